This is an optimization exercise on Yosys and OpenROAD, whose aim is small area, not a production implementation.
At most, simulation tests tie the RTL to the original design; equivalence was not proved.
Runs are listed by start time; runs that overlapped did not see each other's results, and the first one shown may already differ from the original design.
Some runs may be left out. An edit can pass the tests and still lose a function that they never use.
Function not checked in runs 2 and 4: the RTL went through the layout flow alone.
In runs 7 to 12 the design's own scripts or RTL, not TritonCTS, make the clock network.
The flow treats the clock pin as an ideal source. Dropping or thinning the clock tree relies on that and would not hold on a real chip.
Power and IR drop assume default switching activity.

==> flow/config.mk <==
export PLATFORM = sky130hd
export DESIGN_NAME = top
export DESIGN_NICKNAME = top
export VERILOG_FILES = /design/flow/design.v
export SDC_FILE = /design/flow/constraint.sdc
export NUM_CORES = 4
export LEC_CHECK = 0
export CAP_MARGIN = 20
export CORE_MARGIN = 2
export CORE_UTILIZATION = 40
export SLEW_MARGIN = 20
==> flow/constraint.sdc <==
create_clock -name core_clock -period 10.0 [get_ports {CLK}]
set_input_delay 2.0000 -clock core_clock [delete_from_list [all_inputs] [get_ports {CLK}]]
set_output_delay 2.0000 -clock core_clock [all_outputs]
set_load 0.01 [all_outputs]
==> flow/design.v <==
`default_nettype none
module top(
           input  CLK,
           input  RST,
           input  BTN1,
           input  BTN2,
           input  BTN3,
           output LED1,
           output LED2,
           output LED3,
           output LED4,
           output LED5,
           output LEDR_N,
           output LEDG_N,
           output P1A1,
           output P1A2,
           output P1A3,
           output P1A4,
           output P1A7,
           output P1A8,
           output P1A9,
           output P1A10
           );
   reg [1:0]           radix;
   reg [2:0]        override;
   reg                  override_ena;
   reg                  hold_zero;
   reg                  btn1_press;
   reg                  btn2_press;
   reg                  btn3_press;
   reg                  btn1_release;
   reg                  btn2_release;
   reg                  btn3_release;
   reg   [3:0]          tens_digit, ones_digit;
   reg                  fi_active, bu_active;
   reg                  fi, bu;
   reg                  counter_inc;
   reg                  overflow;
   wire [7:0]           pmod_pins_n;
   wire [3:0]           led_ring_pins;
   assign {P1A10, P1A9, P1A8, P1A7, P1A4, P1A3, P1A2, P1A1} = pmod_pins_n;
   assign {LED5, LED4, LED3, LED2} = led_ring_pins;
   assign LEDR_N = ~bu_active;
   assign LEDG_N = ~fi_active;
   button_debouncer db1(
                        .clk(CLK),
                        .rst(RST),
                        .button_pin(BTN1),
                        .press_evt(btn1_press),
                        .release_evt(btn1_release)
                        );
   button_debouncer db2(
                        .clk(CLK),
                        .rst(RST),
                        .button_pin(BTN2),
                        .press_evt(btn2_press),
                        .release_evt(btn2_release)
                        );
   button_debouncer db3(
                        .clk(CLK),
                        .rst(RST),
                        .button_pin(BTN3),
                        .press_evt(btn3_press),
                        .release_evt(btn3_release)
                        );
   controller ctl(
                  .clk(CLK),
                  .rst(RST),
                  .btn1_press(btn1_press),
                  .btn1_release(btn1_release),
                  .btn2_press(btn2_press),
                  .btn2_release(btn2_release),
                  .btn3_press(btn3_press),
                  .btn3_release(btn3_release),
                  .radix(radix),
                  .override(override),
                  .override_ena(override_ena),
                  .hold_zero(hold_zero),
                  .fi_active(fi_active),
                  .bu_active(bu_active)
                  );
   hypercounter hc(
                   .clk(CLK),
                   .rst(RST),
                   .hold_zero(hold_zero),
                   .radix(radix),
                   .digit_msec(333),
                   .tens(tens_digit),
                   .ones(ones_digit),
                   .inc(counter_inc),
                   .overflow(overflow)
                   );
   zzer zz(
           .clk(CLK),
           .rst(RST),
           .inc(counter_inc),
           .hold_zero(hold_zero | overflow),
           .fi(fi),
           .bu(bu)
           );
   wire                 display_fi;
   wire                 display_bu;
   wire                 display_fb;
   wire                 all_ovrd_ena;
   wire [2:0]       all_ovrd;
   assign display_fi = fi_active & fi;
   assign display_bu = bu_active & bu;
   assign display_fb = display_fi & display_bu;
   assign all_ovrd_ena = override_ena | display_fi | display_bu;
   assign all_ovrd = (display_fb ? 3'd7 :
                      display_fi ? 3'd5 :
                      display_bu ? 3'd6 :
                      override);
   display_driver dd(
                     .clk(CLK),
                     .rst(RST),
                     .tens_digit(tens_digit),
                     .ones_digit(ones_digit),
                     .override(all_ovrd),
                     .override_ena(all_ovrd_ena),
                     .bright(display_fi | display_bu),
                     .blink(display_fi | display_bu),
                     .blank_leading(radix == 2'd0),
                     .pmod_pins_n(pmod_pins_n)
                     );
   led_anim la(
               .clk(CLK),
               .rst(RST),
               .btn_press(btn1_press | btn2_press | btn3_press),
               .btn_release(btn1_release | btn2_release | btn3_release),
               .fi(fi),
               .bu(bu),
               .center_led_pin(LED1),
               .led_ring_pins(led_ring_pins)
               );
endmodule  
module controller(
                  input                clk,
                  input                rst,
                  input                btn1_press,
                  input                btn1_release,
                  input                btn2_press,
                  input                btn2_release,
                  input                btn3_press,
                  input                btn3_release,
                  output reg [1:0]    radix,
                  output reg [2:0] override,
                  output reg           override_ena,
                  output reg           hold_zero,
                  output reg           fi_active,
                  output reg           bu_active
                  );
   always @(posedge clk) begin
      if (rst) begin
         radix <= 0; override <= 0; override_ena <= 0; hold_zero <= 0; fi_active <= 0; bu_active <= 0;
      end
      else begin
      if (btn1_press) begin
         radix <= radix + 1;
         hold_zero <= 1;
         override_ena <= 1;
         case ((radix + 1) & 3)
           2'd0: override <= 3'd1;
           2'd1:   override <= 3'd2;
           2'd2:     override <= 3'd3;
           2'd3:  override <= 3'd4;
         endcase
      end
      if (btn1_release) begin
         override_ena <= 0;
         hold_zero <= 0;
      end
      if (btn2_press) begin
         fi_active <= ~fi_active;
         override_ena <= 1;
         hold_zero <= 1;
         override <= 3'd0;
      end
      if (btn2_release) begin
         override_ena <= 0;
         hold_zero <= 0;
      end
      if (btn3_press) begin
         bu_active <= ~bu_active;
         override_ena <= 1;
         hold_zero <= 1;
         override <= 3'd0;
      end
      if (btn3_release) begin
         override_ena <= 0;
         hold_zero <= 0;
      end
   end
   end
endmodule  
module hypercounter(input            clk,
                    input            rst,
                    input            hold_zero,
                    input            [1:0] radix,
                    input [10:0]     digit_msec,
                    output reg [3:0] tens,
                    output reg [3:0] ones,
                    output reg       inc,
                    output reg       overflow
                    );
   reg [4:0] fast_counter;
   wire       khz_tick;
   assign khz_tick = fast_counter[4];
   reg [10:0] msec_counter;
   reg [3:0] max;
   always @(*)
     case (radix)
       2'd0: max <= 9;
       2'd1:   max <= 7;
       2'd2:     max <= 'hF;
       2'd3:  max <= 'b1;
     endcase
   always @(posedge clk) begin
      if (rst) begin
         fast_counter <= 0; msec_counter <= 0; tens <= 0; ones <= 0; inc <= 0; overflow <= 0;
      end
      else begin
      if (fast_counter[4])
        fast_counter <= 12 - 1;
      else
        fast_counter <= fast_counter - 1;
      if (khz_tick) begin
         if (hold_zero) begin
            tens <= 0;
            ones <= 0;
            msec_counter <= 0;
            inc <= 0;
         end
         else begin
            if (msec_counter) begin
               msec_counter <= msec_counter - 1;
               inc <= 0;
               overflow <= 0;
            end
            else begin
               msec_counter <= digit_msec;
               inc <= 1;
               if (ones == max) begin
                  ones <= 0;
                  if (tens == max) begin
                     tens <= 0;
                     overflow <= 1;
                  end
                  else
                    tens <= tens + 1;
               end
               else
                 ones <= ones + 1;
            end
         end
      end  
      else
        inc <= 0;
   end
   end
endmodule  
module zzer(input clk,
            input rst,
            input inc,
            input hold_zero,
            output reg fi,
            output reg bu
            );
   reg [1:0] fcount;
   reg [2:0] bcount;
   always @(posedge clk) begin
      if (rst) begin
         fcount <= 0; bcount <= 0; fi <= 0; bu <= 0;
      end
      else begin
      if (hold_zero) begin
         fcount <= 0;
         bcount <= 0;
         fi <= 0;
         bu <= 0;
      end
      else if (inc) begin
         if (fcount == 2) begin
            fcount <= 0;
            fi <= 1;
         end
         else begin
            fcount <= fcount + 1;
            fi <= 0;
         end
         if (bcount == 4) begin
            bcount <= 0;
            bu <= 1;
         end
         else begin
            bcount <= bcount + 1;
            bu <= 0;
         end
      end
   end
   end
endmodule  
module led_anim(input        clk,
                input        rst,
                input        btn_press,
                input        btn_release,
                input        fi,
                input        bu,
                output       center_led_pin,
                output [3:0] led_ring_pins
                );
   reg                       center_led;
   reg [3:0]                 led_ring;
   reg [14:0]                duration;
   reg                       counting;
   assign center_led_pin = center_led;
   assign led_ring_pins = led_ring;
   always @(posedge clk) begin
      if (rst) begin
         center_led <= 0; led_ring <= 0; duration <= 0; counting <= 0;
      end
      else begin
      if (btn_press) begin
         duration <= 0;
         counting <= 1;
      end
      if (btn_release) begin
         counting <= 0;
      end
      if (counting) begin
         if (!duration[14])
           duration <= duration + 1;
         center_led <= 1;
         led_ring <= 4'b0000;
      end
      else begin
         center_led <= 0;
         if (duration) begin
            duration <= duration - 1;
            led_ring <= 4'b1111;
         end
         else
           led_ring <= {4{fi}} & 4'b0011 | {4{bu}} & 4'b1100;
      end
   end
   end
endmodule  
module button_debouncer(input      clk,
                        input      rst,
                        input      button_pin,
                        output reg press_evt,
                        output reg release_evt
                        );
   localparam COUNT_BITS = 7;
   reg is_down;
   reg was_down;
   reg [COUNT_BITS-1:0]      counter;
   always @(posedge clk)
     if (rst)
       begin counter <= 0; is_down <= 0; was_down <= 0; press_evt <= 0; release_evt <= 0; end
     else
     if (counter) begin
        counter <= counter + 1;
        press_evt <= 0;
        release_evt <= 0;
        was_down <= is_down;
     end
     else begin
        was_down <= is_down;
        is_down <= button_pin;
        if (is_down != was_down) begin
           counter <= 1;
           press_evt <= is_down;
           release_evt <= was_down;
        end
     end
endmodule  
module display_driver(input           clk,
                      input           rst,
                      input  [3:0]    tens_digit,
                      input  [3:0]    ones_digit,
                      input [2:0] override,
                      input           override_ena,
                      input           bright,
                      input           blink,
                      input           blank_leading,
                      output [7:0]    pmod_pins_n
                      );
   reg [10:0] counter;
   wire [3:0] state;
   wire       blinker;
   assign state = counter[3:0];
   assign blinker = (counter[10] | counter[9]) & blink;
   reg [6:0] ones_segments, tens_segments;
   reg [6:0] left_segments, right_segments;
   digit_to_segments d2s1(clk, rst, ones_digit, ones_segments);
   digit_to_segments d2s10(clk, rst, tens_digit, tens_segments);
   special_to_segments s(clk, rst, override, left_segments, right_segments);
   reg [6:0] left_out;
   reg [6:0] right_out;
   reg [6:0] pmod_segments_n;
   reg       pmod_digit_sel;
   assign pmod_pins_n = {pmod_digit_sel, pmod_segments_n};
   always @(posedge clk) begin
      if (rst) begin
         counter <= 0; left_out <= 0; right_out <= 0; pmod_segments_n <= 0; pmod_digit_sel <= 0;
      end
      else begin
      counter <= counter + 1;
      if (override_ena) begin
         left_out <= left_segments;
         right_out <= right_segments;
      end
      else begin
         right_out <= ones_segments;
         if (tens_digit == 0 && blank_leading)
           left_out <= 0;
         else
           left_out <= tens_segments;
      end
      case (state)
        0: pmod_digit_sel <= 0;
        1: pmod_segments_n <= ~left_out | {7{blinker}};
        4: pmod_segments_n <= ~left_out | {7{~bright | blinker}};
        7: pmod_segments_n <= ~0;
        8: pmod_digit_sel <= 1;
        9: pmod_segments_n <= ~right_out | {7{blinker}};
        12: pmod_segments_n <= ~right_out | {7{~bright | blinker}};
        15: pmod_segments_n <= ~0;
      endcase
   end
   end
endmodule  
module special_to_segments(input            clk,
                           input            rst,
                           input [2:0]  override,
                           output reg [6:0] left_segments,
                           output reg [6:0] right_segments
                           );
   always @(posedge clk)
     if (rst)
       begin left_segments <= 0; right_segments <= 0; end
     else
     case (override)
       3'd0:
         begin
            left_segments  <= 0;
            right_segments <= 0;
         end
       3'd1:
         begin
            left_segments  <= 7'b1011110;
            right_segments <= 0;
         end
       3'd2:
         begin
            left_segments  <= 7'b1011100;
            right_segments <= 0;
         end
       3'd3:
         begin
            left_segments  <= 7'b1110100;
            right_segments <= 0;
         end
       3'd4:
         begin
            left_segments  <= 7'b1111100;
            right_segments <= 0;
         end
       3'd5:
         begin
            left_segments  <= 7'b1110001;
            right_segments <= 7'b0010000;
         end
       3'd6:
         begin
            left_segments  <= 7'b1111100;
            right_segments <= 7'b0011100;
         end
       3'd7:
         begin
            left_segments  <= 7'b1110001;
            right_segments <= 7'b1111100;
         end
     endcase
endmodule  
module digit_to_segments(input            clk,
                         input            rst,
                         input      [3:0] digit,
                         output reg [6:0] segments
                         );
   always @(posedge clk)
     if (rst)
       begin segments <= 0; end
     else
     case (digit)
       0: segments <= 7'b0111111;
       1: segments <= 7'b0000110;
       2: segments <= 7'b1011011;
       3: segments <= 7'b1001111;
       4: segments <= 7'b1100110;
       5: segments <= 7'b1101101;
       6: segments <= 7'b1111101;
       7: segments <= 7'b0000111;
       8: segments <= 7'b1111111;
       9: segments <= 7'b1101111;
       4'hA: segments <= 7'b1110111;
       4'hB: segments <= 7'b1111100;
       4'hC: segments <= 7'b0111001;
       4'hD: segments <= 7'b1011110;
       4'hE: segments <= 7'b1111001;
       4'hF: segments <= 7'b1110001;
     endcase
endmodule  
==> flow/run.sh <==
#!/bin/bash
# synth_recipe.tcl (not shown) runs the flow's synth.tcl, then flattens the netlist and writes it again
# the make line also repeats each setting of config.mk as NAME=value (left out here)
make -C /OpenROAD-flow-scripts/flow DESIGN_CONFIG=/design/flow/config.mk WORK_HOME=/design/flow/orfs CLKGATE_MAP_FILE= SYNTH_SCRIPT=/design/flow/synth_recipe.tcl finish
==> flow_metrics.env, run 1 <==
export IMPL_cts_buffers=17
export IMPL_outcome="timing/DRC/antenna clean"
export IMPL_antenna_found_initial=0
export IMPL_grt_max_degree=69
export IMPL_drive_above_1_share_pct=5.66
export IMPL_viasPerCell=5.24
export IMPL_synth_top_cells_by_area="dfxtp_1 41%, ha_1 7.1%, nor2_1 5.2%"
export IMPL_dieArea_um2=19200
export IMPL_grt_pass1_vias=5199
export IMPL_clock_sinks=149
export IMPL_report_final_slew_viol_count=0
export IMPL_fin_tns_setup_ns=0
export IMPL_core_area_um2=17800
export IMPL_max_freq_mhz=279
export IMPL_vdd_ir_drop_worst_uv=158
export IMPL_setup_violations=0
export IMPL_drtIter0Drc=355
export IMPL_routedWlPerCell_um=13.3
export IMPL_cts_resized=0
export IMPL_synth_warnings=9
export IMPL_max_stage_delay_ns=0.68
export IMPL_syn_nets=884
export IMPL_slew_headroom_pct=37.5
export IMPL_p_seq_share_pct=39.0
export IMPL_ant_nets=0
export IMPL_worst_pin_slew_ns=0.931
export IMPL_syn_avg_cell_area_um2=8.63
export IMPL_r2r_cells=6
export IMPL_ios=20
export IMPL_regToRegSetupSlack_ns=7.60
export IMPL_period_minus_slack_ns=3.58
export IMPL_clkPwrFrac_pct=30.6
export IMPL_hp_start="dd.left_out[6]$_SDFF_PP0_"
export IMPL_cellPowerDensity_nw_per_um2=268
export IMPL_hold_depth=1
export IMPL_async_flop_share_pct=0
export IMPL_p_sw_share_pct=36.1
export IMPL_crit_fanout=68
export IMPL_drc=0
export IMPL_crit_top_cell="buf_4"
export IMPL_grt_usage_pct=15.4
export IMPL_fillers=1719
export IMPL_cts_tree="done"
export IMPL_synth_edf_count=0
export IMPL_die_y_um=138
export IMPL_rsz0062_at_grt="no"
export IMPL_power_leakage_uw=0.00310
export IMPL_ys_seq_area_share_pct=41.2
export IMPL_htree_levels=4
export IMPL_ctsHoldBuffers=0
export IMPL_endpoint_kind="flop"
export IMPL_cts_buffer_depth=2
export IMPL_critical_path_arrival_ns=3.87
export IMPL_clk_pin_slew_ns=0.06
export IMPL_dr_pass1_iters=4
export IMPL_min_to="dd.pmod_segments_n[6]$_SDFFE_PP0P_"
export IMPL_timing_worst_setup_path_type="in2reg"
export IMPL_place_hpwl_um=9790
export IMPL_synthFlopType="dfxtp_1"
export IMPL_startpoint_type="input port"
export IMPL_final_cell_mix="149 x dfxtp_1, 101 x nor2_1, 58 x nand2_1"
export IMPL_place_congestion=0.821
export IMPL_row_count=49
export IMPL_cp_cell_sequence="buf_4, buf_4, nand2b_1, nor2_1, a311oi_1, a21oi_1"
export IMPL_postSynthCellCount=838
export IMPL_fin_nets=881
export IMPL_fin_crit_sh_pct=35.8
export IMPL_crit_path_top_delay_cell="buf_4"
export IMPL_p_comb_share_pct=30.4
export IMPL_insertion_delay_ns=0.42
export IMPL_synth_top_area_share_pct=41.2
export IMPL_diodes=0
export IMPL_syn_to_final_growth_pct=12.8
export IMPL_vias=5639
export IMPL_clock_tree_root_cell="clkbuf_16"
export IMPL_yosysTopAreaCell="dfxtp_1"
export IMPL_globalRoute_totalOverflow=0
export IMPL_clock_skew_ns=0.0101
export IMPL_p_int_uw=1400
export IMPL_cap_violations=0
export IMPL_timing_rr_end="la.duration[5]$_SDFF_PP0_"
export IMPL_hold_viol=0
export IMPL_grt_pass1_wl_um=24800
export IMPL_die_x_um=138
export IMPL_synth_cell_type_count=68
export IMPL_switchingPower_uw=791
export IMPL_synth_area_um2=7230
export IMPL_port_buffers=19
export IMPL_drt_total_wl_um=14300
export IMPL_mostFrequentLayoutCell="dfxtp_1"
export IMPL_cts_setup_buffers=0
export IMPL_synth_ff_latch_count=149
export IMPL_hold_class="reg2reg"
export IMPL_initial_core_util_pct=40.5
export IMPL_r2r_start="la.duration[0]$_SDFF_PP0_"
export IMPL_critPathRequiredTime_ns=10.29
export IMPL_fin_util_pct=45.7
power groups by stage:
| stage | Combinational, uW | Sequential, uW | Clock (uW) |
|---|---|---|---|
| floorplan | 588 | 785 | 0 |
| global placement | 659 | 866 | 0 |
| detailed placement | 664 | 867 | 0 |
| CTS | 668 | 853 | 683 |
| global route | 754 | 877 | 713 |
| finish | 665 | 855 | 669 |
synthesized netlist by cell type, types with 5 or more instances:
cell,n
nor2b_1,12
a31oi_1,15
nand3_1,33
inv_1,47
o21ai_0,28
nand3b_1,7
xor2_1,20
a211oi_1,17
o211ai_1,5
a22oi_1,7
or3_1,6
xnor2_1,22
a221oi_1,13
nor2_1,101
o21bai_1,9
o21ai_1,6
nand2b_1,15
and3_1,14
nor3_1,32
a21oi_1,44
clkbuf_1,32
dfxtp_1,149
nand2_1,58
nor3b_1,5
nor4_1,10
mux2i_1,12
nand4_1,6
ha_1,41
flip-flops by register name (all words and copies together) (netlist names), 4 cells and up:
name / count
dd.pmod_segments_n: 7
hc.fast_counter: 5
db2.counter: 7
hc.tens: 4
dd.d2s1.segments: 7
dd.d2s10.segments: 7
db1.counter: 7
dd.counter: 11
hc.ones: 4
dd.right_out: 7
dd.left_out: 7
hc.msec_counter: 11
la.duration: 15
db3.counter: 7
dd.s.left_segments: 6
worst max-delay path: cells and delay by family:
family	cells	cell delay, ns
buf+inv	2	1.13
simple gates	2	0.36
compound gates	2	0.32
cell type report:
| type | instances | area, um2 | area share (%) |
|---|---|---|---|
| Clock buffer | 20 | 457 | 5.60 |
| Clock inverter | 12 | 165 | 2.02 |
| Inverter | 47 | 176 | 2.16 |
| Multi-Input combinational cell | 600 | 3900 | 47.8 |
| Sequential cell | 149 | 2980 | 36.6 |
| Tap cell | 229 | 287 | 3.51 |
| Timing Repair Buffer | 20 | 195 | 2.39 |
cell families after synthesis:
family / after synthesis / share of synthesized area, %
AOI/OAI and AO/OA: 179 / 16.4
xor gates and xnor gates: 42 / 5.08
adders and majority gates: 44 / 7.51
buffers and inverters: 89 / 4.96
DFF: 149 / 41.2
muxes: 16 / 2.59
and+or+nand+nor: 319 / 22.2
metal layers:
layer  up-vias  routed length [um]  track usage (%)
met1      2617                7320             21.2
met2        59                6450             23.5
met3        18                 371             4.12
met4         0                 186             5.32
li1       2945                   -                -
met5         -                   0                0
how the worst max path moves through the flow:
stage               start                          to  slack, ns  cells after the start
floorplan             RST  la.duration[10]$_SDFF_PP0_       7.01                      4
global placement      RST   la.duration[5]$_SDFF_PP0_       5.99                      6
detailed placement    RST   la.duration[9]$_SDFF_PP0_       6.01                      6
CTS                   RST   la.duration[5]$_SDFF_PP0_       6.46                      6
global route          RST   la.duration[5]$_SDFF_PP0_       6.31                      6
finish                RST   la.duration[5]$_SDFF_PP0_       6.42                      6
stage by stage:
step | hold slack [ns] | instance area [um2] | total power (uW) | setup slack [ns] | cells
floorplan | 0.398 | 7230 | 1370 | 7.01 | 838
global placement | 0.405 | 7540 | 1530 | 5.99 | 1045
detailed placement | 0.410 | 7540 | 1530 | 6.01 | 1045
CTS | 0.418 | 8160 | 2200 | 6.46 | 1077
global route | 0.431 | 8160 | 2340 | 6.31 | 1077
finish | 0.416 | 8160 | 2190 | 6.42 | 1077
==> run 2, diff against run 1 <==
==> flow/design.v (replaced) <==
`default_nettype none
module top(
           input  CLK,
           input  RST,
           input  BTN1,
           input  BTN2,
           input  BTN3,
           output LED1,
           output LED2,
           output LED3,
           output LED4,
           output LED5,
           output LEDR_N,
           output LEDG_N,
           output P1A1,
           output P1A2,
           output P1A3,
           output P1A4,
           output P1A7,
           output P1A8,
           output P1A9,
           output P1A10
           );
   wire p1, r1, p2, r2, p3, r3;
   debounce db1(.clk(CLK), .rst(RST), .pin(BTN1), .press(p1), .release_(r1));
   debounce db2(.clk(CLK), .rst(RST), .pin(BTN2), .press(p2), .release_(r2));
   debounce db3(.clk(CLK), .rst(RST), .pin(BTN3), .press(p3), .release_(r3));
   reg [1:0] radix, radix_nx;
   reg       ovr_radix, ovr_radix_nx;    
   reg       hz, hz_nx;                  
   reg       fi_active, fi_active_nx;
   reg       bu_active, bu_active_nx;
   always @(*) begin
      radix_nx = radix;
      ovr_radix_nx = ovr_radix;
      hz_nx = hz;
      fi_active_nx = fi_active;
      bu_active_nx = bu_active;
      if (p1) radix_nx = radix + 1;
      if (p2 | p3) ovr_radix_nx = 0;
      else if (p1) ovr_radix_nx = 1;
      if (r3) hz_nx = 0;
      else if (p3) hz_nx = 1;
      else if (r2) hz_nx = 0;
      else if (p2) hz_nx = 1;
      else if (r1) hz_nx = 0;
      else if (p1) hz_nx = 1;
      if (p2) fi_active_nx = ~fi_active;
      if (p3) bu_active_nx = ~bu_active;
      if (RST) begin
         radix_nx = 0; ovr_radix_nx = 0; hz_nx = 0; fi_active_nx = 0; bu_active_nx = 0;
      end
   end
   always @(posedge CLK) begin
      radix <= radix_nx;
      ovr_radix <= ovr_radix_nx;
      hz <= hz_nx;
      fi_active <= fi_active_nx;
      bu_active <= bu_active_nx;
   end
   reg [3:0] fc;
   reg [8:0] msec;
   reg [3:0] tens, ones, tens_nx, ones_nx;
   reg       overflow, overflow_nx;
   reg [8:0] msec_nx;
   reg [3:0] fc_nx;
   wire      tick = (fc == 4'd15);
   wire      msec_zero = (msec == 0);
   wire      inc = (fc == 4'd11) && (msec == 9'd89);
   reg [3:0] max;
   always @(*)
     case (radix)
       2'd0: max = 4'd9;
       2'd1: max = 4'd7;
       2'd2: max = 4'd15;
       2'd3: max = 4'd1;
     endcase
   always @(*) begin
      if (tick)
        fc_nx = 4'd11;
      else if (fc == 4'd0)
        fc_nx = 4'd15;
      else
        fc_nx = fc - 1;
      tens_nx = tens;
      ones_nx = ones;
      msec_nx = msec;
      overflow_nx = overflow;
      if (tick) begin
         if (hz) begin
            tens_nx = 0;
            ones_nx = 0;
            msec_nx = 0;
         end
         else if (!msec_zero) begin
            msec_nx = {msec[7:0], ~(msec[8] ^ msec[4])};
            overflow_nx = 0;
         end
         else begin
            msec_nx = 9'd89;
            if (ones == max) begin
               ones_nx = 0;
               if (tens == max) begin
                  tens_nx = 0;
                  overflow_nx = 1;
               end
               else
                 tens_nx = tens + 1;
            end
            else
              ones_nx = ones + 1;
         end
      end
      if (RST) begin
         fc_nx = 0; tens_nx = 0; ones_nx = 0; msec_nx = 0; overflow_nx = 0;
      end
   end
   always @(posedge CLK) begin
      fc <= fc_nx;
      msec <= msec_nx;
      tens <= tens_nx;
      ones <= ones_nx;
      overflow <= overflow_nx;
   end
   reg [1:0] fs, fs_nx;
   reg [2:0] bs, bs_nx;
   wire      fi = (fs == 2'd3);
   wire      bu = (bs == 3'd5);
   always @(*) begin
      fs_nx = fs;
      bs_nx = bs;
      if (RST | hz | overflow) begin
         fs_nx = 0; bs_nx = 0;
      end
      else if (inc) begin
         fs_nx = (fs == 2'd3) ? 2'd1 : fs + 1;
         bs_nx = (bs == 3'd5) ? 3'd1 : bs + 1;
      end
   end
   always @(posedge CLK) begin
      fs <= fs_nx;
      bs <= bs_nx;
   end
   wire      any_press = p1 | p2 | p3;
   wire      any_release = r1 | r2 | r3;
   reg       counting;
   reg       center_led;
   reg       ring_f, ring_b;
   reg [14:0] d;    
   wire      dur_nz = |d;
   wire      sat = (d == 15'h7f01);
   wire [14:0] fwd = {d[13:0], ~(d[14] ^ d[13])};
   wire [14:0] bwd = {~(d[0] ^ d[14]), d[14:1]};
   always @(posedge CLK) begin
      if (RST) begin
         counting <= 0; center_led <= 0; ring_f <= 0; ring_b <= 0; d <= 0;
      end
      else begin
         if (any_release) counting <= 0;
         else if (any_press) counting <= 1;
         center_led <= counting;
         if (counting) begin
            ring_f <= 0; ring_b <= 0;
            if (!sat)
              d <= fwd;
            else if (any_press)
              d <= 0;
         end
         else begin
            ring_f <= dur_nz | fi;
            ring_b <= dur_nz | bu;
            if (dur_nz)
              d <= bwd;
         end
      end
   end
   assign LED1 = center_led;
   assign LED2 = ring_f;
   assign LED3 = ring_f;
   assign LED4 = ring_b;
   assign LED5 = ring_b;
   assign LEDR_N = ~bu_active;
   assign LEDG_N = ~fi_active;
   localparam [4:0] C_BLANK = 5'd16, C_O = 5'd17, C_H = 5'd18, C_I = 5'd19, C_U = 5'd20;
   localparam [4:0] C_D = 5'd13, C_B = 5'd11, C_F = 5'd15, C_8 = 5'd8;
   wire       dfi = fi_active & fi;
   wire       dbu = bu_active & bu;
   wire       bright = dfi | dbu;
   wire [2:0] override = ovr_radix ? {1'b0, radix} + 3'd1 : 3'd0;
   wire [2:0] all_ovrd = (dfi & dbu) ? 3'd7 : dfi ? 3'd5 : dbu ? 3'd6 : override;
   wire       ena_nx = hz_nx | (fi_active_nx & (fs_nx == 2'd3)) | (bu_active_nx & (bs_nx == 3'd5));
   wire       blank_nx = (tens_nx == 0) && (radix_nx == 2'd0);
   reg [10:0] dc;
   wire [3:0] st = dc[3:0];
   wire       blinker = (dc[10] | dc[9]) & bright;
   wire       right = st[3] ^ st[2];
   wire       load_sym = (st == 4'd15) || (st == 4'd2) || (st == 4'd7) || (st == 4'd10);
   reg [4:0]  ovr_sym;
   always @(*)
     if (!right)
       case (all_ovrd)
         3'd0: ovr_sym = C_BLANK;
         3'd1: ovr_sym = C_D;
         3'd2: ovr_sym = C_O;
         3'd3: ovr_sym = C_H;
         3'd4: ovr_sym = C_B;
         3'd5: ovr_sym = C_F;
         3'd6: ovr_sym = C_B;
         3'd7: ovr_sym = C_F;
       endcase
     else
       case (all_ovrd)
         3'd5: ovr_sym = C_I;
         3'd6: ovr_sym = C_U;
         3'd7: ovr_sym = C_B;
         default: ovr_sym = C_BLANK;
       endcase
   wire [4:0] sym_nx = ena_nx ? ovr_sym :
                       (!right && blank_nx) ? C_BLANK :
                       {1'b0, right ? ones : tens};
   reg [4:0]  sym;
   always @(posedge CLK)
     if (RST)
       sym <= C_BLANK;
     else if (load_sym)
       sym <= sym_nx;
   reg [4:0]  shown;
   reg        dsel;
   always @(posedge CLK) begin
      if (RST) begin
         dc <= 0; shown <= C_8; dsel <= 0;
      end
      else begin
         dc <= dc + 1;
         case (st)
           4'd0: dsel <= 0;
           4'd1, 4'd9: shown <= blinker ? C_BLANK : sym;
           4'd4, 4'd12: shown <= (~bright | blinker) ? C_BLANK : sym;
           4'd7, 4'd15: shown <= C_BLANK;
           4'd8: dsel <= 1;
           default: ;
         endcase
      end
   end
   wire [31:0] hot = 32'd1 << shown;
   wire [6:0]  seg;
   assign seg[0] = |(hot & 32'h0000d7ed);
   assign seg[1] = |(hot & 32'h0000279f);
   assign seg[2] = |(hot & 32'h00162ffb);
   assign seg[3] = |(hot & 32'h00127b6d);
   assign seg[4] = |(hot & 32'h001efd45);
   assign seg[5] = |(hot & 32'h0004df71);
   assign seg[6] = |(hot & 32'h0006ef7c);
   assign {P1A10, P1A9, P1A8, P1A7, P1A4, P1A3, P1A2, P1A1} = {dsel, ~seg};
endmodule  
module debounce(input clk, input rst, input pin, output press, output release_);
   reg       is_down, was_down;
   reg [6:0] cnt;
   wire      low0 = (cnt[5:1] == 0);
   wire      idle = low0 & ~cnt[6] & ~cnt[0];
   wire      first = low0 & ~cnt[6] & cnt[0];
   wire      last = low0 & cnt[6] & ~cnt[0];
   wire      fb = (cnt[6] ^ cnt[5]) & ~last | idle & (is_down ^ was_down);
   always @(posedge clk)
     if (rst) begin
        is_down <= 0; was_down <= 0; cnt <= 0;
     end
     else begin
        was_down <= is_down;
        if (idle) is_down <= pin;
        cnt <= {cnt[5:0], fb};
     end
   assign press = first & was_down;
   assign release_ = first & ~was_down;
endmodule  
==> flow/flow/run.sh (new file) <==
#!/bin/bash
# Layout flow: the standard synthesis, then an area-oriented re-mapping of
# its combinational logic (flip-flops untouched), then the standard ORFS
# steps with small port buffers and a clock tree of small buffers.
set -uo pipefail
R=orfs/results/${FLOW_PLATFORM}/top/base
LIB=$FLOW_HOME/platforms/sky130hd/lib/sky130_fd_sc_hd__tt_025C_1v80.lib

bash standard.sh synth > synth.log 2>&1 || exit 1
cp $R/1_2_yosys.v std_netlist.v

# Cells the platform does not allow.
DU=""
for c in $(sed -n '/^export DONT_USE_CELLS/,/^$/p' $FLOW_HOME/platforms/sky130hd/config.mk | tr -d '\\' | grep -o 'sky130_fd_sc_hd__[a-z0-9_]*'); do
  DU="$DU -dont_use $c"
done

yosys -p "read_liberty -ignore_miss_func $LIB; blackbox sky130_fd_sc_hd__dfxtp_1; read_verilog std_netlist.v; hierarchy -top top; flatten; opt_clean; abc -liberty $LIB $DU -script flow/area.abc; opt_clean -purge; stat -liberty $LIB; write_verilog -noattr resyn_netlist.v" > resyn.log 2>&1
ok=$?
if [ $ok -eq 0 ]; then
  # Prove the re-mapped netlist equal to the standard one (registers matched by name).
  yosys -p "read_liberty -ignore_miss_func $LIB; read_verilog std_netlist.v; rename top gold; read_verilog resyn_netlist.v; rename top gate; flatten; opt_clean; equiv_make gold gate equiv; hierarchy -top equiv; equiv_simple; equiv_induct; equiv_status -assert" > equiv.log 2>&1
  ok=$?
fi
if [ $ok -eq 0 ] && [ "$(grep -c 'sky130_fd_sc_hd__df' std_netlist.v)" = "$(grep -c 'sky130_fd_sc_hd__df' resyn_netlist.v)" ]; then
  echo "using re-mapped netlist" > netlist_choice.txt
  cp resyn_netlist.v $R/1_2_yosys.v
  rm -f $R/1_synth.odb $R/1_synth.sdc
else
  echo "using standard netlist" > netlist_choice.txt
fi

export BUFFER_PORTS_ARGS="-buffer_cell sky130_fd_sc_hd__buf_1"
export CTS_ARGS="-sink_clustering_enable -repair_clock_nets -dont_use_dummy_load -buf_list sky130_fd_sc_hd__clkbuf_8"
bash standard.sh > flow.log 2>&1
==> flow/flow/area.abc (new file) <==
&get -n
&st
&dch
&nf -R 1000
&put
strash
&get -n
&dch
&nf -R 1000
&put
strash
&get -n
&dch
&nf -R 1000
&put
==> flow/standard.sh (new file) <==
#!/bin/bash
# synth_recipe.tcl (not shown) runs the flow's synth.tcl, then flattens the netlist and writes it again
# the make line also repeats each setting of config.mk as NAME=value (left out here)
make -C /OpenROAD-flow-scripts/flow DESIGN_CONFIG=/design/flow/config.mk WORK_HOME=/design/flow/orfs CLKGATE_MAP_FILE= SYNTH_SCRIPT=/design/flow/synth_recipe.tcl "${@:-finish}"
removed: flow/run.sh
==> run 2 against run 1 <==
  * Power is 67% lower
  * Clock power shrank about 70%
  * Critical path depth grew 4
  * Still clean
  * Cell area fell by 44%
  * Largest cell class unchanged
==> flow_metrics.env, run 2 <==
export IMPL_outcome="timing/DRC/antenna clean"
export IMPL_max_freq_mhz=244
export IMPL_grt_use_met3_pct=3.83
export IMPL_cellPowerDensity_nw_per_um2=158
export IMPL_grt_pass1_vias=3087
export IMPL_mostFrequentLayoutCell="dfxtp_1"
export IMPL_postSynthCellCount=492
export IMPL_clock_tree_root_cell="clkbuf_8"
export IMPL_worst_pin_slew_ns=0.860
export IMPL_critPathRequiredTime_ns=10.20
export IMPL_place_area_um2=4470
export IMPL_antenna_found_initial=0
export IMPL_critPathTopFamily="simple AND/OR/NAND/NOR gates"
export IMPL_top_usage_layer="met2"
export IMPL_largest_register_ffs=15
export IMPL_hold_viol=0
export IMPL_hp_start="sym[4]$_SDFFE_PP1P_"
export IMPL_clock_sinks=101
export IMPL_slew_headroom_pct=42.5
export IMPL_power_leakage_uw=0.00169
export IMPL_hold_class="reg2reg"
export IMPL_top_regs="d: 15 flops, dc: 11 flops, msec: 9 flops"
export IMPL_drive_above_1_share_pct=2.30
export IMPL_crit_buf_inv=2
export IMPL_crit_path_top_delay_cell="buf_4"
export IMPL_final_cell_mix="101 x dfxtp_1, 74 x nor2_1, 42 x a21oi_1"
export IMPL_setup_violations=0
export IMPL_grt_pass1_wl_um=13800
export IMPL_period_minus_slack_ns=4.10
export IMPL_gr_usage_met2_pct=23.4
export IMPL_die_y_um=107
export IMPL_vdd_ir_drop_worst_uv=90.6
export IMPL_vias=3461
export IMPL_cp_startpoint="RST"
export IMPL_finalInstanceArea_um2=4590
export IMPL_final_cells=658
export IMPL_port_buffers=19
export IMPL_initial_core_util_pct=41.0
export IMPL_dieArea_um2=11400
export IMPL_dr_pass1_iters=4
export IMPL_htree_levels=3
export IMPL_grt_max_degree=70
export IMPL_crit_fanout=69
export IMPL_top_register="d"
export IMPL_timing_worst_setup_path_type="in2reg"
export IMPL_drt_total_wl_um=8000
export IMPL_drtIter0Drc=189
export IMPL_cp_cell_sequence="clkbuf_2, buf_4, nor2_1, nor2_1, nor3_1, nor3_1, a31o_1, nor2_1, a211oi_1, nor3_1"
export IMPL_globalRoute_totalOverflow=0
export IMPL_row_count=37
export IMPL_syn_avg_cell_area_um2=8.56
export IMPL_die_x_um=107
export IMPL_fin_tns_setup_ns=0
export IMPL_r2r_start="radix[0]$_DFF_P_"
export IMPL_clk_pin_slew_ns=0.07
export IMPL_cts_buffer_depth=2
export IMPL_cts_tree="done"
export IMPL_grt_usage_pct=14.5
export IMPL_insertion_delay_ns=0.35
export IMPL_syn_to_final_growth_pct=9.06
export IMPL_diodes=0
export IMPL_place_congestion=0.787
export IMPL_synth_area_um2=4210
export IMPL_clock_skew_ns=0.0204
export IMPL_report_final_slew_viol_count=0
export IMPL_ant_nets=0
export IMPL_viasPerCell=5.26
export IMPL_cts_resized=0
export IMPL_ios=20
export IMPL_rsz0062_at_grt="no"
export IMPL_cap_violations=0
export IMPL_critical_path_arrival_ns=4.30
export IMPL_ctsHoldBuffers=0
export IMPL_cts_setup_buffers=0
export IMPL_fin_crit_sh_pct=41.0
export IMPL_fillers=1038
export IMPL_synth_warnings=2
export IMPL_drc=0
export IMPL_place_hpwl_um=5610
export IMPL_max_stage_delay_ns=0.53
export IMPL_fin_nets=529
export IMPL_routedWlPerCell_um=12.2
export IMPL_dp_cells=649
export IMPL_cts_buffers=9
export IMPL_endpoint_kind="flop"
export IMPL_startpoint_type="input port"
export IMPL_use_met1_pct=19.3
export IMPL_core_area_um2=10300
export IMPL_syn_nets=497
## run 2: cell count changes in the layout (fill, tap and decap cells not counted), moves of 15 or more
cell,before,now
buf_1,0,18
nand2_1,58,39
inv_1,47,0
nand2b_1,15,0
dfxtp_1,149,101
ha_1,41,0
clkbuf_16,17,0
nor2b_1,12,37
nor2_1,101,74
nand3_1,33,8
clkdlybuf4s50_1,18,0
## run 2: metrics by stage
| stage | worst slack, ns | power (uW) | util [%] | hold WS (ns) |
|---|---|---|---|---|
| final | 5.90 | 727 | 44.7 | 0.459 |
| after global routing | 5.65 | 766 | 44.7 | 0.482 |
| after CTS | 5.90 | 738 | 44.7 | 0.467 |
| after detailed placement | 5.54 | 539 | 43.5 | 0.451 |
| after global placement | 5.65 | 537 | 43.5 | 0.451 |
| after floorplan | 6.48 | 513 | - | 0.434 |
## run 2: worst paths after layout
| kind | end | slack [ns] | depth (start not counted) |
|---|---|---|---|
| worst max-delay path | sym[2]$_SDFFE_PP0P_ | 5.90 | 10 |
| worst max register to register | sym[1]$_SDFFE_PP0P_ | 7.04 | 13 |
| worst min-delay path | sym[4]$_SDFFE_PP1P_ | 0.46 | 1 |
| worst min register to register | sym[4]$_SDFFE_PP1P_ | 0.46 | 1 |
## run 2: routing by layer
layer / share of wire (%) / vias up
li1: - / 1835
met1: 51 / 1572
met2: 44 / 45
met3: 3.2 / 9
met4: 1.3 / 0
met5: 0 / -
## run 2: layout make-up
cell class	count	area, um2	area share [%]
inverter	8	30.0	0.654
sequential	101	2020	44.0
multi-input combinational	383	2160	47.0
timing repair buffer	21	87.6	1.91
clock buffer	9	124	2.70
tap	136	170	3.70
## run 2: power breakdown
group | switching [uW] | internal [uW] | leakage (uW) | total, uW
clock network | 117 | 81.0 | 0.0000647 | 198
logic | 50.2 | 37.6 | 0.000811 | 87.9
registers | 21.4 | 420 | 0.000819 | 441
total | 188 | 539 | 0.00169 | 727
==> run 3, diff against run 2 <==
--- a/flow/design.v
+++ b/flow/design.v
@@ -145,2 +145,3 @@
    wire      any_release = r1 | r2 | r3;
+   localparam [14:0] Z = 15'h7f7e;
    reg       counting;
@@ -148,10 +149,11 @@
    reg       ring_f, ring_b;
-   reg [14:0] d;    
-   wire      dur_nz = |d;
-   wire      sat = (d == 15'h7f01);
-   wire [14:0] fwd = {d[13:0], ~(d[14] ^ d[13])};
-   wire [14:0] bwd = {~(d[0] ^ d[14]), d[14:1]};
-   always @(posedge CLK) begin
-      if (RST) begin
-         counting <= 0; center_led <= 0; ring_f <= 0; ring_b <= 0; d <= 0;
+   reg [14:0] d;
+   wire      low_ones = &d[13:0];
+   wire      sat = low_ones & d[14];
+   wire      dur_nz = (d != Z);
+   wire [14:0] fwd = {d[13:0], ~(d[14] ^ d[13]) | low_ones};
+   wire [14:0] bwd = {~(d[0] ^ d[14]) & ~sat, d[14:1]};
+   always @(posedge CLK) begin
+      if (RST) begin
+         counting <= 0; center_led <= 0; ring_f <= 0; ring_b <= 0; d <= Z;
       end
@@ -163,6 +165,3 @@
             ring_f <= 0; ring_b <= 0;
-            if (!sat)
-              d <= fwd;
-            else if (any_press)
-              d <= 0;
+            d <= (sat & any_press) ? Z : fwd;
          end
@@ -171,4 +170,3 @@
             ring_b <= dur_nz | bu;
-            if (dur_nz)
-              d <= bwd;
+            d <= dur_nz ? bwd : Z;
          end
@@ -227,6 +225,5 @@
    reg [4:0]  shown;
-   reg        dsel;
-   always @(posedge CLK) begin
-      if (RST) begin
-         dc <= 0; shown <= C_8; dsel <= 0;
+   always @(posedge CLK) begin
+      if (RST) begin
+         dc <= 0; shown <= C_8;
       end
@@ -235,3 +232,2 @@
          case (st)
-           4'd0: dsel <= 0;
            4'd1, 4'd9: shown <= blinker ? C_BLANK : sym;
@@ -239,3 +235,2 @@
            4'd7, 4'd15: shown <= C_BLANK;
-           4'd8: dsel <= 1;
            default: ;
@@ -253,2 +248,3 @@
    assign seg[6] = |(hot & 32'h0006ef7c);
+   wire       dsel = (st[3] & (st[2:0] != 0)) | ((st == 0) & shown[4]);
    assign {P1A10, P1A9, P1A8, P1A7, P1A4, P1A3, P1A2, P1A1} = {dsel, ~seg};
==> run 3 against run 2 <==
  * Still clean on timing, DRC and antenna
  * Sequential share of layout area fell by 4.8 points
  * Global-route usage is 0.95 points higher
  * Die area up 14%
  * Synthesized area increased by 15%
  * Clock skew increased by 0.00094 ns
  * Clock power about the same
  * Final cell count is 8.2% higher
  * Count of clock-buffer cells in the layout did not move
  * Register-to-register slack lost 0.49 ns
  * Worst hold slack worse by 0.0077 ns
==> flow_metrics.env, run 3 <==
export IMPL_fin_tns_setup_ns=0
export IMPL_drive_above_1_share_pct=4.25
export IMPL_viasPerCell=5.43
export IMPL_ctsHoldBuffers=0
export IMPL_place_hpwl_um=6830
export IMPL_finalInstanceArea_um2=5100
export IMPL_clock_skew_ns=0.0213
export IMPL_final_cell_mix="100 x dfxtp_1, 68 x nor2_1, 38 x nand2_1"
export IMPL_globalRoute_totalOverflow=0
export IMPL_synth_area_um2=4820
export IMPL_rsz0062_at_grt="no"
export IMPL_timing_rr_end="sym[3]$_SDFFE_PP0P_"
export IMPL_fillers=1209
export IMPL_hold_class="reg2reg"
export IMPL_place_area_um2=4980
export IMPL_postSynthCellCount=563
export IMPL_routedWlPerCell_um=13.4
export IMPL_diodes=0
export IMPL_setup_violations=0
export IMPL_drt_total_wl_um=9520
export IMPL_critical_path_arrival_ns=4.43
export IMPL_grt_max_degree=69
export IMPL_clk_pin_slew_ns=0.10
export IMPL_report_final_slew_viol_count=0
export IMPL_slew_headroom_pct=46.9
export IMPL_r2r_cells=9
export IMPL_hold_viol=0
export IMPL_syn_to_final_growth_pct=5.78
export IMPL_ant_nets=0
export IMPL_cts_resized=0
export IMPL_clock_tree_root_cell="clkbuf_8"
export IMPL_synth_ff_latch_count=100
export IMPL_mostFrequentLayoutCell="dfxtp_1"
export IMPL_largest_register_ffs=15
export IMPL_timing_worst_setup_path_type="in2reg"
export IMPL_drtIter0Drc=177
export IMPL_max_freq_mhz=239
export IMPL_grt_usage_pct=15.5
export IMPL_vias=3867
export IMPL_cap_violations=0
export IMPL_grt_pass1_wl_um=16500
export IMPL_synth_warnings=2
export IMPL_initial_core_util_pct=40.5
export IMPL_yosysTopAreaCell="dfxtp_1"
export IMPL_die_y_um=114
export IMPL_drc=0
export IMPL_fin_crit_sh_pct=41.9
export IMPL_regToRegSetupSlack_ns=6.55
export IMPL_syn_avg_cell_area_um2=8.57
export IMPL_row_count=40
export IMPL_async_flop_share_pct=0
export IMPL_cts_setup_buffers=0
export IMPL_cellPowerDensity_nw_per_um2=148
export IMPL_synthTopCellsByCount="100 x dfxtp_1, 68 x nor2_1, 38 x nand2_1"
export IMPL_ys_seq_area_share_pct=41.5
export IMPL_dieArea_um2=13000
export IMPL_worst_pin_slew_ns=0.790
export IMPL_syn_nets=589
export IMPL_htree_levels=3
export IMPL_place_congestion=0.815
export IMPL_dr_pass1_iters=6
export IMPL_power_leakage_uw=0.00198
export IMPL_synth_top_cells_by_area="dfxtp_1 41%, ha_1 5.4%, nor2_1 5.3%"
export IMPL_startpoint_type="input port"
export IMPL_top_register="d"
export IMPL_endpoint_kind="flop"
export IMPL_synth_top_area_share_pct=41.5
export IMPL_hp_start="db3.cnt[1]$_SDFF_PP0_"
export IMPL_top_regs="d: 15 flops, dc: 11 flops, msec: 9 flops"
export IMPL_die_x_um=114
export IMPL_core_area_um2=11900
export IMPL_antenna_found_initial=0
export IMPL_cts_buffer_depth=2
export IMPL_synthFlopType="dfxtp_1"
export IMPL_cts_tree="done"
export IMPL_cts_buffers=9
export IMPL_synth_edf_count=0
export IMPL_outcome="timing/DRC/antenna clean"
export IMPL_fin_nets=593
export IMPL_period_minus_slack_ns=4.19
export IMPL_crit_fanout=68
export IMPL_insertion_delay_ns=0.37
export IMPL_ios=20
export IMPL_hold_depth=1
export IMPL_seq_area_um2=2000
export IMPL_grt_pass1_vias=3572
export IMPL_clock_sinks=100
export IMPL_critPathRequiredTime_ns=10.25
export IMPL_r2r_start="radix[0]$_DFF_P_"
export IMPL_min_to="db3.cnt[2]$_SDFF_PP0_"
export IMPL_multi_input_comb_area_um2=2620
export IMPL_synth_most_common_cell="dfxtp_1"
export IMPL_vdd_ir_drop_worst_uv=73.5
export IMPL_synth_cell_type_count=63
export IMPL_port_buffers=19
## run 3: cell count changes in the layout (fill, tap and decap cells not counted), moves of 7 or more
| cell | change |
|---|---|
| o21ai_1 | +7 |
| nor3_1 | -25 |
| nand3_1 | +8 |
| inv_1 | +25 |
| ha_1 | +21 |
| a21oi_1 | -7 |
| clkinv_1 | -8 |
| nor2b_1 | -8 |
| o22a_1 | +10 |
## run 3: kinds of logic (layout without fill, tap and decap cells)
kind of cell             count (synthesis)  after routing  synth area share, %
AND/OR/NAND/NOR                        229            229                 24.6
AO/OA/AOI/OAI                          131            131                 18.3
flip-flops                             100            100                 41.5
buffers and inverters                   52             54                 4.20
adder cells (fa/ha/maj)                 21             21                 5.45
XOR/XNOR                                18             18                 3.27
multiplexers                            12             12                 2.62
## run 3: where the power goes
| group | internal [uW] | switching [uW] | leakage [uW] |
|---|---|---|---|
| Clock | 80.9 | 120 | 0.0000647 |
| Combinational | 47.1 | 60.8 | 0.00110 |
| Sequential | 420 | 27.6 | 0.000814 |
## run 3: worst max-delay path by stage
stage          start                   to  slack, ns
3_3_place_gp     RST  sym[1]$_SDFFE_PP0P_       5.50
2_1_floorplan    RST  sym[4]$_SDFFE_PP1P_       6.33
5_1_grt          RST  sym[0]$_SDFFE_PP0P_       5.61
3_5_place_dp     RST  sym[3]$_SDFFE_PP0P_       5.42
6_report         RST  sym[3]$_SDFFE_PP0P_       5.81
4_1_cts          RST  sym[3]$_SDFFE_PP0P_       5.81
## run 3: layout make-up
type	instances	share of cell area [%]
clock buffers	9	2.43
inverters	25	1.84
multi-input cells	411	51.3
flip-flops and latches	100	39.2
well taps	147	3.60
repair buffers	20	1.57
## run 3: per-layer routing
metal	vias to the layer above	wire [um]	global-route usage, %
met2	43	4360	25.1
met3	14	208	2.02
met4	0	171	7.24
met1	1796	4780	20.5
li1	2014	-	-
met5	-	0	0
## run 3: critical path: stages
cell,delay [ns]
clkbuf_2,0.08
buf_4,0.53
a41oi_1,0.24
and3b_1,0.26
nor4b_1,0.15
a311oi_1,0.26
or4b_4,0.52
and3_1,0.18
o221a_1,0.21
## run 3: stage by stage
step	std cells	util (%)	hold WS (ns)	power, uW	worst slack, ns
floorplan	563	-	0.430	540	6.33
global placement	703	41.8	0.447	561	5.50
detailed placement	703	41.8	0.457	565	5.42
CTS	712	42.8	0.458	765	5.81
global route	712	42.8	0.463	802	5.61
finish	712	42.8	0.452	756	5.81
==> run 4, diff against run 3 <==
--- a/flow/design.v
+++ b/flow/design.v
@@ -69,2 +69,5 @@
    wire      inc = (fc == 4'd11) && (msec == 9'd89);
+   function [3:0] dnext(input [3:0] v);
+      dnext = {v[2:0], v[3] ^ v[2] ^ (v[2:0] == 3'd0)};
+   endfunction
    reg [3:0] max;
@@ -72,5 +75,5 @@
      case (radix)
-       2'd0: max = 4'd9;
-       2'd1: max = 4'd7;
-       2'd2: max = 4'd15;
+       2'd0: max = 4'd5;
+       2'd1: max = 4'd13;
+       2'd2: max = 4'd8;
        2'd3: max = 4'd1;
@@ -107,6 +110,6 @@
                else
-                 tens_nx = tens + 1;
+                 tens_nx = dnext(tens);
             end
             else
-              ones_nx = ones + 1;
+              ones_nx = dnext(ones);
          end
@@ -182,3 +185,3 @@
    localparam [4:0] C_BLANK = 5'd16, C_O = 5'd17, C_H = 5'd18, C_I = 5'd19, C_U = 5'd20;
-   localparam [4:0] C_D = 5'd13, C_B = 5'd11, C_F = 5'd15, C_8 = 5'd8;
+   localparam [4:0] C_D = 5'd14, C_B = 5'd7, C_F = 5'd8, C_8 = 5'd10;
    wire       dfi = fi_active & fi;
@@ -241,9 +244,9 @@
    wire [6:0]  seg;
-   assign seg[0] = |(hot & 32'h0000d7ed);
-   assign seg[1] = |(hot & 32'h0000279f);
-   assign seg[2] = |(hot & 32'h00162ffb);
-   assign seg[3] = |(hot & 32'h00127b6d);
-   assign seg[4] = |(hot & 32'h001efd45);
-   assign seg[5] = |(hot & 32'h0004df71);
-   assign seg[6] = |(hot & 32'h0006ef7c);
+   assign seg[0] = |(hot & 32'h0000bd7d);
+   assign seg[1] = |(hot & 32'h00006e37);
+   assign seg[2] = |(hot & 32'h00166efb);
+   assign seg[3] = |(hot & 32'h0012d4fd);
+   assign seg[4] = |(hot & 32'h001eddc5);
+   assign seg[5] = |(hot & 32'h00049fe9);
+   assign seg[6] = |(hot & 32'h00065ffc);
    wire       dsel = (st[3] & (st[2:0] != 0)) | ((st == 0) & shown[4]);
==> flow/flow/run.sh (replaced) <==
#!/bin/bash
# Layout flow: the standard synthesis; then the combinational logic between
# its flip-flops is re-mapped for area by ABC (flip-flops untouched, several
# scripts tried, each result proven equal to the standard netlist, the
# smallest kept); then the standard ORFS steps, with small port buffers and
# a clock tree of clkbuf_8 without dummy loads.
set -uo pipefail
R=orfs/results/${FLOW_PLATFORM}/top/base
LIB=$FLOW_HOME/platforms/sky130hd/lib/sky130_fd_sc_hd__tt_025C_1v80.lib

bash standard.sh synth > synth.log 2>&1 || exit 1
cp $R/1_2_yosys.v std_netlist.v

DU=""
for c in $(sed -n '/^export DONT_USE_CELLS/,/^$/p' $FLOW_HOME/platforms/sky130hd/config.mk | tr -d '\\' | grep -o 'sky130_fd_sc_hd__[a-z0-9_]*'); do
  DU="$DU -dont_use $c"
done

python3 flow/cutff.py std_netlist.v cut_std.v > cut_std.log 2>&1

remap() {   # remap NAME: flow/s_NAME.abc -> remap_NAME.v, prints its area if proven equal
  local n=$1
  yosys -p "read_liberty -ignore_miss_func $LIB; blackbox sky130_fd_sc_hd__dfxtp_1; read_verilog std_netlist.v; hierarchy -top top; flatten; opt_clean; abc -liberty $LIB $DU -script flow/s_$n.abc; opt_clean -purge; tee -o area_$n.txt stat -liberty $LIB; write_verilog -noattr remap_$n.v" > remap_$n.log 2>&1 || return
  python3 flow/cutff.py remap_$n.v cut_$n.v > cut_$n.log 2>&1 || return
  yosys -p "read_liberty -ignore_miss_func $LIB; read_verilog cut_std.v; rename top gold; read_verilog cut_$n.v; rename top gate; flatten; opt_clean; miter -equiv -flatten -make_outputs gold gate miter; hierarchy -top miter; sat -verify -prove trigger 0 miter" > equiv_$n.log 2>&1 || return
  [ "$(grep -c 'sky130_fd_sc_hd__df' std_netlist.v)" = "$(grep -c 'sky130_fd_sc_hd__df' remap_$n.v)" ] || return
  echo "$(grep 'Chip area' area_$n.txt | awk '{print $NF}') $n" > ok_$n.txt
}

for n in c4 deep1 deep2 deep3; do remap $n & done
wait
cat ok_*.txt 2>/dev/null | sort -g > candidates.txt
best=$(head -1 candidates.txt | awk '{print $2}')
if [ -n "$best" ]; then
  echo "using remap_$best.v" > netlist_choice.txt
  cp remap_$best.v $R/1_2_yosys.v
  rm -f $R/1_synth.odb $R/1_synth.sdc
else
  echo "using the standard netlist" > netlist_choice.txt
fi

export BUFFER_PORTS_ARGS="-buffer_cell sky130_fd_sc_hd__buf_1"
export CTS_ARGS="-sink_clustering_enable -repair_clock_nets -dont_use_dummy_load -buf_list sky130_fd_sc_hd__clkbuf_8"
bash standard.sh > flow.log 2>&1
==> flow/flow/cutff.py (new file) <==
#!/usr/bin/env python3
"""Cut every flip-flop out of a flat gate-level netlist: its Q net becomes a
primary input and its D net a primary output, both named after the
flip-flop instance, so two netlists with the same flip-flops can be compared
as combinational logic."""
import re, sys

src = open(sys.argv[1]).read()
inst_re = re.compile(r'^\s*(sky130_fd_sc_hd__df\w+)\s+(\\\S+|\w+)\s*\((.*?)\);\s*$', re.S | re.M)
pin_re = re.compile(r'\.(\w+)\(\s*(.*?)\s*\)\s*(?:,|$)', re.S)
ports, assigns, names = [], [], []
def cut(m):
    cell, name, body = m.group(1), m.group(2), m.group(3)
    pins = {p: n.strip() for p, n in pin_re.findall(body)}
    k = 'ff_' + re.sub(r'[^A-Za-z0-9_]', '_', name) + '_%d' % len(names)
    names.append(name)
    for p, n in sorted(pins.items()):
        if p in ('CLK',):
            continue
        if p.startswith('Q'):
            ports.append('  input %s_%s;' % (k, p))
            assigns.append('  assign %s = %s_%s;' % (n if n.startswith('\\') is False else n + ' ', k, p))
        else:
            ports.append('  output %s_%s;' % (k, p))
            assigns.append('  assign %s_%s = %s;' % (k, p, n if not n.startswith('\\') else n + ' '))
    return ''
# keep flip-flop order stable: sort by instance name
items = sorted(inst_re.finditer(src), key=lambda m: m.group(2))
order = {m.group(2): i for i, m in enumerate(items)}
names_sorted = [m.group(2) for m in items]
src2 = inst_re.sub(lambda m: '', src)
for m in items:
    cut(m)
# add the new ports to the module header and declarations
hdr = re.search(r'module\s+(\w+)\s*\((.*?)\);', src2, re.S)
newports = [p.split()[-1].rstrip(';') for p in ports]
src2 = src2[:hdr.end(2)] + ', ' + ', '.join(newports) + src2[hdr.end(2):]
pos = src2.index(';', src2.index('module')) + 1
src2 = src2[:pos] + '\n' + '\n'.join(ports) + '\n' + src2[pos:]
end = src2.rindex('endmodule')
src2 = src2[:end] + '\n'.join(assigns) + '\n' + src2[end:]
open(sys.argv[2], 'w').write(src2)
print(len(names), 'flip-flops cut')
==> flow/flow/s_c4.abc (new file) <==
&get -n
&st
&dch
&nf -R 1000
&put
strash
&get -n
&dch
&nf -R 1000
&put
strash
&get -n
&dch
&nf -R 1000
&put
==> flow/flow/s_deep1.abc (new file) <==
&get -n
&st
&deepsyn -T 150 -S 1
&dch
&nf -R 1000
&put
strash
&get -n
&dch
&nf -R 1000
&put
==> flow/flow/s_deep2.abc (new file) <==
&get -n
&st
&deepsyn -T 150 -S 2
&dch
&nf -R 1000
&put
strash
&get -n
&dch
&nf -R 1000
&put
==> flow/flow/s_deep3.abc (new file) <==
&get -n
&st
&deepsyn -T 150 -S 3
&dch
&nf -R 1000
&put
strash
&get -n
&dch
&nf -R 1000
&put
removed: flow/flow/area.abc
==> run 4 against run 3 <==
  * Still clean on timing, DRC and antenna
  * Non-clock buffer count stayed put
  * Die area fell by 18%
  * Utilization is 1.8 points higher
  * Register-to-register slack worse by 0.39 ns
  * Clock power is essentially flat
  * Global-route usage fell by 0.51 points
  * Sequential share of layout area increased by 7.3 points
  * Combinational power grew 59%
  * Worst hold slack about the same
  * Synthesized cell count fell by 25%
  * Synthesized area decreased by 19%
  * Setup slack worse by 1.2 ns
  * Critical endpoint is now sym[2]$_SDFFE_PP0P_
  * Largest cell class is now sequential cells
==> flow_metrics.env, run 4 <==
export IMPL_crit_fanout=61
export IMPL_port_buffers=19
export IMPL_drc=0
export IMPL_grt_pass1_wl_um=12600
export IMPL_grt_max_degree=62
export IMPL_cts_buffers=9
export IMPL_clock_skew_ns=0.0244
export IMPL_antenna_found_initial=0
export IMPL_ctsHoldBuffers=0
export IMPL_slew_headroom_pct=30.6
export IMPL_top_register="d"
export IMPL_layout_setup_ws_ns=4.60
export IMPL_syn_to_final_growth_pct=9.43
export IMPL_initial_core_util_pct=40.8
export IMPL_hold_viol=0
export IMPL_critical_path_arrival_ns=5.63
export IMPL_ant_nets=0
export IMPL_setup_violations=0
export IMPL_timing_worst_setup_path_type="in2reg"
export IMPL_synth_warnings=2
export IMPL_drt_total_wl_um=7630
export IMPL_gr_usage_met2_pct=23.9
export IMPL_syn_avg_cell_area_um2=9.24
export IMPL_clock_sinks=100
export IMPL_largest_register_ffs=15
export IMPL_dr_pass1_iters=4
export IMPL_r2r_cells=11
export IMPL_place_congestion=0.774
export IMPL_hold_class="reg2reg"
export IMPL_use_met1_pct=19.3
export IMPL_cts_setup_buffers=0
export IMPL_synth_area_um2=3930
export IMPL_cellPowerDensity_nw_per_um2=198
export IMPL_report_final_slew_viol_count=0
export IMPL_syn_nets=430
export IMPL_clock_tree_root_cell="clkbuf_8"
export IMPL_dieArea_um2=10600
export IMPL_fin_tns_setup_ns=0
export IMPL_critPathRequiredTime_ns=10.23
export IMPL_place_hpwl_um=5350
export IMPL_top_usage_layer="met2"
export IMPL_core_area_um2=9640
export IMPL_top_regs="d: 15 flops, dc: 11 flops, msec: 9 flops"
export IMPL_cts_resized=0
export IMPL_vias=3105
export IMPL_dp_slack_ns=4.22
export IMPL_outcome="timing/DRC/antenna clean"
export IMPL_grt_use_met3_pct=4.14
export IMPL_period_minus_slack_ns=5.40
export IMPL_cts_buffer_depth=2
export IMPL_cts_tree="done"
export IMPL_grt_pass1_vias=2830
export IMPL_diodes=0
export IMPL_max_freq_mhz=185
export IMPL_globalRoute_totalOverflow=0
export IMPL_clk_pin_slew_ns=0.06
export IMPL_die_y_um=103
export IMPL_power_leakage_uw=0.00162
export IMPL_vdd_ir_drop_worst_uv=112
export IMPL_fin_crit_sh_pct=54.0
export IMPL_worst_pin_slew_ns=1.03
export IMPL_viasPerCell=5.29
export IMPL_htree_levels=3
export IMPL_endpoint_kind="flop"
export IMPL_drtIter0Drc=100
export IMPL_grt_usage_pct=15.0
export IMPL_startpoint_type="input port"
export IMPL_row_count=36
export IMPL_final_cell_mix="100 x dfxtp_1, 39 x nor2_1, 37 x nand2_1"
export IMPL_insertion_delay_ns=0.36
export IMPL_rsz0062_at_grt="no"
export IMPL_ios=20
export IMPL_cap_violations=0
export IMPL_drive_above_1_share_pct=2.42
export IMPL_mostFrequentLayoutCell="dfxtp_1"
export IMPL_hold_depth=2
export IMPL_postSynthCellCount=425
export IMPL_die_x_um=103
export IMPL_routedWlPerCell_um=13.0
export IMPL_fillers=1028
export IMPL_fin_nets=461
[run 4: changes by cell type in the layout (fill, tap and decap cells not counted), sizes merged, moves of 11 or more]
cell,previous run,this run
clkinv,0,11
nand3,16,5
ha,21,0
nor2,68,39
o21a,2,13
inv,25,0
[run 4: worst max-delay path: stages]
cell and delay (ns):
clkbuf_2 0.08, buf_4 0.30, nor3_1 0.91, nand2b_1 0.41
nor2_1 0.27, nor2_1 0.12, a22o_1 0.25, or4_1 0.51
o21ai_0 0.21, nor2_1 0.11, a222oi_1 0.37, nand2_1 0.08
[run 4: layout make-up]
cell class	instances	area, um2	area share (%)
multi-input combinational	314	1890	43.9
clock buffer	9	124	2.88
inverter	11	41.3	0.960
sequential	100	2000	46.6
timing repair buffer	20	80.1	1.86
tap	133	166	3.87
[run 4: metrics by stage]
step	power [uW]	area (um2)	hold WS, ns	util [%]	instances
floorplan	614	3930	0.418	-	425
global placement	657	4180	0.441	43.3	578
detailed placement	662	4180	0.443	43.3	578
CTS	863	4300	0.453	44.6	587
global route	903	4300	0.473	44.6	587
finish	853	4300	0.452	44.6	587
[run 4: layer usage]
layer | vias to the layer above | share of wire [%]
li1 | 1616 | -
met1 | 1422 | 50
met2 | 55 | 45
met3 | 12 | 3.9
met4 | 0 | 1.6
met5 | - | 0
[run 4: power breakdown]
group	switching, uW	internal [uW]	total [uW]	leakage [uW]
sequential	37.4	444	481	0.000814
clock	119	80.9	199	0.0000647
combinational	97.5	74.7	172	0.000741
[run 4: path summary, 6_finish.rpt]
path                  startpoint             endpoint  slack, ns
max                          RST  sym[2]$_SDFFE_PP0P_       4.60
min          sym[4]$_SDFFE_PP1P_  sym[4]$_SDFFE_PP1P_       0.45
max reg2reg     fc[0]$_SDFF_PP0_  sym[2]$_SDFFE_PP0P_       6.16
min reg2reg  sym[4]$_SDFFE_PP1P_  sym[4]$_SDFFE_PP1P_       0.45
==> run 5, diff against run 4 <==
--- a/flow/design.v
+++ b/flow/design.v
@@ -184,4 +184,4 @@
    assign LEDG_N = ~fi_active;
-   localparam [4:0] C_BLANK = 5'd16, C_O = 5'd17, C_H = 5'd18, C_I = 5'd19, C_U = 5'd20;
-   localparam [4:0] C_D = 5'd14, C_B = 5'd7, C_F = 5'd8, C_8 = 5'd10;
+   localparam [4:0] C_BLANK = 5'b10000;
+   localparam [4:0] C_8 = 5'd10;
    wire       dfi = fi_active & fi;
@@ -198,23 +198,3 @@
    wire       load_sym = (st == 4'd15) || (st == 4'd2) || (st == 4'd7) || (st == 4'd10);
-   reg [4:0]  ovr_sym;
-   always @(*)
-     if (!right)
-       case (all_ovrd)
-         3'd0: ovr_sym = C_BLANK;
-         3'd1: ovr_sym = C_D;
-         3'd2: ovr_sym = C_O;
-         3'd3: ovr_sym = C_H;
-         3'd4: ovr_sym = C_B;
-         3'd5: ovr_sym = C_F;
-         3'd6: ovr_sym = C_B;
-         3'd7: ovr_sym = C_F;
-       endcase
-     else
-       case (all_ovrd)
-         3'd5: ovr_sym = C_I;
-         3'd6: ovr_sym = C_U;
-         3'd7: ovr_sym = C_B;
-         default: ovr_sym = C_BLANK;
-       endcase
-   wire [4:0] sym_nx = ena_nx ? ovr_sym :
+   wire [4:0] sym_nx = ena_nx ? {1'b1, right, all_ovrd} :
                        (!right && blank_nx) ? C_BLANK :
@@ -244,9 +224,9 @@
    wire [6:0]  seg;
-   assign seg[0] = |(hot & 32'h0000bd7d);
-   assign seg[1] = |(hot & 32'h00006e37);
-   assign seg[2] = |(hot & 32'h00166efb);
-   assign seg[3] = |(hot & 32'h0012d4fd);
-   assign seg[4] = |(hot & 32'h001eddc5);
-   assign seg[5] = |(hot & 32'h00049fe9);
-   assign seg[6] = |(hot & 32'h00065ffc);
+   assign seg[0] = |(hot & 32'h00a0bd7d);
+   assign seg[1] = |(hot & 32'h00026e37);
+   assign seg[2] = |(hot & 32'hc05e6efb);
+   assign seg[3] = |(hot & 32'hc056d4fd);
+   assign seg[4] = |(hot & 32'he0feddc5);
+   assign seg[5] = |(hot & 32'h80f89fe9);
+   assign seg[6] = |(hot & 32'h80fe5ffc);
    wire       dsel = (st[3] & (st[2:0] != 0)) | ((st == 0) & shown[4]);
==> run 5 against run 4 <==
  * Synthesized area shrank 0.61%
  * Power shrank 12%
  * Largest power group unchanged
  * Critical path depth shrank 1
  * Cell area shrank 0.44%
  * Setup slack gained 0.58 ns
  * First-iteration DRC count shrank 30%
  * Die area shrank 0.58%
  * Fmax grew 12%
  * Count of clock-buffer cells in the layout is the same
  * Critical endpoint is now sym[0]$_SDFFE_PP0P_
  * Wire length shrank 2.1%
==> flow_metrics.env, run 5 <==
export IMPL_r2r_cells=11
export IMPL_cts_resized=0
export IMPL_hold_class="reg2reg"
export IMPL_worst_pin_slew_ns=0.911
export IMPL_row_count=36
export IMPL_drtIter0Drc=70
export IMPL_rsz0062_at_grt="no"
export IMPL_dr_pass1_iters=4
export IMPL_mostFrequentLayoutCell="dfxtp_1"
export IMPL_startpoint_type="input port"
export IMPL_antenna_found_initial=0
export IMPL_ctsHoldBuffers=0
export IMPL_dp_cells=573
export IMPL_largest_register_ffs=15
export IMPL_die_y_um=103
export IMPL_hold_depth=1
export IMPL_ant_nets=0
export IMPL_grt_pass1_vias=2872
export IMPL_place_congestion=0.829
export IMPL_grt_max_degree=59
export IMPL_cellPowerDensity_nw_per_um2=175
export IMPL_synth_area_um2=3900
export IMPL_hp_start="dc[10]$_SDFF_PP0_"
export IMPL_p_seq_share_pct=60.1
export IMPL_crit_buf_inv=1
export IMPL_crit_top_cell="and2_0"
export IMPL_diodes=0
export IMPL_outcome="timing/DRC/antenna clean"
export IMPL_cts_tree="done"
export IMPL_timing_rr_end="sym[0]$_SDFFE_PP0P_"
export IMPL_cts_buffers=9
export IMPL_max_stage_delay_ns=0.55
export IMPL_fin_nets=456
export IMPL_critPathTopFamily="simple AND/OR/NAND/NOR gates"
export IMPL_syn_avg_cell_area_um2=9.30
export IMPL_top_register="d"
export IMPL_syn_nets=425
export IMPL_drt_total_wl_um=7470
export IMPL_cp_cell_sequence="clkbuf_2, nor3_2, nor2b_1, and2_0, nor2_1, a22o_1, or4_1, o21ai_0, nor3_1, and2_0, a221o_1"
export IMPL_hold_viol=0
export IMPL_clock_tree_root_cell="clkbuf_8"
export IMPL_clkPwrFrac_pct=26.3
export IMPL_period_minus_slack_ns=4.82
export IMPL_vias=3086
export IMPL_crit_path_top_delay_cell="nor3_2"
export IMPL_fin_crit_sh_pct=48.2
export IMPL_critical_path_arrival_ns=5.06
export IMPL_worstSetupPathDepth=11
export IMPL_regToRegSetupSlack_ns=6.34
export IMPL_timing_worst_setup_path_type="in2reg"
export IMPL_viasPerCell=5.30
export IMPL_initial_core_util_pct=40.5
export IMPL_power_leakage_uw=0.00159
export IMPL_drive_above_1_share_pct=2.67
export IMPL_globalRoute_totalOverflow=0
export IMPL_cts_buffer_depth=2
export IMPL_setup_violations=0
export IMPL_cts_setup_buffers=0
export IMPL_max_freq_mhz=207
export IMPL_final_cell_mix="100 x dfxtp_1, 43 x nor2_1, 34 x nor2b_1"
export IMPL_port_buffers=19
export IMPL_ios=20
export IMPL_report_final_slew_viol_count=0
export IMPL_switchingPower_uw=199
export IMPL_critPathRequiredTime_ns=10.24
export IMPL_fin_tns_setup_ns=0
export IMPL_place_hpwl_um=5320
export IMPL_cap_violations=0
export IMPL_clock_sinks=100
export IMPL_postSynthCellCount=420
export IMPL_clk_pin_slew_ns=0.08
export IMPL_endpoint_kind="flop"
export IMPL_final_cells=582
export IMPL_drc=0
export IMPL_slew_headroom_pct=38.7
export IMPL_top_regs="d: 15 flops, dc: 11 flops, msec: 9 flops"
export IMPL_vdd_ir_drop_worst_uv=106
export IMPL_min_to="dc[10]$_SDFF_PP0_"
export IMPL_routedWlPerCell_um=12.8
export IMPL_syn_to_final_growth_pct=9.61
export IMPL_grt_usage_pct=15.2
export IMPL_p_sw_share_pct=26.6
export IMPL_die_x_um=103
export IMPL_insertion_delay_ns=0.35
export IMPL_grt_pass1_wl_um=12900
export IMPL_r2r_start="fc[0]$_SDFF_PP0_"
export IMPL_htree_levels=3
export IMPL_core_area_um2=9640
export IMPL_dieArea_um2=10600
export IMPL_p_comb_share_pct=13.6
export IMPL_synth_warnings=2
export IMPL_p_int_uw=549
export IMPL_clock_skew_ns=0.0209
export IMPL_crit_fanout=11
[run 5: routing by layer]
layer  vias up  wire (um)  GRT usage (%)
met5         -          0              0
met4         0         72           3.95
met3         7        328           4.68
met2        47       3430           24.9
met1      1425       3630           19.7
li1       1607          -              -
[run 5: metrics by stage]
step	hold slack, ns	utilization, %	total power (uW)	area, um2	setup WS, ns
finish	0.451	44.4	747	4280	5.18
global route	0.486	44.4	793	4280	4.84
CTS	0.453	44.4	757	4280	4.87
detailed placement	0.440	43.1	561	4150	4.49
global placement	0.436	43.1	559	4150	4.57
floorplan	0.420	-	530	3910	5.08
[run 5: area by class of cell]
type	instances	area [um2]
Clock buffer	9	124
Fill cell	987	5360
Inverter	13	48.8
Multi-Input combinational cell	307	1860
Sequential cell	100	2000
Tap cell	133	166
Timing Repair Buffer	20	80.1
[run 5: how the worst max path moves through the flow]
stage	slack (ns)	to	from
global placement	4.57	sym[0]$_SDFFE_PP0P_	RST
finish	5.18	sym[0]$_SDFFE_PP0P_	RST
floorplan	5.08	sym[0]$_SDFFE_PP0P_	RST
global route	4.84	sym[0]$_SDFFE_PP0P_	RST
CTS	4.87	sym[0]$_SDFFE_PP0P_	RST
detailed placement	4.49	sym[0]$_SDFFE_PP0P_	RST
[run 5: power by group through the flow]
stage	clock (uW)	combinational, uW	sequential (uW)
2_1_floorplan	0	76.1	454
3_3_place_gp	0	101	458
3_5_place_dp	0	102	459
4_1_cts	205	103	449
5_1_grt	222	118	454
6_report	196	102	449
==> run 6, diff against run 5 <==
--- a/flow/config.mk
+++ b/flow/config.mk
@@ -9,3 +9,4 @@
 export CORE_MARGIN = 2
-export CORE_UTILIZATION = 40
+export CORE_UTILIZATION = 65
+export PLACE_DENSITY = 0.75
 export SLEW_MARGIN = 20
==> run 6 against run 5 <==
  * Still clean
  * Worst hold slack worse by 0.0091 ns
  * Count of clock-buffer cells in the layout did not move
  * Via count up 0.97%
  * Critical path depth rose by 1
  * Non-clock buffer count unchanged
  * Cell area is 1.7% lower
  * Final cell count shrank 10%
  * Utilization increased by 28 points
  * Synthesized cell count stayed put
  * Critical path type unchanged
  * Highest routed layer unchanged
==> flow_metrics.env, run 6 <==
export IMPL_ios=20
export IMPL_cts_setup_buffers=0
export IMPL_diodes=0
export IMPL_die_y_um=81.5
export IMPL_cts_resized=0
export IMPL_htree_levels=3
export IMPL_grt_max_degree=60
export IMPL_hold_class="reg2reg"
export IMPL_setup_violations=0
export IMPL_top_register="d"
export IMPL_clock_sinks=100
export IMPL_fin_tns_setup_ns=0
export IMPL_top_regs="d: 15 flops, dc: 11 flops, msec: 9 flops"
export IMPL_place_congestion=0.842
export IMPL_cellPowerDensity_nw_per_um2=177
export IMPL_drt_total_wl_um=7110
export IMPL_die_x_um=81.5
export IMPL_syn_avg_cell_area_um2=9.30
export IMPL_critical_path_arrival_ns=5.45
export IMPL_clock_tree_root_cell="clkbuf_8"
export IMPL_drive_above_1_share_pct=2.67
export IMPL_vias=3116
export IMPL_largest_register_ffs=15
export IMPL_period_minus_slack_ns=5.24
export IMPL_ctsHoldBuffers=0
export IMPL_place_hpwl_um=5030
export IMPL_syn_to_final_growth_pct=7.75
export IMPL_slew_headroom_pct=38.2
export IMPL_hold_viol=0
export IMPL_fin_nets=456
export IMPL_grt_pass1_vias=2668
export IMPL_cts_tree="done"
export IMPL_cap_violations=0
export IMPL_cts_buffers=9
export IMPL_ant_nets=0
export IMPL_worst_pin_slew_ns=0.919
export IMPL_fin_crit_sh_pct=52.4
export IMPL_globalRoute_totalOverflow=0
export IMPL_clock_skew_ns=0.0403
export IMPL_dr_pass1_iters=5
export IMPL_drc=0
export IMPL_crit_fanout=59
export IMPL_report_final_slew_viol_count=0
export IMPL_initial_core_util_pct=66.7
export IMPL_power_leakage_uw=0.00159
export IMPL_final_cell_mix="100 x dfxtp_1, 43 x nor2_1, 34 x nor2b_1"
export IMPL_crit_path_top_delay_cell="nor3_2"
export IMPL_synth_warnings=2
export IMPL_endpoint_kind="flop"
export IMPL_core_area_um2=5850
export IMPL_grt_usage_pct=22.7
export IMPL_row_count=28
export IMPL_startpoint_type="input port"
export IMPL_crit_top_cell="and2_0"
export IMPL_routedWlPerCell_um=13.6
export IMPL_vdd_ir_drop_worst_uv=131
export IMPL_cp_cell_sequence="clkbuf_2, buf_4, nor3_2, nor2b_1, and2_0, nor2_1, a22o_1, or4_1, o21ai_0, nor3_1, and2_0, a221o_1"
export IMPL_insertion_delay_ns=0.37
export IMPL_dieArea_um2=6640
export IMPL_critPathRequiredTime_ns=10.21
export IMPL_timing_worst_setup_path_type="in2reg"
export IMPL_rsz0062_at_grt="no"
export IMPL_max_freq_mhz=191
export IMPL_viasPerCell=5.95
export IMPL_synth_area_um2=3900
export IMPL_antenna_found_initial=0
export IMPL_grt_pass1_wl_um=11800
export IMPL_mostFrequentLayoutCell="dfxtp_1"
export IMPL_syn_nets=425
export IMPL_port_buffers=19
export IMPL_postSynthCellCount=420
export IMPL_max_stage_delay_ns=0.60
export IMPL_drtIter0Drc=124
export IMPL_fin_hold_ws_ns=0.442
export IMPL_outcome="timing/DRC/antenna clean"
export IMPL_cts_buffer_depth=2
export IMPL_clk_pin_slew_ns=0.10
export IMPL_p_total_uw=747
==> run 6: worst paths after layout <==
check / startpoint / to / slack [ns] / depth (start not counted)
max reg2reg: radix[0]$_DFF_P_ / sym[0]$_SDFFE_PP0P_ / 6.25 / 12
min reg2reg: db3.cnt[3]$_SDFF_PP0_ / db3.cnt[4]$_SDFF_PP0_ / 0.44 / 1
min: db3.cnt[3]$_SDFF_PP0_ / db3.cnt[4]$_SDFF_PP0_ / 0.44 / 1
max: RST / sym[0]$_SDFFE_PP0P_ / 4.76 / 12
==> run 6: critical path: cells and delay by family <==
family          cells  cell delay [ns]
buf+inv             2             0.36
compound gates      3             0.79
simple gates        7             2.25
==> run 6: metrics by stage <==
step | instance area (um2) | worst slack (ns) | utilization (%) | instances
CTS | 4200 | 4.49 | 71.8 | 524
finish | 4210 | 4.76 | 71.9 | 524
floorplan | 3910 | 5.08 | - | 420
global route | 4210 | 4.47 | 71.9 | 524
global placement | 4080 | 4.35 | 69.7 | 515
detailed placement | 4080 | 4.15 | 69.7 | 515
==> run 6: area by class of cell <==
cell class | count | area (um2)
inverters | 13 | 48.8
clock buffers | 9 | 124
repair buffers | 20 | 80.1
well taps | 75 | 93.8
fillers | 430 | 1640
multi-input cells | 307 | 1860
flip-flops and latches | 100 | 2000
==> run 6: power breakdown <==
part           internal [uW]  switching (uW)
sequential               423            26.2
combinational           44.4            56.9
clock                   80.9             115
==> run 6: routing by layer <==
layer | GRT usage (%) | up-vias | wire length [um]
met4 | 5.59 | 0 | 68
met1 | 29.6 | 1453 | 3500
li1 | - | 1606 | -
met5 | 0 | - | 0
met2 | 37.5 | 51 | 3290
met3 | 6.37 | 6 | 255
==> run 7, diff against run 6 <==
--- a/flow/flow/run.sh
+++ b/flow/flow/run.sh
@@ -4,4 +4,5 @@
 # scripts tried, each result proven equal to the standard netlist, the
-# smallest kept); then the standard ORFS steps, with small port buffers and
-# a clock tree of clkbuf_8 without dummy loads.
+# smallest kept); then the standard ORFS steps, with small port buffers,
+# and in place of ORFS's clock tree synthesis a tree of a few large buffers
+# (flow/clock_tree.tcl; ORFS's own CTS with clkbuf_8 if that fails).
 set -uo pipefail
@@ -43,2 +44,12 @@
 export CTS_ARGS="-sink_clustering_enable -repair_clock_nets -dont_use_dummy_load -buf_list sky130_fd_sc_hd__clkbuf_8"
+bash standard.sh place > place.log 2>&1 || exit 1
+if CT_IN_ODB=$R/3_place.odb CT_IN_SDC=$R/3_place.sdc CT_OUT_ODB=$R/4_1_cts.odb CT_OUT_SDC=$R/4_cts.sdc \
+     openroad -no_init -exit flow/clock_tree.tcl > clock_tree.log 2>&1; then
+  cp -p $R/4_1_cts.odb $R/4_cts.odb
+  touch $R/4_cts.sdc
+  echo "clock tree: flow/clock_tree.tcl" > clock_tree_choice.txt
+else
+  rm -f $R/4_1_cts.odb $R/4_cts.odb $R/4_cts.sdc
+  echo "clock tree: ORFS CTS" > clock_tree_choice.txt
+fi
 bash standard.sh > flow.log 2>&1
==> flow/flow/clock_tree.tcl (new file) <==
# Clock tree of a few large buffers, each driving one cluster of flip-flops
# (k-means on their placed positions), straight from the clock port.
# Tries the candidate trees in order of cell area and keeps the first whose
# estimated clock-pin slew is at most SLEW_TARGET; leaves the design
# unchanged if none is.
set platform_dir $::env(FLOW_HOME)/platforms/sky130hd
read_lef $platform_dir/lef/sky130_fd_sc_hd.tlef
read_lef $platform_dir/lef/sky130_fd_sc_hd_merged.lef
read_liberty $platform_dir/lib/sky130_fd_sc_hd__tt_025C_1v80.lib
read_db $::env(CT_IN_ODB)
read_sdc $::env(CT_IN_SDC)
source $platform_dir/setRC.tcl

set slew_target 0.110
set block [ord::get_db_block]
set clknet [$block findNet CLK]
set sinks [$clknet getITerms]
set pts {}
foreach it $sinks {
  set bb [[$it getInst] getBBox]
  lappend pts [list [expr {([$bb xMin] + [$bb xMax]) / 2}] [expr {([$bb yMin] + [$bb yMax]) / 2}]]
}
set n [llength $pts]
puts "clock sinks: $n"

proc kmeans { pts k } {
  set n [llength $pts]
  set sorted [lsort -integer -index 0 $pts]
  set cent {}
  for {set i 0} {$i < $k} {incr i} { lappend cent [lindex $sorted [expr {int(($i + 0.5) * $n / $k)}]] }
  for {set iter 0} {$iter < 50} {incr iter} {
    set asg {}
    foreach p $pts {
      set best 0; set bd 1e18
      for {set i 0} {$i < $k} {incr i} {
        set c [lindex $cent $i]
        set d [expr {abs([lindex $p 0] - [lindex $c 0]) + abs([lindex $p 1] - [lindex $c 1])}]
        if {$d < $bd} { set bd $d; set best $i }
      }
      lappend asg $best
    }
    set newc {}
    for {set i 0} {$i < $k} {incr i} {
      set sx 0; set sy 0; set m 0
      foreach p $pts a $asg { if {$a == $i} { set sx [expr {$sx + [lindex $p 0]}]; set sy [expr {$sy + [lindex $p 1]}]; incr m } }
      if {$m > 0} { lappend newc [list [expr {$sx / $m}] [expr {$sy / $m}]] } else { lappend newc [lindex $cent $i] }
    }
    set cent $newc
  }
  return [list $cent $asg]
}

proc worst_clk_slew {} {
  set worst 0
  foreach p [get_pins -hierarchical */CLK] {
    set s [get_property $p slew_max]
    if {$s > $worst} { set worst $s }
  }
  return $worst
}

set candidates {
  {sky130_fd_sc_hd__clkbuf_16 2}
  {sky130_fd_sc_hd__clkbuf_8 3}
  {sky130_fd_sc_hd__clkbuf_8 4}
  {sky130_fd_sc_hd__clkbuf_16 3}
  {sky130_fd_sc_hd__clkbuf_16 4}
}
set done 0
set_propagated_clock [all_clocks]
foreach cand $candidates {
  lassign $cand bufm k
  lassign [kmeans $pts $k] cent asg
  set master [[ord::get_db] findMaster $bufm]
  set insts {}; set nets {}
  for {set i 0} {$i < $k} {incr i} {
    set inst [odb::dbInst_create $block $master "clkbuf_leaf_$i"]
    set net [odb::dbNet_create $block "clknet_leaf_$i"]
    $net setSigType CLOCK
    [$inst findITerm A] connect $clknet
    [$inst findITerm X] connect $net
    set c [lindex $cent $i]
    $inst setLocation [lindex $c 0] [lindex $c 1]
    $inst setPlacementStatus PLACED
    lappend insts $inst; lappend nets $net
  }
  foreach it $sinks a $asg { $it disconnect; $it connect [lindex $nets $a] }
  detailed_placement
  estimate_parasitics -placement
  set w [worst_clk_slew]
  puts "candidate $bufm x $k: worst clock-pin slew $w"
  if {$w <= $slew_target} { set done 1; break }
  # undo
  foreach it $sinks { $it disconnect; $it connect $clknet }
  foreach inst $insts { odb::dbInst_destroy $inst }
  foreach net $nets { odb::dbNet_destroy $net }
}
if {!$done} {
  puts "no candidate tree met the slew target"
  exit 1
}
detailed_placement
check_placement -verbose
estimate_parasitics -placement
report_clock_skew
report_worst_slack -min
report_worst_slack -max
write_db $::env(CT_OUT_ODB)
write_sdc -no_timestamp $::env(CT_OUT_SDC)
==> run 7 against run 6 <==
  * Still clean
  * Global-route usage down 1.4 points
  * Die area is the same
  * Sequential share of layout area up 0.27 points
  * Largest power group unchanged
  * Highest routed layer unchanged
==> flow_metrics.env, run 7 <==
export IMPL_outcome="timing/DRC/antenna clean"
export IMPL_setup_violations=0
export IMPL_diodes=0
export IMPL_largest_register_ffs=15
export IMPL_ios=20
export IMPL_report_final_slew_viol_count=0
export IMPL_synth_area_um2=3900
export IMPL_syn_to_final_growth_pct=7.15
export IMPL_routedWlPerCell_um=13.8
export IMPL_hold_class="reg2reg"
export IMPL_dieArea_um2=6640
export IMPL_dr_pass1_iters=5
export IMPL_dp_cells=515
export IMPL_multi_input_comb_area_um2=1860
export IMPL_layout_setup_ws_ns=4.61
export IMPL_fin_nets=451
export IMPL_fin_hold_ws_ns=0.456
export IMPL_clock_skew_ns=0.0142
export IMPL_insertion_delay_ns=0.16
export IMPL_synth_warnings=2
export IMPL_dp_slack_ns=4.15
export IMPL_port_buffers=19
export IMPL_rsz0062_at_grt="no"
export IMPL_startpoint_type="input port"
export IMPL_mostFrequentLayoutCell="dfxtp_1"
export IMPL_power_leakage_uw=0.00157
export IMPL_syn_avg_cell_area_um2=9.30
export IMPL_grt_max_degree=60
export IMPL_grt_usage_pct=21.3
export IMPL_core_area_um2=5850
export IMPL_grt_pass1_wl_um=11800
export IMPL_cellPowerDensity_nw_per_um2=172
export IMPL_top_regs="d: 15 flops, dc: 11 flops, msec: 9 flops"
export IMPL_grt_pass1_vias=2637
export IMPL_syn_nets=425
export IMPL_cap_violations=0
export IMPL_die_x_um=81.5
export IMPL_place_hpwl_um=5030
export IMPL_globalRoute_totalOverflow=0
export IMPL_ant_nets=0
export IMPL_drt_total_wl_um=7160
export IMPL_clk_pin_slew_ns=0.10
export IMPL_critical_path_arrival_ns=5.44
export IMPL_critPathRequiredTime_ns=10.05
export IMPL_top_register="d"
export IMPL_slew_headroom_pct=40.2
export IMPL_postSynthCellCount=420
export IMPL_row_count=28
export IMPL_drtIter0Drc=118
export IMPL_fin_tns_setup_ns=0
export IMPL_fillers=432
export IMPL_die_y_um=81.5
export IMPL_final_cells=519
export IMPL_worst_pin_slew_ns=0.889
export IMPL_vdd_ir_drop_worst_uv=148
export IMPL_place_congestion=0.842
export IMPL_drc=0
export IMPL_fin_util_pct=71.5
export IMPL_endpoint_kind="flop"
export IMPL_crit_fanout=59
export IMPL_vias=3094
export IMPL_timing_worst_setup_path_type="in2reg"
export IMPL_drive_above_1_share_pct=1.58
export IMPL_antenna_found_initial=0
export IMPL_max_freq_mhz=186
export IMPL_hold_viol=0
export IMPL_final_cell_mix="100 x dfxtp_1, 43 x nor2_1, 34 x nor2b_1"
export IMPL_period_minus_slack_ns=5.39
export IMPL_initial_core_util_pct=66.7
export IMPL_seq_area_um2=2000
export IMPL_fin_crit_sh_pct=53.9
export IMPL_viasPerCell=5.96
==> run 7: worst max-delay path, cell delays in order <==
cell	delay [ns]
clkbuf_2	0.08
buf_4	0.29
nor3_2	0.60
nor2b_1	0.43
and2_0	0.26
nor2_1	0.11
a22o_1	0.25
or4_1	0.50
o21ai_0	0.23
nor3_1	0.11
and2_0	0.24
a221o_1	0.31
==> run 7: cell type report <==
type,instances,share of cell area [%]
flip-flops and latches,100,47.8
repair buffers,20,1.91
inverters,13,1.17
well taps,75,2.24
plain buffers,4,2.39
multi-input cells,307,44.4
==> run 7: worst paths after layout <==
kind                            cells after the start                   to              start  slack [ns]
worst max-delay path                               12  sym[0]$_SDFFE_PP0P_                RST        4.61
worst min register to register                      1    dc[10]$_SDFF_PP0_  dc[10]$_SDFF_PP0_        0.46
worst max register to register                     12  sym[0]$_SDFFE_PP0P_   radix[0]$_DFF_P_        6.30
worst min-delay path                                1    dc[10]$_SDFF_PP0_  dc[10]$_SDFF_PP0_        0.46
==> run 7: metal layers <==
metal	global-route usage [%]	routed length, um	share of wire, %	up-vias
met2	37.2	3350	47	45
met3	1.21	174	2.4	6
met5	0	0	0	-
li1	-	-	-	1604
met4	2.88	85	1.2	0
met1	29.9	3550	50	1439
==> run 7: report_power, final <==
group | leakage (uW) | switching (uW) | total [uW] | internal [uW]
combinational | 0.000709 | 57.2 | 102 | 44.4
clock | 0.0000493 | 95.8 | 169 | 73.4
sequential | 0.000814 | 26.8 | 450 | 423
total | 0.00157 | 180 | 721 | 541
==> run 7: stage by stage <==
step	instance area, um2	power [uW]
floorplan	3910	530
global placement	4080	557
detailed placement	4080	559
global route	4180	753
finish	4180	721
==> run 8, diff against run 7 <==
--- a/flow/flow/clock_tree.tcl
+++ b/flow/flow/clock_tree.tcl
@@ -61,5 +61,6 @@
 
+# (cell, count) in order of total cell area
 set candidates {
+  {sky130_fd_sc_hd__clkbuf_8 3}
   {sky130_fd_sc_hd__clkbuf_16 2}
-  {sky130_fd_sc_hd__clkbuf_8 3}
   {sky130_fd_sc_hd__clkbuf_8 4}
--- a/flow/config.mk
+++ b/flow/config.mk
@@ -9,4 +9,4 @@
 export CORE_MARGIN = 2
-export CORE_UTILIZATION = 65
-export PLACE_DENSITY = 0.75
+export CORE_UTILIZATION = 80
+export PLACE_DENSITY = 0.88
 export SLEW_MARGIN = 20
==> run 8 against run 7 <==
  * Worst hold slack hardly changed
  * Die area is 18% lower
  * Critical path type unchanged
  * Utilization increased by 17 points
  * Fmax down 4.9%
  * Clock power barely moved
==> flow_metrics.env, run 8 <==
export IMPL_worst_pin_slew_ns=0.979
export IMPL_grt_pass1_vias=2781
export IMPL_timing_worst_setup_path_type="in2reg"
export IMPL_synth_warnings=2
export IMPL_mostFrequentLayoutCell="dfxtp_1"
export IMPL_drc=0
export IMPL_postSynthCellCount=420
export IMPL_period_minus_slack_ns=5.67
export IMPL_antenna_found_initial=0
export IMPL_hold_viol=0
export IMPL_synth_area_um2=3900
export IMPL_critPathRequiredTime_ns=10.06
export IMPL_grt_pass1_wl_um=12700
export IMPL_place_congestion=0.860
export IMPL_die_x_um=73.9
export IMPL_dr_pass1_iters=5
export IMPL_slew_headroom_pct=34.3
export IMPL_place_hpwl_um=5360
export IMPL_insertion_delay_ns=0.16
export IMPL_crit_fanout=59
export IMPL_dp_cells=507
export IMPL_critPathTopFamily="simple AND/OR/NAND/NOR gates"
export IMPL_die_y_um=73.9
export IMPL_p_comb_share_pct=14.6
export IMPL_top_register="d"
export IMPL_hold_class="reg2reg"
export IMPL_cp_cell_sequence="clkbuf_2, buf_4, nor3_1, nor2b_1, and2_0, nor2_1, a22o_1, or4_1, o21ai_0, nor3_1, and2_0, a221o_1"
export IMPL_syn_avg_cell_area_um2=9.30
export IMPL_grt_usage_pct=28.5
export IMPL_critical_path_arrival_ns=5.72
export IMPL_drtIter0Drc=192
export IMPL_endpoint_kind="flop"
export IMPL_setup_violations=0
export IMPL_max_stage_delay_ns=0.86
export IMPL_top_regs="d: 15 flops, dc: 11 flops, msec: 9 flops"
export IMPL_final_cells=511
export IMPL_globalRoute_totalOverflow=0
export IMPL_initial_core_util_pct=82.7
export IMPL_dieArea_um2=5460
export IMPL_final_cell_mix="100 x dfxtp_1, 43 x nor2_1, 34 x nor2b_1"
export IMPL_clk_pin_slew_ns=0.10
export IMPL_p_seq_share_pct=62.2
export IMPL_switchingPower_uw=185
export IMPL_p_sw_share_pct=25.5
export IMPL_largest_register_ffs=15
export IMPL_vias=3252
export IMPL_fin_crit_sh_pct=56.7
export IMPL_grt_max_degree=60
export IMPL_core_area_um2=4720
export IMPL_report_final_slew_viol_count=0
export IMPL_cap_violations=0
export IMPL_crit_path_top_delay_cell="nor3_1"
export IMPL_syn_to_final_growth_pct=6.76
export IMPL_crit_buf_inv=2
export IMPL_drive_above_1_share_pct=1.35
export IMPL_vdd_ir_drop_worst_uv=154
export IMPL_power_leakage_uw=0.00157
export IMPL_rsz0062_at_grt="no"
export IMPL_fin_nets=451
export IMPL_fin_tns_setup_ns=0
export IMPL_outcome="timing/DRC/antenna clean"
export IMPL_p_int_uw=541
export IMPL_clkPwrFrac_pct=23.2
export IMPL_row_count=25
export IMPL_diodes=0
export IMPL_syn_nets=425
export IMPL_max_freq_mhz=176
export IMPL_startpoint_type="input port"
export IMPL_cellPowerDensity_nw_per_um2=174
export IMPL_clock_skew_ns=0.0198
export IMPL_routedWlPerCell_um=15.4
export IMPL_ios=20
export IMPL_viasPerCell=6.36
export IMPL_ant_nets=0
export IMPL_port_buffers=19
export IMPL_fin_util_pct=88.3
export IMPL_drt_total_wl_um=7870
==> run 8: worst paths after layout <==
kind	startpoint	to	slack, ns	cells after the start
worst max-delay path	RST	sym[0]$_SDFFE_PP0P_	4.33	12
worst min register to register	dc[10]$_SDFF_PP0_	dc[10]$_SDFF_PP0_	0.46	1
worst min-delay path	dc[10]$_SDFF_PP0_	dc[10]$_SDFF_PP0_	0.46	1
worst max register to register	fc[1]$_SDFF_PP0_	sym[0]$_SDFFE_PP0P_	6.09	11
==> run 8: per-layer routing <==
layer	vias up	wire [um]	GRT usage, %
met5	-	0	0
met4	0	52	3.43
met3	6	389	2.06
met2	106	3910	50.7
met1	1540	3520	39.1
li1	1600	-	-
==> run 8: cell type report <==
class | instances | area [um2]
Sequential cell | 100 | 2000
Multi-Input combinational cell | 307 | 1850
Fill cell | 249 | 554
Buffer | 4 | 100
Tap cell | 67 | 83.8
Timing Repair Buffer | 20 | 80.1
Inverter | 13 | 48.8
==> run 8: stage by stage <==
stage               instance area [um2]  setup WS (ns)  hold WS (ns)  total power, uW
floorplan                          3910           5.08         0.420              530
detailed placement                 4070           4.19         0.440              562
global route                       4170           4.03         0.470              754
global placement                   4070           4.36         0.433              555
finish                             4170           4.33         0.455              726
==> run 8: power groups by stage <==
stage	Combinational (uW)	Clock (uW)	Sequential (uW)
global route	117	182	455
floorplan	76.1	0	454
detailed placement	103	0	459
global placement	97.8	0	457
finish	106	168	452
==> run 8: worst reg2reg max path, delay by kind of cell (launching register included) <==
kind	cells	cell delay [ns]
flip-flops	1	0.42
AND/OR/NAND/NOR	8	2.62
AO/OA/AOI/OAI	3	0.80
==> run 9, diff against run 8 <==
--- a/flow/flow/clock_tree.tcl
+++ b/flow/flow/clock_tree.tcl
@@ -1,3 +1,4 @@
-# Clock tree of a few large buffers, each driving one cluster of flip-flops
-# (k-means on their placed positions), straight from the clock port.
+# Clock tree of a few large inverters (or buffers), each driving one
+# cluster of flip-flops (k-means on their placed positions), fed by one
+# root inverter (or straight from the clock port).
 # Tries the candidate trees in order of cell area and keeps the first whose
@@ -13,3 +14,3 @@
 
-set slew_target 0.110
+set slew_target 0.108
 set block [ord::get_db_block]
@@ -61,9 +62,11 @@
 
-# (cell, count) in order of total cell area
+# {leaf cell, leaf count, root cell}, in order of total cell area; with a
+# root, the leaves are inverters driven by an inverter, so every flip-flop
+# still sees the clock port's polarity.
 set candidates {
-  {sky130_fd_sc_hd__clkbuf_8 3}
-  {sky130_fd_sc_hd__clkbuf_16 2}
-  {sky130_fd_sc_hd__clkbuf_8 4}
-  {sky130_fd_sc_hd__clkbuf_16 3}
-  {sky130_fd_sc_hd__clkbuf_16 4}
+  {sky130_fd_sc_hd__inv_16 3 sky130_fd_sc_hd__inv_4}
+  {sky130_fd_sc_hd__inv_8 5 sky130_fd_sc_hd__inv_8}
+  {sky130_fd_sc_hd__inv_16 3 sky130_fd_sc_hd__inv_8}
+  {sky130_fd_sc_hd__inv_12 4 sky130_fd_sc_hd__inv_8}
+  {sky130_fd_sc_hd__clkbuf_16 4 {}}
 }
@@ -72,3 +75,3 @@
 foreach cand $candidates {
-  lassign $cand bufm k
+  lassign $cand bufm k rootm
   lassign [kmeans $pts $k] cent asg
@@ -76,2 +79,15 @@
   set insts {}; set nets {}
+  set src $clknet
+  if {$rootm ne ""} {
+    set rinst [odb::dbInst_create $block [[ord::get_db] findMaster $rootm] "clkbuf_root"]
+    set rnet [odb::dbNet_create $block "clknet_root"]
+    $rnet setSigType CLOCK
+    [$rinst findITerm A] connect $clknet
+    foreach it [$rinst getITerms] { if {[$it isOutputSignal]} { $it connect $rnet } }
+    set sx 0; set sy 0; foreach c $cent { set sx [expr {$sx + [lindex $c 0]}]; set sy [expr {$sy + [lindex $c 1]}] }
+    $rinst setLocation [expr {int($sx / $k)}] [expr {int($sy / $k)}]
+    $rinst setPlacementStatus PLACED
+    lappend insts $rinst; lappend nets $rnet
+    set src $rnet
+  }
   for {set i 0} {$i < $k} {incr i} {
@@ -80,4 +96,4 @@
     $net setSigType CLOCK
-    [$inst findITerm A] connect $clknet
-    [$inst findITerm X] connect $net
+    [$inst findITerm A] connect $src
+    foreach it [$inst getITerms] { if {[$it isOutputSignal]} { $it connect $net } }
     set c [lindex $cent $i]
@@ -87,3 +103,4 @@
   }
-  foreach it $sinks a $asg { $it disconnect; $it connect [lindex $nets $a] }
+  set leafnets [lrange $nets [expr {[llength $nets] - $k}] end]
+  foreach it $sinks a $asg { $it disconnect; $it connect [lindex $leafnets $a] }
   detailed_placement
--- a/flow/config.mk
+++ b/flow/config.mk
@@ -9,4 +9,4 @@
 export CORE_MARGIN = 2
-export CORE_UTILIZATION = 80
-export PLACE_DENSITY = 0.88
+export CORE_UTILIZATION = 65
+export PLACE_DENSITY = 0.75
 export SLEW_MARGIN = 20
==> run 9 against run 8 <==
  * Still clean on timing, DRC and antenna
  * Via count fell by 4.7%
  * Fmax rose by 5.5%
  * Final cell count rose by 1.6%
  * Sequential share of layout area rose by 0.16 points
  * Highest routed layer unchanged
==> flow_metrics.env, run 9 <==
export IMPL_power_leakage_uw=0.00156
export IMPL_switchingPower_uw=218
export IMPL_dp_cells=515
export IMPL_ant_nets=0
export IMPL_slew_headroom_pct=40.7
export IMPL_drtIter0Drc=137
export IMPL_outcome="timing/DRC/antenna clean"
export IMPL_initial_core_util_pct=66.7
export IMPL_r2r_cells=12
export IMPL_ios=20
export IMPL_syn_to_final_growth_pct=6.41
export IMPL_crit_fanout=59
export IMPL_port_buffers=19
export IMPL_grt_max_degree=60
export IMPL_core_area_um2=5850
export IMPL_p_comb_share_pct=14.3
export IMPL_worst_pin_slew_ns=0.881
export IMPL_drive_above_1_share_pct=1.58
export IMPL_largest_register_ffs=15
export IMPL_startpoint_type="input port"
export IMPL_p_int_uw=492
export IMPL_cp_cell_sequence="clkbuf_2, buf_4, nor3_2, nor2b_1, and2_0, nor2_1, a22o_1, or4_1, o21ai_0, nor3_1, and2_0, a221o_1"
export IMPL_final_cells=519
export IMPL_final_cell_mix="100 x dfxtp_1, 43 x nor2_1, 34 x nor2b_1"
export IMPL_die_x_um=81.5
export IMPL_grt_usage_pct=20.9
export IMPL_die_y_um=81.5
export IMPL_row_count=28
export IMPL_finalInstanceArea_um2=4160
export IMPL_postSynthCellCount=420
export IMPL_p_seq_share_pct=63.4
export IMPL_mostFrequentLayoutCell="dfxtp_1"
export IMPL_drc=0
export IMPL_rsz0062_at_grt="no"
export IMPL_grt_pass1_wl_um=11600
export IMPL_hold_depth=1
export IMPL_grt_pass1_vias=2604
export IMPL_critical_path_arrival_ns=5.44
export IMPL_hold_class="reg2reg"
export IMPL_clock_skew_ns=0.0117
export IMPL_synth_area_um2=3900
export IMPL_vias=3100
export IMPL_layout_setup_ws_ns=4.63
export IMPL_max_stage_delay_ns=0.59
export IMPL_fin_nets=451
export IMPL_dieArea_um2=6640
export IMPL_report_final_slew_viol_count=0
export IMPL_place_area_um2=4080
export IMPL_syn_nets=425
export IMPL_cap_violations=0
export IMPL_period_minus_slack_ns=5.37
export IMPL_regToRegSetupSlack_ns=6.28
export IMPL_antenna_found_initial=0
export IMPL_vdd_ir_drop_worst_uv=138
export IMPL_clkPwrFrac_pct=22.4
export IMPL_setup_violations=0
export IMPL_crit_path_top_delay_cell="nor3_2"
export IMPL_cellPowerDensity_nw_per_um2=171
export IMPL_insertion_delay_ns=0.18
export IMPL_top_register="d"
export IMPL_drt_total_wl_um=7040
export IMPL_critPathRequiredTime_ns=10.07
export IMPL_hold_viol=0
export IMPL_top_regs="d: 15 flops, dc: 11 flops, msec: 9 flops"
export IMPL_diodes=0
export IMPL_timing_worst_setup_path_type="in2reg"
export IMPL_max_freq_mhz=186
export IMPL_globalRoute_totalOverflow=0
export IMPL_clk_pin_slew_ns=0.10
export IMPL_fin_crit_sh_pct=53.7
export IMPL_p_sw_share_pct=30.6
export IMPL_fin_tns_setup_ns=0
export IMPL_routedWlPerCell_um=13.6
export IMPL_endpoint_kind="flop"
export IMPL_dr_pass1_iters=4
export IMPL_crit_top_cell="and2_0"
export IMPL_place_congestion=0.842
export IMPL_syn_avg_cell_area_um2=9.30
export IMPL_place_hpwl_um=5030
export IMPL_dp_slack_ns=4.15
export IMPL_synth_warnings=2
export IMPL_viasPerCell=5.97
-- run 9: worst max-delay path, delay by kind of cell --
family / cells / cell delay, ns
AND/OR/NAND/NOR: 7 / 2.24
AO/OA/AOI/OAI: 3 / 0.79
buffers and inverters: 2 / 0.37
-- run 9: final cells by class --
| cell class | count | area [um2] |
|---|---|---|
| fill | 433 | 1700 |
| inverter | 17 | 120 |
| multi-input combinational | 307 | 1860 |
| sequential | 100 | 2000 |
| tap | 75 | 93.8 |
| timing repair buffer | 20 | 80.1 |
-- run 9: final timing paths --
path | start | end
worst max register to register | radix[0]$_DFF_P_ | sym[0]$_SDFFE_PP0P_
worst min-delay path | dc[10]$_SDFF_PP0_ | dc[10]$_SDFF_PP0_
worst max-delay path | RST | sym[0]$_SDFFE_PP0P_
worst min register to register | dc[10]$_SDFF_PP0_ | dc[10]$_SDFF_PP0_
-- run 9: metrics by stage --
| step | hold WS [ns] | util [%] | power (uW) |
|---|---|---|---|
| floorplan | 0.420 | - | 530 |
| global placement | 0.432 | 69.7 | 557 |
| detailed placement | 0.441 | 69.7 | 559 |
| global route | 0.483 | 71.0 | 745 |
| finish | 0.454 | 71.0 | 710 |
-- run 9: routing by layer --
layer / vias to the layer above / part of all wire (%) / global-route usage, %
met5: - / 0 / 0
met4: 0 / 0.95 / 1.69
met3: 7 / 2.4 / 1.43
met2: 34 / 46 / 36.6
met1: 1451 / 50 / 29.6
li1: 1608 / - / -
-- run 9: power groups by stage --
stage	registers, uW	logic [uW]	clock network, uW
detailed placement	458	101	0
finish	450	101	159
global placement	458	99.2	0
floorplan	454	76.1	0
global route	454	117	173
==> run 10, diff against run 9 <==
--- a/flow/flow/run.sh
+++ b/flow/flow/run.sh
@@ -30,4 +30,5 @@
 
-for n in c4 deep1 deep2 deep3; do remap $n & done
-wait
+export -f remap
+export LIB DU
+ls flow/s_*.abc | sed 's|flow/s_||; s|\.abc$||' | xargs -P 4 -I{} bash -c 'remap {}'
 cat ok_*.txt 2>/dev/null | sort -g > candidates.txt
==> flow/flow/s_deep4.abc (new file) <==
&get -n
&st
&deepsyn -T 150 -S 4
&dch
&nf -R 1000
&put
strash
&get -n
&dch
&nf -R 1000
&put
==> flow/flow/s_deep5.abc (new file) <==
&get -n
&st
&deepsyn -T 150 -S 5
&dch
&nf -R 1000
&put
strash
&get -n
&dch
&nf -R 1000
&put
==> flow/flow/s_deep6.abc (new file) <==
&get -n
&st
&deepsyn -T 150 -S 6
&dch
&nf -R 1000
&put
strash
&get -n
&dch
&nf -R 1000
&put
==> flow/flow/s_deep7.abc (new file) <==
&get -n
&st
&deepsyn -T 150 -S 7
&dch
&nf -R 1000
&put
strash
&get -n
&dch
&nf -R 1000
&put
==> run 10 against run 9 <==
  * Still clean on timing, DRC and antenna
  * Fmax stayed put
  * Sequential cell count stayed put
  * Clock power hardly changed
  * Via count stayed put
  * Synthesized cell count stayed put
  * Setup slack stayed put
  * First-iteration DRC count stayed put
  * Combinational power hardly changed
  * Synthesized area stayed put
  * Critical path type unchanged
==> flow_metrics.env, run 10 <==
export IMPL_hold_class="reg2reg"
export IMPL_clk_pin_slew_ns=0.10
export IMPL_hold_viol=0
export IMPL_dp_slack_ns=4.15
export IMPL_grt_usage_pct=20.9
export IMPL_cellPowerDensity_nw_per_um2=171
export IMPL_die_x_um=81.5
export IMPL_timing_worst_setup_path_type="in2reg"
export IMPL_synth_area_um2=3900
export IMPL_clock_skew_ns=0.0117
export IMPL_fin_crit_sh_pct=53.7
export IMPL_finalInstanceArea_um2=4160
export IMPL_critical_path_arrival_ns=5.44
export IMPL_postSynthCellCount=420
export IMPL_drt_total_wl_um=7040
export IMPL_drive_above_1_share_pct=1.58
export IMPL_worst_pin_slew_ns=0.881
export IMPL_syn_to_final_growth_pct=6.41
export IMPL_port_buffers=19
export IMPL_syn_avg_cell_area_um2=9.30
export IMPL_setup_violations=0
export IMPL_drc=0
export IMPL_dieArea_um2=6640
export IMPL_vdd_ir_drop_worst_uv=138
export IMPL_dp_cells=515
export IMPL_power_leakage_uw=0.00156
export IMPL_cap_violations=0
export IMPL_slew_headroom_pct=40.7
export IMPL_crit_buf_inv=2
export IMPL_startpoint_type="input port"
export IMPL_top_regs="d: 15 flops, dc: 11 flops, msec: 9 flops"
export IMPL_insertion_delay_ns=0.18
export IMPL_period_minus_slack_ns=5.37
export IMPL_synth_warnings=2
export IMPL_routedWlPerCell_um=13.6
export IMPL_ios=20
export IMPL_ant_nets=0
export IMPL_grt_pass1_vias=2604
export IMPL_row_count=28
export IMPL_place_congestion=0.842
export IMPL_max_stage_delay_ns=0.59
export IMPL_place_area_um2=4080
export IMPL_max_freq_mhz=186
export IMPL_rsz0062_at_grt="no"
export IMPL_top_register="d"
export IMPL_drtIter0Drc=137
export IMPL_dr_pass1_iters=4
export IMPL_report_final_slew_viol_count=0
export IMPL_crit_top_cell="and2_0"
export IMPL_critPathTopFamily="simple AND/OR/NAND/NOR gates"
export IMPL_outcome="timing/DRC/antenna clean"
export IMPL_endpoint_kind="flop"
export IMPL_core_area_um2=5850
export IMPL_final_cells=519
export IMPL_diodes=0
export IMPL_critPathRequiredTime_ns=10.07
export IMPL_largest_register_ffs=15
export IMPL_cp_cell_sequence="clkbuf_2, buf_4, nor3_2, nor2b_1, and2_0, nor2_1, a22o_1, or4_1, o21ai_0, nor3_1, and2_0, a221o_1"
export IMPL_fin_tns_setup_ns=0
export IMPL_layout_setup_ws_ns=4.63
export IMPL_grt_pass1_wl_um=11600
export IMPL_crit_path_top_delay_cell="nor3_2"
export IMPL_mostFrequentLayoutCell="dfxtp_1"
export IMPL_grt_max_degree=60
export IMPL_die_y_um=81.5
export IMPL_syn_nets=425
export IMPL_viasPerCell=5.97
export IMPL_crit_fanout=59
export IMPL_vias=3100
export IMPL_antenna_found_initial=0
export IMPL_initial_core_util_pct=66.7
export IMPL_place_hpwl_um=5030
export IMPL_fin_nets=451
export IMPL_final_cell_mix="100 x dfxtp_1, 43 x nor2_1, 34 x nor2b_1"
export IMPL_globalRoute_totalOverflow=0
## run 10: final timing paths
kind              slack, ns              start  cells after the start             endpoint
setup / recovery       4.63                RST                     12  sym[0]$_SDFFE_PP0P_
hold / removal         0.45  dc[10]$_SDFF_PP0_                      1    dc[10]$_SDFF_PP0_
setup reg to reg       6.28   radix[0]$_DFF_P_                     12  sym[0]$_SDFFE_PP0P_
hold reg to reg        0.45  dc[10]$_SDFF_PP0_                      1    dc[10]$_SDFF_PP0_
## run 10: area by class of cell
cell class	instances	area, um2
flip-flops and latches	100	2000
repair buffers	20	80.1
inverters	17	120
fillers	433	1700
well taps	75	93.8
multi-input cells	307	1860
## run 10: power breakdown
group | internal (uW) | total, uW | switching, uW
clock network | 24.7 | 159 | 134
registers | 423 | 450 | 26.5
logic | 44.4 | 101 | 57.0
## run 10: metrics by stage
stage / utilization, % / hold slack (ns) / power, uW
after floorplan: - / 0.420 / 530
after global placement: 69.7 / 0.432 / 557
after detailed placement: 69.7 / 0.441 / 559
after global routing: 71.0 / 0.483 / 745
final: 71.0 / 0.454 / 710
## run 10: routing by layer
layer | vias up | track usage, % | part of all wire [%]
li1 | 1608 | - | -
met2 | 34 | 36.6 | 46
met3 | 7 | 1.43 | 2.4
met5 | - | 0 | 0
met1 | 1451 | 29.6 | 50
met4 | 0 | 1.69 | 0.95
==> run 11, diff against run 10 <==
--- a/flow/design.v
+++ b/flow/design.v
@@ -152,6 +152,7 @@
    reg       ring_f, ring_b;
-   reg [14:0] d;
+   reg [14:0] q;
+   wire [14:0] d = q ^ Z;
    wire      low_ones = &d[13:0];
    wire      sat = low_ones & d[14];
-   wire      dur_nz = (d != Z);
+   wire      dur_nz = |q;
    wire [14:0] fwd = {d[13:0], ~(d[14] ^ d[13]) | low_ones};
@@ -160,3 +161,3 @@
       if (RST) begin
-         counting <= 0; center_led <= 0; ring_f <= 0; ring_b <= 0; d <= Z;
+         counting <= 0; center_led <= 0; ring_f <= 0; ring_b <= 0; q <= 0;
       end
@@ -168,3 +169,3 @@
             ring_f <= 0; ring_b <= 0;
-            d <= (sat & any_press) ? Z : fwd;
+            q <= (sat & any_press) ? 15'd0 : fwd ^ Z;
          end
@@ -173,3 +174,3 @@
             ring_b <= dur_nz | bu;
-            d <= dur_nz ? bwd : Z;
+            q <= dur_nz ? bwd ^ Z : 15'd0;
          end
@@ -235,4 +236,7 @@
 module debounce(input clk, input rst, input pin, output press, output release_);
-   reg       is_down, was_down;
-   reg [6:0] cnt;
+   localparam [6:0] M = 7'b1010101;
+   reg       is_down, was_n;
+   reg [6:0] q;
+   wire [6:0] cnt = q ^ M;
+   wire      was_down = ~was_n;
    wire      low0 = (cnt[5:1] == 0);
@@ -244,8 +248,8 @@
      if (rst) begin
-        is_down <= 0; was_down <= 0; cnt <= 0;
+        is_down <= 0; was_n <= 1; q <= M;
      end
      else begin
-        was_down <= is_down;
+        was_n <= ~is_down;
         if (idle) is_down <= pin;
-        cnt <= {cnt[5:0], fb};
+        q <= {cnt[5:0], fb} ^ M;
      end
@@ -253,2 +257,2 @@
    assign release_ = first & ~was_down;
-endmodule  
+endmodule
==> run 11 against run 10 <==
  * First-iteration DRC count up 1.5%
  * Fmax fell by 6.2%
  * Critical path type unchanged
  * Combinational power decreased by 19%
  * Die area decreased by 1.2%
  * Synthesized cell count increased by 2.4%
  * Worst hold slack worse by 0.069 ns
  * Setup slack got worse by 0.35 ns
  * Still clean
  * Wire length increased by 5.0%
  * Clock skew is 0.0064 ns higher
  * Clock power is 4% lower
  * Synthesized area decreased by 1.2%
  * Highest routed layer unchanged
==> flow_metrics.env, run 11 <==
export IMPL_grt_max_degree=40
export IMPL_final_cell_mix="100 x dfxtp_1, 53 x nand2_1, 45 x nor2_1"
export IMPL_hold_viol=0
export IMPL_drive_above_1_share_pct=1.97
export IMPL_viasPerCell=6.00
export IMPL_fin_nets=464
export IMPL_drt_total_wl_um=7390
export IMPL_cp_cell_sequence="buf_1, buf_4, clkinv_1, and2_0, nand2b_1, or2_0, a22o_1, nor3_1, nand3_1, o31ai_1, or3_1, nor2_1, a221o_1"
export IMPL_clock_skew_ns=0.0181
export IMPL_final_cells=532
export IMPL_gr_usage_met2_pct=40.2
export IMPL_power_leakage_uw=0.00156
export IMPL_mostFrequentLayoutCell="dfxtp_1"
export IMPL_vias=3190
export IMPL_syn_avg_cell_area_um2=8.97
export IMPL_syn_nets=435
export IMPL_largest_register_ffs=15
export IMPL_max_freq_mhz=175
export IMPL_port_buffers=19
export IMPL_drc=0
export IMPL_core_area_um2=5820
export IMPL_hold_class="reg2reg"
export IMPL_worstSetupPathDepth=13
export IMPL_crit_buf_inv=3
export IMPL_die_y_um=81.0
export IMPL_place_congestion=0.835
export IMPL_worst_pin_slew_ns=0.713
export IMPL_timing_worst_setup_path_type="in2reg"
export IMPL_use_met1_pct=31.0
export IMPL_report_final_slew_viol_count=0
export IMPL_critPathTopFamily="simple AND/OR/NAND/NOR gates"
export IMPL_synth_area_um2=3860
export IMPL_critical_path_arrival_ns=5.79
export IMPL_rsz0062_at_grt="no"
export IMPL_postSynthCellCount=430
export IMPL_grt_pass1_wl_um=12300
export IMPL_fin_hold_ws_ns=0.385
export IMPL_dieArea_um2=6570
export IMPL_hold_depth=1
export IMPL_place_hpwl_um=5360
export IMPL_row_count=28
export IMPL_initial_core_util_pct=66.3
export IMPL_drtIter0Drc=139
export IMPL_grt_pass1_vias=2843
export IMPL_top_usage_layer="met2"
export IMPL_cap_violations=0
export IMPL_outcome="timing/DRC/antenna clean"
export IMPL_fillers=480
export IMPL_die_x_um=81.0
export IMPL_max_stage_delay_ns=0.66
export IMPL_grt_usage_pct=22.5
export IMPL_period_minus_slack_ns=5.72
export IMPL_cellPowerDensity_nw_per_um2=164
export IMPL_crit_fanout=39
export IMPL_ios=20
export IMPL_dr_pass1_iters=4
export IMPL_top_regs="q: 15 flops, dc: 11 flops, msec: 9 flops"
export IMPL_slew_headroom_pct=51.2
export IMPL_antenna_found_initial=0
export IMPL_setup_violations=0
export IMPL_fin_tns_setup_ns=0
export IMPL_synth_warnings=2
export IMPL_place_area_um2=4040
export IMPL_p_total_uw=674
export IMPL_grt_use_met3_pct=1.22
export IMPL_finalInstanceArea_um2=4110
export IMPL_vdd_ir_drop_worst_uv=130
export IMPL_top_register="q"
export IMPL_insertion_delay_ns=0.17
export IMPL_clk_pin_slew_ns=0.10
export IMPL_globalRoute_totalOverflow=0
export IMPL_regToRegSetupSlack_ns=6.23
export IMPL_ant_nets=0
export IMPL_startpoint_type="input port"
export IMPL_syn_to_final_growth_pct=6.55
export IMPL_critPathRequiredTime_ns=10.07
export IMPL_diodes=0
export IMPL_endpoint_kind="flop"
export IMPL_crit_path_top_delay_cell="clkinv_1"
export IMPL_dp_cells=526
export IMPL_routedWlPerCell_um=13.9
export IMPL_r2r_cells=13
export IMPL_fin_crit_sh_pct=57.2
[run 11: layer usage]
metal	vias up	share of wire (%)	wire length (um)
met5	-	0	0
met4	0	1.2	90
met3	7	3.2	240
met2	57	48	3580
met1	1499	47	3480
li1	1627	-	-
[run 11: final cells by class]
type                            count  area (um2)  area share (%)
Inverter                           20         120            2.92
Multi-Input combinational cell    316        1810            44.0
Sequential cell                   100        2000            48.7
Tap cell                           75        93.8            2.28
Timing Repair Buffer               21        86.3            2.10
[run 11: through the flow]
stage,util [%],worst slack [ns]
final,70.7,4.28
after floorplan,-,5.30
after detailed placement,69.4,4.10
after global routing,70.7,3.98
after global placement,69.4,4.22
[run 11: power by group]
group          switching [uW]  internal, uW
Combinational            46.1          35.5
Sequential               21.2           418
Clock                     130          22.6
Total                     197           476
[run 11: final timing paths]
| kind | startpoint | end |
|---|---|---|
| max | RST | sym[2]$_SDFFE_PP0P_ |
| min | db1.q[2]$_SDFF_PP1_ | db1.q[3]$_SDFF_PP0_ |
| max reg2reg | radix[0]$_DFF_P_ | sym[2]$_SDFFE_PP0P_ |
| min reg2reg | db1.q[2]$_SDFF_PP1_ | db1.q[3]$_SDFF_PP0_ |
==> run 12, diff against run 11 <==
--- a/flow/design.v
+++ b/flow/design.v
@@ -66,5 +66,5 @@
    reg [3:0] fc_nx;
-   wire      tick = (fc == 4'd15);
+   wire      tick = (fc == 4'b0001);
    wire      msec_zero = (msec == 0);
-   wire      inc = (fc == 4'd11) && (msec == 9'd89);
+   wire      inc = (fc == 4'b0011) && (msec == 9'd89);
    function [3:0] dnext(input [3:0] v);
@@ -81,8 +81,3 @@
    always @(*) begin
-      if (tick)
-        fc_nx = 4'd11;
-      else if (fc == 4'd0)
-        fc_nx = 4'd15;
-      else
-        fc_nx = fc - 1;
+      fc_nx = {fc[2:0], fc[3] ^ (~fc[2] | fc[1])};
       tens_nx = tens;
@@ -129,4 +124,6 @@
    reg [2:0] bs, bs_nx;
-   wire      fi = (fs == 2'd3);
-   wire      bu = (bs == 3'd5);
+   function fi_of(input [1:0] f); fi_of = f[1] & ~f[0]; endfunction
+   function bu_of(input [2:0] b); bu_of = b[2] & ~b[1]; endfunction
+   wire      fi = fi_of(fs);
+   wire      bu = bu_of(bs);
    always @(*) begin
@@ -138,4 +135,4 @@
       else if (inc) begin
-         fs_nx = (fs == 2'd3) ? 2'd1 : fs + 1;
-         bs_nx = (bs == 3'd5) ? 3'd1 : bs + 1;
+         fs_nx = {fs[0], ~(fs[1] & fs[0])};
+         bs_nx = {bs[1:0], ~(bs[2] & (bs[1] | bs[0]))};
       end
@@ -192,3 +189,3 @@
    wire [2:0] all_ovrd = (dfi & dbu) ? 3'd7 : dfi ? 3'd5 : dbu ? 3'd6 : override;
-   wire       ena_nx = hz_nx | (fi_active_nx & (fs_nx == 2'd3)) | (bu_active_nx & (bs_nx == 3'd5));
+   wire       ena_nx = hz_nx | (fi_active_nx & fi_of(fs_nx)) | (bu_active_nx & bu_of(bs_nx));
    wire       blank_nx = (tens_nx == 0) && (radix_nx == 2'd0);
@@ -198,3 +195,3 @@
    wire       right = st[3] ^ st[2];
-   wire       load_sym = (st == 4'd15) || (st == 4'd2) || (st == 4'd7) || (st == 4'd10);
+   wire       load_sym = st[1] & (st[2] | ~st[0]);
    wire [4:0] sym_nx = ena_nx ? {1'b1, right, all_ovrd} :
==> run 12 against run 11 <==
  * Still clean on timing, DRC and antenna
  * Global-route usage shrank 1.0 points
  * Via count fell by 2.3%
  * Clock power about the same
  * Wire length decreased by 1.7%
  * First-iteration DRC count rose by 45%
  * Fmax rose by 17%
  * Die area increased by 0.27%
  * Critical path type unchanged
  * Critical endpoint unchanged
  * Largest power group unchanged
==> flow_metrics.env, run 12 <==
export IMPL_setup_violations=0
export IMPL_rsz0062_at_grt="no"
export IMPL_fin_crit_sh_pct=49.1
export IMPL_grt_max_degree=63
export IMPL_synth_area_um2=3870
export IMPL_p_total_uw=725
export IMPL_power_leakage_uw=0.00153
export IMPL_routedWlPerCell_um=14.0
export IMPL_core_area_um2=5850
export IMPL_syn_avg_cell_area_um2=9.30
export IMPL_drc=0
export IMPL_row_count=28
export IMPL_drive_above_1_share_pct=2.03
export IMPL_crit_fanout=62
export IMPL_vdd_ir_drop_worst_uv=154
export IMPL_die_x_um=81.1
export IMPL_critPathTopFamily="simple AND/OR/NAND/NOR gates"
export IMPL_r2r_start="msec[4]$_SDFFE_PP0N_"
export IMPL_dp_cells=512
export IMPL_worst_pin_slew_ns=0.921
export IMPL_crit_path_top_delay_cell="a21boi_0"
export IMPL_hp_start="db3.q[1]$_SDFF_PP0_"
export IMPL_max_freq_mhz=204
export IMPL_cap_violations=0
export IMPL_cellPowerDensity_nw_per_um2=176
export IMPL_dr_pass1_iters=4
export IMPL_initial_core_util_pct=66.1
export IMPL_port_buffers=19
export IMPL_startpoint_type="input port"
export IMPL_regToRegSetupSlack_ns=6.83
export IMPL_vias=3118
export IMPL_r2r_cells=10
export IMPL_critPathRequiredTime_ns=10.06
export IMPL_min_to="db3.q[2]$_SDFF_PP1_"
export IMPL_finalInstanceArea_um2=4120
export IMPL_fillers=466
export IMPL_antenna_found_initial=0
export IMPL_hold_depth=1
export IMPL_cp_startpoint="RST"
export IMPL_syn_to_final_growth_pct=6.44
export IMPL_globalRoute_totalOverflow=0
export IMPL_crit_buf_inv=3
export IMPL_seq_area_um2=2000
export IMPL_clock_skew_ns=0.0182
export IMPL_mostFrequentLayoutCell="dfxtp_1"
export IMPL_die_y_um=81.1
export IMPL_timing_worst_setup_path_type="in2reg"
export IMPL_fin_tns_setup_ns=0
export IMPL_ios=20
export IMPL_slew_headroom_pct=37.8
export IMPL_critical_path_arrival_ns=4.97
export IMPL_dieArea_um2=6580
export IMPL_multi_input_comb_area_um2=1800
export IMPL_timing_rr_end="sym[2]$_SDFFE_PP0P_"
export IMPL_drt_total_wl_um=7260
export IMPL_syn_nets=421
export IMPL_ant_nets=0
export IMPL_clk_pin_slew_ns=0.11
export IMPL_hold_viol=0
export IMPL_diodes=0
export IMPL_cp_cell_sequence="clkbuf_2, buf_4, nor4_1, buf_4, and2_0, a21boi_0, nor2_1, a22o_1, nor3_1, a21oi_1, and2_0, a221o_1"
export IMPL_outcome="timing/DRC/antenna clean"
export IMPL_hold_class="reg2reg"
export IMPL_endpoint_kind="flop"
export IMPL_top_regs="q: 15 flops, dc: 11 flops, msec: 9 flops"
export IMPL_place_area_um2=4050
export IMPL_grt_pass1_wl_um=11800
export IMPL_final_cell_mix="100 x dfxtp_1, 44 x nor2_1, 31 x a21oi_1"
export IMPL_final_cells=518
export IMPL_place_congestion=0.879
export IMPL_top_register="q"
export IMPL_insertion_delay_ns=0.18
export IMPL_largest_register_ffs=15
export IMPL_max_stage_delay_ns=0.43
export IMPL_synth_warnings=2
export IMPL_period_minus_slack_ns=4.91
export IMPL_viasPerCell=6.02
export IMPL_place_hpwl_um=5060
export IMPL_drtIter0Drc=202
export IMPL_fin_nets=450
export IMPL_report_final_slew_viol_count=0
export IMPL_grt_pass1_vias=2639
export IMPL_postSynthCellCount=416
export IMPL_grt_usage_pct=21.5
[run 12: power by group]
part	switching (uW)	internal (uW)	total, uW
Sequential	34.9	427	462
Clock	130	22.5	153
Combinational	60.8	49.2	110
[run 12: per-layer routing]
metal | wire, um | track usage [%]
met1 | 3660 | 31.5
met2 | 3230 | 35.3
met3 | 275 | 2.22
met4 | 100 | 3.05
met5 | 0 | 0
[run 12: cell type report]
class	instances	share of cell area [%]
Inverter	23	3.19
Multi-Input combinational cell	299	43.8
Sequential cell	100	48.6
Tap cell	75	2.28
Timing Repair Buffer	21	2.13
[run 12: metrics by stage]
stage,utilization [%],setup slack [ns],hold slack (ns)
global route,70.4,4.86,0.419
finish,70.4,5.09,0.390
detailed placement,69.2,4.93,0.379
floorplan,-,5.14,0.370
global placement,69.2,5.06,0.379
[run 12: how the worst max path moves through the flow]
stage | to | slack [ns] | cells past startpoint
after floorplan | sym[2]$_SDFFE_PP0P_ | 5.14 | 9
after global placement | sym[2]$_SDFFE_PP0P_ | 5.06 | 12
after detailed placement | sym[2]$_SDFFE_PP0P_ | 4.93 | 12
after global routing | sym[2]$_SDFFE_PP0P_ | 4.86 | 12
final | sym[2]$_SDFFE_PP0P_ | 5.09 | 12
==> run 13, diff against run 12 <==
--- a/flow/design.v
+++ b/flow/design.v
@@ -66,5 +66,5 @@
    reg [3:0] fc_nx;
-   wire      tick = (fc == 4'b0001);
+   wire      tick = (fc == 4'd15);
    wire      msec_zero = (msec == 0);
-   wire      inc = (fc == 4'b0011) && (msec == 9'd89);
+   wire      inc = (fc == 4'd11) && (msec == 9'd89);
    function [3:0] dnext(input [3:0] v);
@@ -81,3 +81,8 @@
    always @(*) begin
-      fc_nx = {fc[2:0], fc[3] ^ (~fc[2] | fc[1])};
+      if (tick)
+        fc_nx = 4'd11;
+      else if (fc == 4'd0)
+        fc_nx = 4'd15;
+      else
+        fc_nx = fc - 1;
       tens_nx = tens;
@@ -124,6 +129,4 @@
    reg [2:0] bs, bs_nx;
-   function fi_of(input [1:0] f); fi_of = f[1] & ~f[0]; endfunction
-   function bu_of(input [2:0] b); bu_of = b[2] & ~b[1]; endfunction
-   wire      fi = fi_of(fs);
-   wire      bu = bu_of(bs);
+   wire      fi = (fs == 2'd3);
+   wire      bu = (bs == 3'd5);
    always @(*) begin
@@ -135,4 +138,4 @@
       else if (inc) begin
-         fs_nx = {fs[0], ~(fs[1] & fs[0])};
-         bs_nx = {bs[1:0], ~(bs[2] & (bs[1] | bs[0]))};
+         fs_nx = (fs == 2'd3) ? 2'd1 : fs + 1;
+         bs_nx = (bs == 3'd5) ? 3'd1 : bs + 1;
       end
@@ -189,3 +192,3 @@
    wire [2:0] all_ovrd = (dfi & dbu) ? 3'd7 : dfi ? 3'd5 : dbu ? 3'd6 : override;
-   wire       ena_nx = hz_nx | (fi_active_nx & fi_of(fs_nx)) | (bu_active_nx & bu_of(bs_nx));
+   wire       ena_nx = hz_nx | (fi_active_nx & (fs_nx == 2'd3)) | (bu_active_nx & (bs_nx == 3'd5));
    wire       blank_nx = (tens_nx == 0) && (radix_nx == 2'd0);
@@ -196,10 +199,9 @@
    wire       load_sym = st[1] & (st[2] | ~st[0]);
-   wire [4:0] sym_nx = ena_nx ? {1'b1, right, all_ovrd} :
-                       (!right && blank_nx) ? C_BLANK :
-                       {1'b0, right ? ones : tens};
+   wire       right_l = right & ~RST;
+   wire [4:0] sym_nx = ena_nx ? {1'b1, right_l, all_ovrd} :
+                       (!right_l && blank_nx) ? C_BLANK :
+                       {1'b0, right_l ? ones : tens};
    reg [4:0]  sym;
    always @(posedge CLK)
-     if (RST)
-       sym <= C_BLANK;
-     else if (load_sym)
+     if (RST | load_sym)
        sym <= sym_nx;
==> run 13 against run 12 <==
  * Sequential share of layout area down 7.3 points
  * Setup slack better by 1.0 ns
  * Largest cell class is now multi-input combinational cells
  * Highest routed layer unchanged
  * Critical path depth fell by 7
  * Utilization down 1.1 points
  * Wire length is 21% higher
  * Final cell count up 24%
==> flow_metrics.env, run 13 <==
export IMPL_outcome="timing/DRC/antenna clean"
export IMPL_viasPerCell=5.78
export IMPL_ant_nets=0
export IMPL_synth_ff_latch_count=100
export IMPL_dr_wl_met3_um=238
export IMPL_fin_nets=568
export IMPL_ios=20
export IMPL_top_regs="q: 15 flops, dc: 11 flops, msec: 9 flops"
export IMPL_ctsHoldBuffers=0
export IMPL_globalRoute_totalOverflow=0
export IMPL_diodes=0
export IMPL_synthFlopType="dfxtp_1"
export IMPL_row_count=31
export IMPL_async_flop_share_pct=0
export IMPL_cts_tree="done"
export IMPL_htree_levels=3
export IMPL_startpoint_type="flop"
export IMPL_drive_above_1_share_pct=4.77
export IMPL_synth_most_common_cell="dfxtp_1"
export IMPL_max_freq_mhz=256
export IMPL_fin_crit_sh_pct=39.1
export IMPL_clock_sinks=100
export IMPL_mostFrequentLayoutCell="dfxtp_1"
export IMPL_r2r_start="radix[0]$_DFF_P_"
export IMPL_dr_pass1_iters=4
export IMPL_die_x_um=89.5
export IMPL_cp_startpoint="shown[2]$_SDFFE_PP0P_"
export IMPL_endpoint_kind="output port"
export IMPL_setup_violations=0
export IMPL_synth_top_area_share_pct=40.0
export IMPL_cellPowerDensity_nw_per_um2=154
export IMPL_rsz0062_at_grt="no"
export IMPL_vdd_ir_drop_worst_uv=105
export IMPL_grt_usage_pct=22.4
export IMPL_cts_buffer_depth=2
export IMPL_place_hpwl_um=6170
export IMPL_die_y_um=89.5
export IMPL_dp_cells=635
export IMPL_critPathRequiredTime_ns=8.00
export IMPL_seq_area_um2=2050
export IMPL_ys_seq_area_share_pct=43.2
export IMPL_grt_pass1_wl_um=14200
export IMPL_place_congestion=0.812
export IMPL_critical_path_arrival_ns=1.91
export IMPL_synth_edf_count=5
export IMPL_timing_worst_setup_path_type="reg2out"
export IMPL_synth_top_cells_by_area="dfxtp_1 40%, nor2_1 5.2%, ha_1 4.2%"
export IMPL_clock_skew_ns=0.0289
export IMPL_syn_avg_cell_area_um2=8.80
export IMPL_top_register="q"
export IMPL_hold_viol=0
export IMPL_syn_to_final_growth_pct=4.56
export IMPL_yosysTopAreaCell="dfxtp_1"
export IMPL_finalInstanceArea_um2=4970
export IMPL_antenna_found_initial=0
export IMPL_highest_layer="met4"
export IMPL_synth_warnings=2
export IMPL_place_area_um2=4840
export IMPL_crit_fanout=14
export IMPL_cap_violations=0
export IMPL_cts_buffers=9
export IMPL_met1_length_um=4310
export IMPL_largest_register_ffs=15
export IMPL_syn_nets=561
export IMPL_drc=0
export IMPL_worst_pin_slew_ns=0.971
export IMPL_fin_tns_setup_ns=0
export IMPL_period_minus_slack_ns=3.91
export IMPL_clock_tree_root_cell="clkbuf_8"
export IMPL_cts_resized=0
export IMPL_grt_pass1_vias=3203
export IMPL_report_final_slew_viol_count=0
export IMPL_slew_headroom_pct=35.1
export IMPL_power_leakage_uw=0.00190
export IMPL_synth_area_um2=4750
export IMPL_drt_total_wl_um=8800
export IMPL_final_cell_mix="95 x dfxtp_1, 66 x nor2_1, 43 x nand2_1"
export IMPL_grt_max_degree=79
export IMPL_synth_cell_type_count=68
export IMPL_synthTopCellsByCount="95 x dfxtp_1, 66 x nor2_1, 43 x nand2_1"
export IMPL_hold_class="reg2reg"
export IMPL_initial_core_util_pct=66.2
export IMPL_clk_pin_slew_ns=0.10
export IMPL_multi_input_comb_area_um2=2470
export IMPL_core_area_um2=7180
export IMPL_insertion_delay_ns=0.36
export IMPL_hp_start="db2.q[2]$_SDFF_PP1_"
export IMPL_vias=3725
export IMPL_fillers=609
export IMPL_wl_met2_um=4170
export IMPL_postSynthCellCount=540
export IMPL_drtIter0Drc=153
export IMPL_port_buffers=19
export IMPL_final_cells=644
export IMPL_dieArea_um2=8010
export IMPL_cts_setup_buffers=0
export IMPL_routedWlPerCell_um=13.7
[run 13: critical path, cell delays in order, from the launching register on]
cell	delay (ns)
dfxtp_1	0.58
nand2b_1	0.24
a21boi_0	0.28
nor2_1	0.07
a211oi_1	0.21
buf_1	0.17
[run 13: metrics by stage]
stage | total power [uW] | util (%) | worst slack (ns) | hold WS [ns]
final | 765 | 69.2 | 6.09 | 0.402
after global routing | 805 | 69.2 | 5.90 | 0.417
after CTS | 772 | 69.2 | 6.09 | 0.405
after detailed placement | 576 | 67.5 | 5.89 | 0.387
after global placement | 572 | 67.5 | 5.97 | 0.372
after floorplan | 551 | - | 6.61 | 0.366
[run 13: layer usage]
| layer | up-vias | global-route usage [%] |
|---|---|---|
| li1 | 1943 | - |
| met1 | 1721 | 29.0 |
| met2 | 56 | 37.8 |
| met3 | 5 | 4.80 |
| met4 | 0 | 6.78 |
| met5 | - | 0 |
[run 13: cell type report]
class	instances	area share, %
Clock buffer	9	2.49
Inverter	28	2.12
Multi-Input combinational cell	387	49.8
Sequential cell	100	41.3
Tap cell	99	2.49
Timing Repair Buffer	21	1.76
[run 13: cells by family (layout without fill, tap and decap cells)]
kind of cell	count (synthesis)	after routing	synth area share, %
buffers and inverters	53	58	4.71
muxes	9	9	1.98
xor gates and xnor gates	18	18	3.32
DFF	100	100	43.2
AOI/OAI and AO/OA	132	132	19.5
and+or+nand+nor	211	211	22.9
adders and majority gates	17	17	4.42
[run 13: worst paths after layout]
kind                              end  slack, ns  depth (start not counted)
setup / recovery                 P1A8       6.09                          5
hold / removal    db2.q[3]$_SDFF_PP0_       0.40                          1
setup reg to reg     sym[2]$_DFFE_PP_       6.81                          8
hold reg to reg   db2.q[3]$_SDFF_PP0_       0.40                          1
[run 13: power by group]
part / total, uW / switching, uW / internal, uW
Clock: 197 / 116 / 81.0
Sequential: 454 / 30.0 / 424
Combinational: 113 / 63.6 / 49.8
Total: 765 / 210 / 555

## what the ideal ports hide
The results above use ideal ports. As a check the final layouts listed here were re-extracted and re-timed, cells and wires unchanged. Step 1, drivers: a clkbuf_16 drives CLK and a buf_2 each remaining input, both assumed. Step 2 times the ports against the registers' clock, not the clock port: input delays grow and output delays shrink by t, the midpoint of the rising clock arrivals with the driver on. Slacks: ideal / step 1 / step 2; pairs: ideal / step 1.
run	shift t [ns]	slack for setup (ns)	worst hold slack (ns)	worst register clock-pin slew, ns	pins driven straight from the clock port
run 1	0.462	6.421 / 6.441 / 5.980	0.416 / 0.416 / 0.416	0.07 / 0.07	1
run 2	0.374	5.901 / 5.910 / 5.536	0.459 / 0.459 / 0.459	0.09 / 0.09	1
run 3	0.388	5.812 / 5.823 / 5.435	0.452 / 0.452 / 0.452	0.10 / 0.10	1
run 4	0.382	4.596 / 4.605 / 4.223	0.452 / 0.452 / 0.452	0.09 / 0.09	1
run 5	0.373	5.180 / 5.182 / 4.808	0.451 / 0.451 / 0.451	0.09 / 0.09	1
run 6	0.377	4.763 / 4.770 / 4.394	0.442 / 0.442 / 0.442	0.10 / 0.10	1
run 7	0.227	4.613 / 4.665 / 4.438	0.456 / 0.456 / 0.456	0.10 / 0.10	4
run 8	0.225	4.334 / 4.386 / 4.162	0.455 / 0.456 / 0.456	0.10 / 0.10	4
run 9	0.220	4.629 / 4.655 / 4.436	0.454 / 0.454 / 0.454	0.10 / 0.10	1
run 10	0.220	4.629 / 4.655 / 4.436	0.454 / 0.454 / 0.454	0.10 / 0.10	1
run 11	0.210	4.277 / 4.302 / 4.092	0.385 / 0.385 / 0.385	0.10 / 0.10	1
run 12	0.217	5.092 / 5.120 / 4.902	0.390 / 0.390 / 0.390	0.11 / 0.11	1
run 13	0.376	6.093 / 6.060 / 5.884	0.402 / 0.402 / 0.402	0.10 / 0.10	1
After both steps every run listed still meets setup and hold. The setup slack of run 1, which loses most, moves by +0.020 ns with the drivers and by -0.441 ns with both steps.
